Background: an optimization exercise with open tools, aiming at small area. Do not read the settings as production practice. Where RTL was checked, it was by simulation tests only, not by an equivalence proof against the original. The runs stand in the order in which they began. Some may have run side by side, so a run need not build on the results above it, and the first need not be the original design. Not every run is shown, and edits may drop behaviour that the tests do not exercise. Function not checked in runs 4 to 6: the RTL went through the layout flow alone. In runs 11 to 16 the design's own scripts or RTL, not TritonCTS, make the clock network. The clock input has no modelled driver; a real chip could not lean on it and would need a root buffer or a full tree. Power and IR drop assume default switching activity.

**flow/design.v**
```verilog
`timescale 1ns / 1ps
module seg7ment_sub(
input wire [3:0] num,
output reg [6:0] a_to_g );
always @(*)
case(num)
0: a_to_g=7'b0000001;
1: a_to_g=7'b1001111;
2: a_to_g=7'b0010010;
3: a_to_g=7'b0000110;
4: a_to_g=7'b1001100;
5: a_to_g=7'b0100100;
6: a_to_g=7'b0100000; 
7: a_to_g=7'b0001111;
8: a_to_g=7'b0000000;
9: a_to_g=7'b0000100;
'hA: a_to_g=7'b0001000;
'hB: a_to_g=7'b1100000;
'hC: a_to_g=7'b0110001;
'hD: a_to_g=7'b1000010;
'hE: a_to_g=7'b0110000;
'hF: a_to_g=7'b0111000;
default: a_to_g=7'b0000001;
endcase
endmodule
`timescale 1ns / 1ps
module light_sub(
    input [1:0] light,
    output reg[3:0] convLight
    );
	 always@(*)
		case(light)
		0:convLight = 4'b0001;
		1:convLight = 4'b0010;
		2:convLight = 4'b0100;
		3:convLight = 4'b1101;
		default: convLight = 4'b0000;
		endcase
endmodule
`timescale 1ns / 1ps
module findFnum_sub(
	input [5:0]clk_copy,
	input [3:0]lighttag,
	input [15:0]snum,
	output reg point,
	output reg[3:0]an,
	output reg[3:0]fnum
    );
	 reg[5:0]enable;
	always @(*)
	 begin
	 enable[5:0] = clk_copy[5:0];          
	 if (enable[5:0] < 16 && enable[3:0] <= lighttag[3:0])
	  begin
		an[3:0] = 4'b0111;
		fnum[3:0] = snum[3:0];
		point = 1;
	  end
    else if (enable[5:0] < 32 && enable[3:0] <= lighttag[3:0])
	  begin
		an[3:0] = 4'b1011;
		fnum[3:0] = snum[7:4];
		point = 0;
	  end
	 else if (enable[5:0] < 48 && enable[3:0] <= lighttag[3:0])
	  begin
		an[3:0] = 4'b1101;
		fnum[3:0] = snum[11:8];
		point = 1;
	  end
	 else if (enable[5:0] <= 63 && enable[3:0] <= lighttag[3:0])
	  begin
		an[3:0] = 4'b1110;
		fnum[3:0] = snum[15:12];
		point = 1;
	  end
	 else 
	  begin
	   fnum[3:0] = snum[15:12];
	   an[3:0] = 4'b1111;
		point = 1;
	  end
	 end 
endmodule
`timescale 1ns / 1ps
module choose_show_sub(
    input [15:0] distance,
    input [19:0] altogether,
    input [19:0] onedrive,
    output reg[15:0] snum,
	 input showaltogether,
	 input showdistance
    );
	 always@(*)
	 begin
	 if (showdistance)
		snum[15:0] = distance[15:0];
	 else if (showaltogether)
		begin
		snum[3:0] = altogether[3:0];
		snum[7:4] = altogether[8:5];
		snum[11:8] = altogether[13:10];
		snum[15:12] = altogether[18:15];
		end
	 else 
		begin
	   snum[3:0] = onedrive[3:0];
		snum[7:4] = onedrive[8:5];
		snum[11:8] = onedrive[13:10];
		snum[15:12] = onedrive[18:15];
		end
	 end
endmodule
`timescale 1ns / 1ps
module taxi_top(
	input [1:0] light,
	input restart,
	input endcar,
	input park,
	input showaltogether,
	input clk,
	input rst,
	input showdistance,
	input restartall,
	output [6:0] a_to_g,
	output [3:0] enable,
	output point
    );
	reg [19:0]onedrive;
	reg [19:0]altogether;
	reg [19:0]renewall;
	reg [15:0]distance;
	reg [28:0]clk_cnt;
	reg [3:0]park_cnt;
	wire [3:0]convlight;
	wire [15:0]snum;
	wire [3:0]fnum;
	reg [19:0]onedrive_n;
	reg [19:0]altogether_n;
	reg [19:0]renewall_n;
	reg [15:0]distance_n;
	always @(posedge clk)
	begin
	if (rst)
		clk_cnt <= 0;
	else if (clk_cnt[28:0] == 63)
		clk_cnt <= 0;
	else
		clk_cnt <= clk_cnt + 1;
	end
	always @(posedge clk)
	begin
	if (rst)
		park_cnt <= 0;
	else if (clk_cnt[28:0] == 62)
		if (park_cnt < 10)
			park_cnt <= park_cnt + 1;
		else
			park_cnt <= 'b0000;
	end
	always @(posedge clk)
	begin
	distance_n = distance;
	if (restart || restartall)
		distance_n[15:0] = 0;
	else if (clk_cnt[28:0] == 62 && !park && !endcar)
		begin
		if (distance_n[3:0] < 9)
			distance_n[3:0] = distance_n[3:0] + 1;
		else
			begin
			distance_n[3:0] = distance_n[3:0] - 9;
			if (distance_n[7:4] < 9)
				distance_n[7:4] = distance_n[7:4] + 1;
			else
				begin
				distance_n[7:4] = distance_n[7:4] - 9;
				if (distance_n[11:8] < 9)
					distance_n[11:8] = distance_n[11:8]+1;
				else
					begin
					distance_n[11:8] =  distance_n[11:8] - 9;
					if (distance_n[15:12] < 9)
						distance_n[15:12] = distance_n[15:12]+1;
					else
						distance_n[15:0] = 'h9999;
					end
				end
			end
		end
	if (rst)
		distance <= 0;
	else
		distance <= distance_n;
	end
	always @(posedge clk)
	begin
	onedrive_n = onedrive;
	if (restart || restartall)
		begin
		if(light == 3)
			onedrive_n[19:0] = 20'b0000_0000_0100_1000_0000;
		else
			onedrive_n[19:0] = 20'b0000_0000_0100_1110_0000;
		end
	else if (clk_cnt[28:0] == 62 && !endcar)
		begin
		if(light == 3)
			begin
			if (park && park_cnt[3:0] == 0)
				begin
				onedrive_n[4:0] = onedrive_n[4:0] + 5;
				end
			else if (distance[15:0] > 'h0100 && distance[3:0] == 1)
				begin
				onedrive_n[9:5] = onedrive_n[9:5] + 4;
				end
			else if (distance[15:0] > 'h0030 && distance[3:0] == 1)
				begin
				onedrive_n[9:5] = onedrive_n[9:5] + 3;
				end
			end
		else if(light !=3)
		begin
			if (park && park_cnt[3:0] == 0)
				begin
				onedrive_n[4:0] = onedrive_n[4:0] + 5;
				end
			else if (distance[15:0] > 'h0100 && distance[3:0] == 1)
				begin
				onedrive_n[9:5] = onedrive_n[9:5] + 5;
				end
			else if (distance[15:0] > 'h0030 && distance[3:0] == 1)
				begin
				onedrive_n[9:5] = onedrive_n[9:5] + 4;
				end
			end
		end
	if (onedrive_n[4:0] > 9)
				begin
				onedrive_n[4:0] = onedrive_n[4:0] - 10;
				onedrive_n[9:5] = onedrive_n[9:5] + 1;
				if (onedrive_n[9:5] > 9)
					begin
					onedrive_n[9:5] = onedrive_n[9:5] - 10;
					onedrive_n[14:10] = onedrive_n[14:10] + 1;
					if (onedrive_n[14:10] > 9)
						begin
						onedrive_n[14:10] = onedrive_n[14:10] - 10;
						onedrive_n[19:15] = onedrive_n[19:15] + 1;
						if (onedrive_n[19:15] > 9)
							onedrive_n[19:0] = 'h99999;
						end
					end
				end
		else if (onedrive_n[9:5] > 9)
				begin
				onedrive_n[9:5] = onedrive_n[9:5] - 10;
				onedrive_n[14:10] = onedrive_n[14:10] + 1;
				if (onedrive_n[14:10] > 9)
					begin
					onedrive_n[14:10] = onedrive_n[14:10] - 10;
					onedrive_n[19:15] = onedrive_n[19:15] + 1;
					if (onedrive_n[19:15] > 9)
						onedrive_n[19:0] = 'h99999;
					end
				end
	if (rst)
		onedrive <= 0;
	else
		onedrive <= onedrive_n;
	end
	always @(posedge clk)
	begin
	altogether_n = altogether;
	renewall_n = renewall;
	if (restartall && restart)
		begin
		altogether_n[19:0] = 20'b0000_0000_0000_0000_0000;
		renewall_n[19:0] = 20'b0000_0000_0000_0000_0000;
		end
	else if (endcar && !restart)
		renewall_n[19:0] = altogether_n[19:0];
	else if (restart)
		begin
		if(light == 3)
			begin
			altogether_n[6:0] = renewall_n[6:0];
			altogether_n[9:7] = renewall_n[9:7] + 1;
			altogether_n[14:10] = renewall_n[14:10] + 1;
			altogether_n[19:15] = renewall_n[19:15];
			end
		else if(light!= 3)
			begin
			altogether_n[4:0] = renewall_n[4:0];
			altogether_n[7:5] = renewall_n[7:5] + 3'b111;
			altogether_n[9:8] = renewall_n[9:8];
			altogether_n[19:10] = renewall_n[19:10] + 1;
			end
		end
	else if (clk_cnt[28:0] == 62 && !endcar)
		begin
			if(light == 3)
				begin
				if (park && park_cnt[3:0] == 0)
					begin
					altogether_n[4:0] = altogether_n[4:0] + 5;
					end
				else if (distance[15:0] > 'h0100 && distance[3:0] == 1)
					begin
					altogether_n[9:5] = altogether_n[9:5] + 4;
					end
				else if (distance[15:0] > 'h0030 && distance[3:0] == 1)
					begin
					altogether_n[9:5] = altogether_n[9:5] + 3;
					end
				end
			else if(light != 3)
				begin
				if (park && park_cnt[3:0] == 0)
					begin
					altogether_n[4:0] = altogether_n[4:0] + 5;
					end
				else if (distance[15:0] > 'h0100 && distance[3:0] == 1)
					begin
					altogether_n[9:5] = altogether_n[9:5] + 5;
					end
				else if (distance[15:0] > 'h0030 && distance[3:0] == 1)
					begin
					altogether_n[9:5] = altogether_n[9:5] + 4;
					end
				end
		end
	if (altogether_n[4:0] > 9)
				begin
				altogether_n[4:0] = altogether_n[4:0] - 10;
				altogether_n[9:5] = altogether_n[9:5] + 1;
				if (altogether_n[9:5] > 9)
					begin
					altogether_n[9:5] = altogether_n[9:5] - 10;
					altogether_n[14:10] = altogether_n[14:10] + 1;
					if (altogether_n[14:10] > 9)
						begin
						altogether_n[14:10] = altogether_n[14:10] - 10;
						altogether_n[19:15] = altogether_n[19:15] + 1;
						if (altogether_n[19:15] > 9)
							altogether_n[19:0] = 'h99999;
						end
					end
				end
		else if (altogether_n[9:5] > 9)
				begin
				altogether_n[9:5] = altogether_n[9:5] - 10;
				altogether_n[14:10] = altogether_n[14:10] + 1;
				if (altogether_n[14:10] > 9)
					begin
					altogether_n[14:10] = altogether_n[14:10] - 10;
					altogether_n[19:15] = altogether_n[19:15] + 1;
					if (altogether_n[19:15] > 9)
						altogether_n[19:0] = 'h99999;
					end
				end
	if (rst)
		begin
		altogether <= 0;
		renewall <= 0;
		end
	else
		begin
		altogether <= altogether_n;
		renewall <= renewall_n;
		end
	end
   choose_show_sub D(.distance(distance),.altogether(renewall),.showdistance(showdistance),
	.showaltogether(showaltogether),.onedrive(onedrive),.snum(snum));
	light_sub A(.light(light),.convLight(convlight));
	findFnum_sub B(.clk_copy(clk_cnt[5:0]),.snum(snum),.fnum(fnum),.an(enable),.lighttag(convlight),.point(point));
	seg7ment_sub C(.num(fnum),.a_to_g(a_to_g));
endmodule
```
**flow/run.sh**
```bash
#!/bin/bash
# synth_recipe.tcl (not shown) runs the flow's synth.tcl, then flattens the netlist and writes it again
# the make line also repeats each setting of config.mk as NAME=value (left out here)
make -C /OpenROAD-flow-scripts/flow DESIGN_CONFIG=/design/flow/config.mk WORK_HOME=/design/flow/orfs CLKGATE_MAP_FILE= SYNTH_SCRIPT=/design/flow/synth_recipe.tcl finish
```
**flow/config.mk**
```make
export PLATFORM = sky130hd
export DESIGN_NAME = taxi_top
export DESIGN_NICKNAME = taxi_top
export VERILOG_FILES = /design/flow/design.v
export SDC_FILE = /design/flow/constraint.sdc
export NUM_CORES = 4
export LEC_CHECK = 0
export CAP_MARGIN = 20
export CORE_MARGIN = 2
export CORE_UTILIZATION = 40
export SLEW_MARGIN = 20
```
**flow/constraint.sdc**
```tcl
create_clock -name core_clock -period 12.0 [get_ports {clk}]
set_input_delay 2.4000 -clock core_clock [delete_from_list [all_inputs] [get_ports {clk}]]
set_output_delay 2.4000 -clock core_clock [all_outputs]
set_load 0.01 [all_outputs]
```
==> flow_summary.yaml, run 1 <==
timing:
  final_hold_viol_count: 0
  fin_skew_ns: 0.01054
  finalSetupTns_ns: 0
  fmax_mhz: 95.50
  finalSetupViolCount: 0
  period_needed_ns: 10.47
  worst_pin_slew_ns: 0.8910
  rsz0062_at_grt: "false"
  holdWs_ns: 0.4535
  drv_slew: 0
  slew_headroom: 0.3998
  finalCritPeriodShare: 0.8726
logic_synthesis:
  ys_seq_area_frac: 0.2285
  yosys_warnings: 5
  synth-edff-count: 0
  synth_ff_type: "dfxtp_1"
  synth-seq-cells: 109
  syn_inst: 1223
  async_flop_share: 0
  ys_types: 108
  syn_nets: 1304
  syn_area_sq_um: 9549
  syn_area_per_cell_sq_um: 7.808
detailed_routing:
  drtIter0Drc: 937
  vias: 9011
  wirelength_um: 26960
  drc: 0
  antenna_left: 0
  dr.pass1.iters: 5
  via_per_inst: 5.893
  wl_per_cell_um: 17.63
cells_and_area:
  final_cell_mix: "nand2_1 (157), dfxtp_1 (109), nor2_1 (102)"
  final_area_sq_um: 10290
  final.fill_count: 2384
  multi_input_area_sq_um: 6863
  num_antenna_cells: 0
  area_delta_synth_final_pct: 7.744
  layout.cells.most_common: "nand2_1"
  nets: 1286
  seq_area_sq_um: 2182
  final_layout_size_suffix_gt1_frac: 0.07934
  final_cells: 1529
outcome:
  outcome: "finished clean"
clock_tree:
  htree_num_levels: 3
  cts_tree: "yes"
  post_cts_buffers: 0
  insertion_delay_ns: 0.37
  clock_sinks: 109
  cts_made_buffers: 9
  clockBufferDepth: 2
  cts_hold_buf: 0
  clk_pin_slew_ns: 0.08
  cts_root_buf: "clkbuf_16"
  cts_resized: 0
die:
  die-width_um: 158.5
  fp.dieH_um: 158.5
  ios: 22
  core_area_sq_um: 23470
  start_util: 0.4068
  num_rows: 56
  fp.dieArea_sq_um: 25130
min_path:
  min_path_type: "flip-flop to flip-flop"
critical_path:
  cp-end-kind: "output pin"
  cp.required_ns: 9.60
  path_class: "primary input to output pin"
  arrival_ns: 8.07
  cp_max_fo: 21
  startpoint_type: "primary input"
global_route:
  antenna_found_initial: 1
  grt_pass1_vias: 8261
  gr-total-overflow: 0
  grt_max_degree: 45
  grt_use_total: 0.2211
  grt_pass1_wl_um: 44000
place:
  routabilityCongestion: 0.8905
  dp_hpwl_um: 19810
  place_inst: 1513
  port_buffers: 21
  placedInstanceArea_sq_um: 9968
power:
  leakage_uw: 0.003657
  peakVddDrop_v: 0.00006760
  power_density_nw_per_um2: 84.05
run:
  maxCapViolations: 0
cells in the mapped netlist (4+ instances only):
| cell type | instances | area (sq um) |
|---|---|---|
| nand2_1 | 157 | 589.3 |
| dfxtp_1 | 109 | 2182 |
| nor2_1 | 102 | 382.9 |
| ha_1 | 71 | 888.4 |
| a21oi_1 | 68 | 340.3 |
| inv_1 | 65 | 244.0 |
| o21ai_0 | 61 | 305.3 |
| nand3_1 | 42 | 210.2 |
| clkbuf_1 | 39 | 146.4 |
| nor3_1 | 39 | 195.2 |
| xor2_1 | 34 | 297.8 |
| xnor2_1 | 26 | 227.7 |
| a211oi_1 | 24 | 180.2 |
| mux2i_1 | 23 | 230.2 |
| a31oi_1 | 19 | 118.9 |
| nand4_1 | 16 | 100.1 |
| nor4_1 | 16 | 100.1 |
| o211ai_1 | 13 | 97.59 |
| buf_2 | 12 | 60.06 |
| o2111ai_1 | 12 | 105.1 |
| and3_1 | 11 | 68.82 |
| mux2_2 | 11 | 123.9 |
| nand2b_1 | 11 | 68.82 |
| and2_1 | 10 | 62.56 |
| o21a_1 | 10 | 75.07 |
| or3_1 | 10 | 62.56 |
| a21o_1 | 9 | 67.56 |
| nor2b_1 | 9 | 56.30 |
| mux4_2 | 8 | 180.2 |
| o22ai_1 | 8 | 50.05 |
| and4_1 | 7 | 61.31 |
| or4_1 | 7 | 52.55 |
| a221oi_1 | 6 | 52.55 |
| nor3b_1 | 6 | 45.04 |
| o21ai_1 | 6 | 30.03 |
| o31a_1 | 6 | 52.55 |
| o31ai_1 | 5 | 37.54 |
| a211o_1 | 4 | 35.03 |
| a21boi_0 | 4 | 30.03 |
| a22oi_1 | 4 | 30.03 |
| a311oi_1 | 4 | 35.03 |
| a41oi_1 | 4 | 35.03 |
| o21bai_1 | 4 | 30.03 |
| o41ai_1 | 4 | 35.03 |
critical path: stages:
cell and delay, ns:
clkdlybuf4s50_1 0.51, ha_1 0.70, clkinv_1 0.53, ha_1 0.44, o21a_1 0.11, o21ai_0 0.69, nand2_1 0.44, mux4_2 0.31
o21ai_0 0.07, o21ai_0 0.55, inv_1 0.18, ha_1 0.27, mux2_2 0.27, o2bb2ai_1 0.12, clkdlybuf4s50_1 0.48
power breakdown:
part           internal, uW  total [uW]  switching [uW]
clock network           168         331             163
logic                  55.6         157             101
registers               367         377            9.30
total                   591         865             274
final cells by class:
type                    instances  area share
clock buffers                   9     0.02189
repair buffers                 29     0.02578
clock inverters                 7    0.008513
inverters                      71     0.02590
flip-flops and latches        109      0.2121
well taps                     319     0.03879
multi-input cells             985      0.6670
path summary, 6_finish.rpt:
check	start	end	slack, ns	cells past startpoint
worst max-delay path	light[0]	a_to_g[1]	1.53	15
worst min register to register	altogether[11]	renewall[11]	0.45	2
worst max register to register	clk_cnt[24]	onedrive[13]	6.43	16
worst min-delay path	altogether[11]	renewall[11]	0.45	2
logic make-up after synthesis:
| kind of cell | count (synthesis) | share of synthesized area |
|---|---|---|
| simple gates | 474 | 0.2526 |
| mux | 44 | 0.05870 |
| buf+inv | 129 | 0.05424 |
| flops | 109 | 0.2285 |
| xor+xnor | 62 | 0.05844 |
| compound gates | 334 | 0.2545 |
| fa+ha+maj | 71 | 0.09303 |
metal layers:
metal | track usage | part of all wire
met5 | 0 | 0
met4 | 0.04805 | 0.014
met3 | 0.03321 | 0.054
met2 | 0.3530 | 0.44
met1 | 0.3151 | 0.49
stage by stage:
stage | util | total power [uW] | setup slack [ns]
global route | 0.4383 | 903.3 | 1.200
global placement | 0.4247 | 537.5 | 1.796
floorplan | - | 498.2 | 3.770
detailed placement | 0.4247 | 539.0 | 1.691
finish | 0.4383 | 864.7 | 1.529
CTS | 0.4380 | 868.7 | 1.688
flip-flops by register name, indices dropped and copies added, names as in the netlist:
name / count
park_cnt: 4
altogether: 20
onedrive: 20
clk_cnt: 29
renewall: 20
distance: 16
==> inputs of run 2 (changes only) <==
==> flow/design.v (replaced) <==
`timescale 1ns / 1ps
module seg7ment_sub(
input wire [3:0] num,
output reg [6:0] a_to_g );
always @(*)
case(num)
0: a_to_g=7'b0000001;
1: a_to_g=7'b1001111;
2: a_to_g=7'b0010010;
3: a_to_g=7'b0000110;
4: a_to_g=7'b1001100;
5: a_to_g=7'b0100100;
6: a_to_g=7'b0100000; 
7: a_to_g=7'b0001111;
8: a_to_g=7'b0000000;
9: a_to_g=7'b0000100;
'hA: a_to_g=7'b0001000;
'hB: a_to_g=7'b1100000;
'hC: a_to_g=7'b0110001;
'hD: a_to_g=7'b1000010;
'hE: a_to_g=7'b0110000;
'hF: a_to_g=7'b0111000;
default: a_to_g=7'b0000001;
endcase
endmodule
module taxi_top(
	input [1:0] light,
	input restart,
	input endcar,
	input park,
	input showaltogether,
	input clk,
	input rst,
	input showdistance,
	input restartall,
	output [6:0] a_to_g,
	output [3:0] enable,
	output point
    );
	reg [5:0]  clk_cnt;
	reg [3:0]  park_cnt;
	reg [15:0] distance;
	reg [19:0] onedrive;
	reg [19:0] altogether;
	reg [19:0] renewall;
	wire day  = light[1] & light[0];
	wire tick = (clk_cnt == 6'd62);
	wire rs   = restart | restartall;
	always @(posedge clk)
		if (rst) clk_cnt <= 0;
		else     clk_cnt <= clk_cnt + 1'b1;
	always @(posedge clk)
		if (rst) park_cnt <= 0;
		else if (tick) park_cnt <= (park_cnt == 4'd10) ? 4'd0 : park_cnt + 1'b1;
	wire [3:0] d0 = distance[3:0], d1 = distance[7:4], d2 = distance[11:8], d3 = distance[15:12];
	wire n0 = d0[3] & d0[0], n1 = d1[3] & d1[0], n2 = d2[3] & d2[0], n3 = d3[3] & d3[0];
	wire dinc = tick & ~park & ~endcar;
	reg [15:0] distance_n;
	always @(*) begin
		distance_n = distance;
		if (n0 & n1 & n2 & n3) distance_n = distance;
		else begin
			distance_n[3:0]   = n0 ? 4'd0 : d0 + 1'b1;
			if (n0) distance_n[7:4]   = n1 ? 4'd0 : d1 + 1'b1;
			if (n0 & n1) distance_n[11:8]  = n2 ? 4'd0 : d2 + 1'b1;
			if (n0 & n1 & n2) distance_n[15:12] = d3 + 1'b1;
		end
	end
	always @(posedge clk)
		if (rst | rs) distance <= 0;
		else if (dinc) distance <= distance_n;
	wire one  = (d0 == 4'd1);
	wire hi   = one & (distance[15:8] != 0);
	wire lo   = one & (d1 >= 4'd3);
	wire addt = tick & ~endcar;
	wire add0 = addt & park & (park_cnt == 0);
	wire add1 = addt & ~(park & (park_cnt == 0)) & (hi | lo);
	wire [2:0] amt1 = day ? (hi ? 3'd4 : 3'd3) : (hi ? 3'd5 : 3'd4);
	function [19:0] carry;
		input [19:0] v;
		reg [4:0] f0, f1, f2, f3;
		reg c0, c1, c2;
		begin
			c0 = v[4:0] > 9;
			f0 = c0 ? v[4:0] - 5'd10 : v[4:0];
			f1 = v[9:5] + c0;
			c1 = f1 > 9;
			if (c1) f1 = f1 - 5'd10;
			f2 = v[14:10] + c1;
			c2 = c1 & (f2 > 9);
			if (c2) f2 = f2 - 5'd10;
			f3 = v[19:15] + c2;
			if (c2 & (f3 > 9)) carry = 20'h99999;
			else carry = {f3, f2, f1, f0};
		end
	endfunction
	function [19:0] addc;
		input [19:0] v;
		begin
			addc = {v[19:10], v[9:5] + (add1 ? amt1 : 3'd0), v[4:0] + (add0 ? 5'd5 : 5'd0)};
		end
	endfunction
	wire [19:0] od_pre = rs ? (day ? 20'h00480 : 20'h004E0) : addc(onedrive);
	always @(posedge clk)
		if (rst) onedrive <= 0;
		else     onedrive <= carry(od_pre);
	reg [19:0] al_pre;
	always @(*) begin
		if (restart & restartall) al_pre = 0;
		else if (endcar & ~restart) al_pre = altogether;
		else if (restart) begin
			if (day) al_pre = {renewall[19:15], renewall[14:10] + 5'd1, renewall[9:7] + 3'd1, renewall[6:0]};
			else     al_pre = {renewall[19:10] + 10'd1, renewall[9:8], renewall[7:5] + 3'd7, renewall[4:0]};
		end
		else al_pre = addc(altogether);
	end
	always @(posedge clk)
		if (rst) altogether <= 0;
		else     altogether <= carry(al_pre);
	always @(posedge clk)
		if (rst | (restart & restartall)) renewall <= 0;
		else if (endcar & ~restart) renewall <= altogether;
	reg show;
	always @(*)
		case (light)
			2'd0: show = clk_cnt[3:0] <= 4'd1;
			2'd1: show = clk_cnt[3:0] <= 4'd2;
			2'd2: show = clk_cnt[3:0] <= 4'd4;
			default: show = clk_cnt[3:0] <= 4'd13;
		endcase
	wire [1:0] dig = clk_cnt[5:4] | {2{~show}};
	reg [3:0] fnum;
	always @(*)
		if (showdistance) fnum = distance[dig*4 +: 4];
		else if (showaltogether) fnum = renewall[dig*5 +: 4];
		else fnum = onedrive[dig*5 +: 4];
	assign enable = show ? ~(4'b1000 >> clk_cnt[5:4]) : 4'b1111;
	assign point  = ~(show & (clk_cnt[5:4] == 2'd1));
	seg7ment_sub C(.num(fnum), .a_to_g(a_to_g));
endmodule
==> flow_summary.yaml, run 2 <==
power:
  leakage_uw: 0.002774
  power_density_nw_per_um2: 96.85
  peakVddDrop_v: 0.00008727
clock_tree:
  cts_root_buf: "clkbuf_16"
  clockBufferDepth: 2
  insertion_delay_ns: 0.35
  cts_resized: 0
  cts_tree: "yes"
  clk_pin_slew_ns: 0.06
  post_cts_buffers: 0
  htree_num_levels: 3
  cts_hold_buf: 0
  cts_made_buffers: 9
  clock_sinks: 86
global_route:
  grt_use_total: 0.1959
  grt_pass1_wl_um: 27800
  grt_pass1_vias: 5439
  antenna_found_initial: 0
  grt_max_degree: 40
  gr-total-overflow: 0
detailed_routing:
  wl_per_cell_um: 16.31
  vias: 5956
  wirelength_um: 17210
  top_layer: "met4"
  drtIter0Drc: 399
  route.met3.wl_um: 810
  dr.pass1.iters: 5
  dr_wl_met2_um: 7928
  antenna_left: 0
  via_per_inst: 5.645
  drc: 0
  wl_met1_um: 8290
critical_path:
  startpoint_type: "primary input"
  cp.required_ns: 12.28
  cp_slowest_cell: "nor3_1"
  cp-end-kind: "flip-flop"
  cp_max_fo: 15
  crit_path_frequent_cell: "ha_1"
  arrival_ns: 10.94
  rrSetupSlack_ns: 2.60
  path_class: "primary input to flip-flop"
  critical-path-max-stage-delay_ns: 0.59
timing:
  finalCritPeriodShare: 0.8881
  finalSetupViolCount: 0
  slew_headroom: 0.3531
  drv_slew: 0
  period_needed_ns: 10.66
  fmax_mhz: 93.83
  fin_skew_ns: 0.005909
  holdWs_ns: 0.4487
  worst_pin_slew_ns: 0.9692
  final_hold_viol_count: 0
  rsz0062_at_grt: "false"
  finalSetupTns_ns: 0
logic_synthesis:
  ys_top_cells_by_count: "nand2_1 (99), dfxtp_1 (86), a21oi_1 (71)"
  synth-seq-cells: 86
  syn_nets: 895
  synth_top_area_frac: 0.2604
  ys_seq_area_frac: 0.2604
  syn_area_per_cell_sq_um: 7.977
  ys_top_cells_by_area: "dfxtp_1 (26%), ha_1 (10%), nand2_1 (5.6%)"
  syn_inst: 829
  synth_ff_type: "dfxtp_1"
  synth-edff-count: 0
  ys_types: 85
  yosysTopAreaCell: "dfxtp_1"
  async_flop_share: 0
  synthMostInstantiatedCell: "nand2_1"
  syn_area_sq_um: 6613
  yosys_warnings: 2
outcome:
  outcome: "finished clean"
cells_and_area:
  seq_area_sq_um: 1722
  multi_input_area_sq_um: 4583
  area_delta_synth_final_pct: 10.10
  layout.cells.most_common: "nand2_1"
  nets: 896
  final.fill_count: 1688
  num_antenna_cells: 0
  final_layout_size_suffix_gt1_frac: 0.06707
  final_cell_mix: "nand2_1 (99), dfxtp_1 (86), a21oi_1 (71)"
min_path:
  min_path_type: "flip-flop to flip-flop"
die:
  ios: 22
  num_rows: 47
  core_area_sq_um: 16350
  die-width_um: 132.6
  fp.dieH_um: 132.6
  fp.dieArea_sq_um: 17580
  start_util: 0.4045
place:
  routabilityCongestion: 0.8564
  dp_hpwl_um: 12470
  port_buffers: 21
run:
  maxCapViolations: 0
run 2: changes by cell type after synthesis, moves of 23 or more:
cell	change
o21ai_0	-35
dfxtp_1	-23
nor3_1	-25
nand2_1	-58
nor2_1	-41
inv_1	-30
run 2: stage by stage:
step / utilization / instance area, sq um / setup WS (ns) / power [uW] / instances
4_1_cts: 0.4454 / 7281 / 1.394 / 711.0 / 1055
3_3_place_gp: 0.4268 / 6978 / 1.259 / 420.9 / 1039
6_report: 0.4454 / 7281 / 1.343 / 705.1 / 1055
5_1_grt: 0.4454 / 7281 / 0.5438 / 735.0 / 1055
3_5_place_dp: 0.4268 / 6978 / 1.072 / 421.1 / 1039
2_1_floorplan: - / 6613 / 2.494 / 385.1 / 829
run 2: cells by family (layout without fill, tap and decap cells):
group	count (synthesis)	after routing	share of synthesized area
xor gates and xnor gates	45	45	0.06074
muxes	29	29	0.05109
AOI/OAI and AO/OA	206	206	0.2117
and+or+nand+nor	333	333	0.2609
adders and majority gates	56	56	0.1082
buffers and inverters	74	80	0.04692
DFF	86	86	0.2604
run 2: worst paths after layout:
| kind | cells past startpoint | start | to |
|---|---|---|---|
| worst max-delay path | 38 | endcar | altogether[0] |
| worst min register to register | 2 | altogether[16] | renewall[16] |
| worst max register to register | 38 | clk_cnt[5] | altogether[0] |
| worst min-delay path | 2 | altogether[16] | renewall[16] |
run 2: power by group:
part           internal, uW  switching (uW)  leakage, uW  total [uW]
Clock                   173             117     0.000146         289
Combinational          50.2            68.1      0.00193         118
Sequential              291            6.58     0.000696         297
Total                   514             191      0.00277         705
run 2: layer usage:
metal | vias up | global-route usage
met3 | 13 | 0.04023
met2 | 131 | 0.3195
met5 | - | 0
li1 | 2998 | -
met4 | 0 | 0.04062
met1 | 2814 | 0.2684
run 2: cell type report:
| cell class | instances | share of cell area |
|---|---|---|
| clock inverters | 3 | 0.005843 |
| inverters | 36 | 0.01856 |
| repair buffers | 28 | 0.03609 |
| well taps | 220 | 0.03781 |
| multi-input cells | 669 | 0.6295 |
| clock buffers | 13 | 0.03575 |
| flip-flops and latches | 86 | 0.2365 |
run 2: worst max-delay path: cells and delay by family:
family	cells	cell delay [ns]
adder cells (fa/ha/maj)	9	2.11
XOR/XNOR	1	0.14
buffers and inverters	4	0.70
AO/OA/AOI/OAI	14	3.36
AND/OR/NAND/NOR	10	2.20
==> inputs of run 3 (changes only) <==
--- a/flow/config.mk
+++ b/flow/config.mk
@@ -6,6 +6,8 @@
 export NUM_CORES = 4
 export LEC_CHECK = 0
+export ABC_AREA = 1
 export CAP_MARGIN = 20
 export CORE_MARGIN = 2
-export CORE_UTILIZATION = 40
+export CORE_UTILIZATION = 60
+export CTS_BUF_LIST = sky130_fd_sc_hd__clkbuf_2 sky130_fd_sc_hd__clkbuf_4 sky130_fd_sc_hd__clkbuf_8
 export SLEW_MARGIN = 20
==> flow_summary.yaml, run 3 <==
timing:
  finalCritPeriodShare: 0.7712
  worst_pin_slew_ns: 1.028
  fmax_mhz: 108.1
  fin_skew_ns: 0.01066
  slew_headroom: 0.3119
  final_hold_viol_count: 0
  rsz0062_at_grt: "false"
  holdWs_ns: 0.4831
  period_needed_ns: 9.254
  finalSetupViolCount: 0
  finalSetupTns_ns: 0
  drv_slew: 0
  worst_slack_ns: 2.746
logic_synthesis:
  synth-edff-count: 0
  synth_ff_type: "dfxtp_1"
  syn_inst: 1014
  ys_top_cells_by_count: "nand2_1 (273), inv_1 (135), nor2_1 (108)"
  async_flop_share: 0
  synth_top_area_frac: 0.2662
  yosys_warnings: 2
  ys_top_cells_by_area: "dfxtp_1 (27%), nand2_1 (16%), ha_1 (10%)"
  syn_area_sq_um: 6469
  synthMostInstantiatedCell: "nand2_1"
  synth_fa_ha_area_frac: 0.1106
  synth-seq-cells: 86
  syn_nets: 1080
  syn_area_per_cell_sq_um: 6.379
  synth_top_family_by_area: "simple AND/OR/NAND/NOR gates"
  ys_types: 45
  synth.area.mux_share: 0.006190
  yosysTopAreaCell: "dfxtp_1"
  synth-xor-area-share: 0.02708
  synth_compound_area_frac: 0.1257
  synth-simple-area-share: 0.3627
  ys_seq_area_frac: 0.2662
global_route:
  gr-total-overflow: 0
  grt_use_total: 0.2842
  grt_max_degree: 34
  antenna_found_initial: 0
  grt_pass1_wl_um: 26590
  grt_pass1_vias: 5668
critical_path:
  arrival_ns: 9.57
  crit_end: "altogether[9]"
  path_class: "primary input to flip-flop"
  startpoint_type: "primary input"
  crit_path_frequent_cell: "ha_1"
  reg2reg_depth: 50
  rr_endpoint: "altogether[9]"
  cp-end-kind: "flip-flop"
  rrSetupSlack_ns: 4.74
  timing.rr.start: "clk_cnt[4]"
  critical-path-max-stage-delay_ns: 0.47
  cp_slowest_cell: "clkdlybuf4s50_1"
  cp_max_fo: 10
  startpoint: "park"
  cp.required_ns: 12.32
power:
  leakage_uw: 0.003189
  power_uw: 655.0
  peakVddDrop_v: 0.00006890
  power_density_nw_per_um2: 94.58
cells_and_area:
  final.fill_count: 1023
  post-route-util: 0.6649
  num_antenna_cells: 0
  final_cell_mix: "nand2_1 (273), inv_1 (135), nor2_1 (108)"
  area_delta_synth_final_pct: 7.060
  final_layout_size_suffix_gt1_frac: 0.05335
  layout.cells.most_common: "nand2_1"
  nets: 1092
detailed_routing:
  dr.pass1.iters: 5
  route.met3.wl_um: 680
  top_layer: "met4"
  drtIter0Drc: 468
  vias: 6286
  wl_met1_um: 7634
  via_per_inst: 5.386
  dr_wl_met2_um: 7146
  wirelength_um: 15640
  drc: 0
  wl_per_cell_um: 13.40
  antenna_left: 0
die:
  num_rows: 37
  start_util: 0.6210
  ios: 22
  die-width_um: 107.8
  fp.dieH_um: 107.8
  core_area_sq_um: 10420
  fp.dieArea_sq_um: 11630
clock_tree:
  clk_pin_slew_ns: 0.09
  cts_made_buffers: 9
  cts_tree: "yes"
  clock_sinks: 86
  post_cts_buffers: 0
  cts_root_buf: "clkbuf_8"
  insertion_delay_ns: 0.38
  cts_resized: 0
  cts_hold_buf: 0
  clockBufferDepth: 2
  htree_num_levels: 3
run:
  maxCapViolations: 0
min_path:
  min_path_type: "flip-flop to flip-flop"
outcome:
  outcome: "finished clean"
place:
  dp_hpwl_um: 12240
  port_buffers: 21
  dp_slack_ns: 2.398
  routabilityCongestion: 0.8764
-- run 3: worst min-delay path by stage --
stage / from / slack (ns) / cells after the start / endpoint
floorplan: altogether[11] / 0.44 / 2 / renewall[11]
global placement: clk_cnt[0] / 0.46 / 1 / clk_cnt[0]
detailed placement: renewall[19] / 0.47 / 2 / renewall[19]
CTS: renewall[19] / 0.49 / 2 / renewall[19]
global route: distance[14] / 0.51 / 2 / distance[15]
finish: renewall[19] / 0.48 / 2 / renewall[19]
-- run 3: cell type report --
type	count	area [sq um]	share of cell area
clock buffer	10	131.4	0.01897
clock inverter	6	47.55	0.006865
inverter	143	539.3	0.07787
multi-input combinational	763	4090	0.5906
sequential	86	1722	0.2486
tap	136	170.2	0.02457
timing repair buffer	23	225.2	0.03252
-- run 3: metal layers --
| layer | up-vias | GRT usage |
|---|---|---|
| li1 | 3291 | - |
| met1 | 2854 | 0.3946 |
| met2 | 124 | 0.4654 |
| met3 | 17 | 0.04056 |
| met4 | 0 | 0.06777 |
| met5 | - | 0 |
-- run 3: kinds of logic after synthesis --
family	Yosys count
xor+xnor	20
mux	4
simple gates	538
flops	86
fa+ha+maj	56
buf+inv	165
compound gates	145
-- run 3: through the flow --
stage,instances,instance area (sq um)
floorplan,1014,6469
global placement,1151,6746
detailed placement,1151,6746
CTS,1167,6925
global route,1167,6925
finish,1167,6925
-- run 3: worst max-delay path: cells and delay by family --
kind	cells	cell delay (ns)
buf+inv	11	1.09
compound gates	6	0.95
simple gates	23	2.85
fa+ha+maj	11	2.28
-- run 3: power breakdown --
group	internal, uW	total, uW	leakage, uW	switching [uW]
Combinational	57.0	157	0.00240	99.9
Clock	79.0	193	0.0000903	114
Sequential	295	305	0.000698	9.64
Total	431	655	0.00319	224
==> inputs of run 4 (changes only) <==
--- a/flow/design.v
+++ b/flow/design.v
@@ -77,12 +77,14 @@
 	wire add1 = addt & ~(park & (park_cnt == 0)) & (hi | lo);
 	wire [2:0] amt1 = day ? (hi ? 3'd4 : 3'd3) : (hi ? 3'd5 : 3'd4);
-	function [19:0] carry;
+	function [19:0] step;
 		input [19:0] v;
+		input a0, a1;
 		reg [4:0] f0, f1, f2, f3;
 		reg c0, c1, c2;
 		begin
-			c0 = v[4:0] > 9;
-			f0 = c0 ? v[4:0] - 5'd10 : v[4:0];
-			f1 = v[9:5] + c0;
+			f0 = v[4:0] + (a0 ? 5'd5 : 5'd0);
+			c0 = f0 > 9;
+			if (c0) f0 = f0 - 5'd10;
+			f1 = v[9:5] + (a1 ? {2'b00, amt1} : 5'd0) + c0;
 			c1 = f1 > 9;
 			if (c1) f1 = f1 - 5'd10;
@@ -91,31 +93,20 @@
 			if (c2) f2 = f2 - 5'd10;
 			f3 = v[19:15] + c2;
-			if (c2 & (f3 > 9)) carry = 20'h99999;
-			else carry = {f3, f2, f1, f0};
+			if (c2 & (f3 > 9)) step = 20'h99999;
+			else step = {f3, f2, f1, f0};
 		end
 	endfunction
-	function [19:0] addc;
-		input [19:0] v;
-		begin
-			addc = {v[19:10], v[9:5] + (add1 ? amt1 : 3'd0), v[4:0] + (add0 ? 5'd5 : 5'd0)};
-		end
-	endfunction
-	wire [19:0] od_pre = rs ? (day ? 20'h00480 : 20'h004E0) : addc(onedrive);
 	always @(posedge clk)
 		if (rst) onedrive <= 0;
-		else     onedrive <= carry(od_pre);
+		else if (rs) onedrive <= day ? 20'h00480 : 20'h004E0;
+		else onedrive <= step(onedrive, add0, add1);
 	reg [19:0] al_pre;
 	always @(*) begin
-		if (restart & restartall) al_pre = 0;
-		else if (endcar & ~restart) al_pre = altogether;
-		else if (restart) begin
-			if (day) al_pre = {renewall[19:15], renewall[14:10] + 5'd1, renewall[9:7] + 3'd1, renewall[6:0]};
-			else     al_pre = {renewall[19:10] + 10'd1, renewall[9:8], renewall[7:5] + 3'd7, renewall[4:0]};
-		end
-		else al_pre = addc(altogether);
+		if (day) al_pre = {renewall[19:15], renewall[14:10] + 5'd1, renewall[9:7] + 3'd1, renewall[6:0]};
+		else     al_pre = {renewall[19:10] + 10'd1, renewall[9:8], renewall[7:5] + 3'd7, renewall[4:0]};
 	end
 	always @(posedge clk)
-		if (rst) altogether <= 0;
-		else     altogether <= carry(al_pre);
+		if (rst | (restart & restartall)) altogether <= 0;
+		else altogether <= step(restart ? al_pre : altogether, add0 & ~restart, add1 & ~restart);
 	always @(posedge clk)
 		if (rst | (restart & restartall)) renewall <= 0;
==> flow/flow/run.sh (new file) <==
#!/bin/bash
# Own layout flow: the standard flow, but synthesis maps the logic with an
# area-oriented abc script and without half/full-adder cells, and port buffers
# are the smallest buffer. Each step's full output is in orfs/logs/.
set -euo pipefail
W=$(pwd)
export FLOW_ABC_SCRIPT=$W/flow/abc_area.script
# standard.sh with our synthesis script in place of synth_recipe.tcl
sed "s|SYNTH_SCRIPT=[^ ]*|SYNTH_SCRIPT=$W/flow/synth.tcl|" standard.sh > run_standard.sh
grep -q "SYNTH_SCRIPT=$W/flow/synth.tcl" run_standard.sh
bash run_standard.sh ADDER_MAP_FILE= "BUFFER_PORTS_ARGS=-buffer_cell sky130_fd_sc_hd__buf_1" finish > flow.log 2>&1
==> flow/flow/abc_area.script (new file) <==
strash
dc2
balance
rewrite
refactor
balance
rewrite
rewrite -z
balance
refactor -z
rewrite -z
balance
dc2
balance
rewrite
refactor
balance
rewrite
rewrite -z
balance
refactor -z
rewrite -z
balance
&get -n
&dch -f
&nf -R 1000
&put
==> flow/flow/synth.tcl (new file) <==
# The standard flow's synthesis (synth_recipe.tcl) with one change: abc maps the logic with
# an area-oriented script (flow/abc_area.script) instead of ORFS's.
proc synth {args} { yosys synth -nofsm -noshare {*}$args }
rename source __orig_source
proc source {args} {
  set r [uplevel 1 [list __orig_source {*}$args]]
  if { [string match *synth_preamble.tcl [lindex $args end]] } {
    upvar #0 abc_args abc_args
    set i [lsearch -exact $abc_args -script]
    lset abc_args [expr {$i + 1}] $::env(FLOW_ABC_SCRIPT)
    puts "abc args: $abc_args"
  }
  return $r
}
source $::env(SCRIPTS_DIR)/synth.tcl
# left out here: clear keep_hierarchy, flatten, clean up, hide names made inside functions, write 1_2_yosys.v
==> flow/standard.sh (new file) <==
#!/bin/bash
# synth_recipe.tcl (not shown) runs the flow's synth.tcl, then flattens the netlist and writes it again
# the make line also repeats each setting of config.mk as NAME=value (left out here)
make -C /OpenROAD-flow-scripts/flow DESIGN_CONFIG=/design/flow/config.mk WORK_HOME=/design/flow/orfs CLKGATE_MAP_FILE= SYNTH_SCRIPT=/design/flow/synth_recipe.tcl "${@:-finish}"
==> flow/config.mk (replaced) <==
export PLATFORM = sky130hd
export DESIGN_NAME = taxi_top
export DESIGN_NICKNAME = taxi_top
export VERILOG_FILES = /design/flow/design.v
export SDC_FILE = /design/flow/constraint.sdc
export NUM_CORES = 4
export LEC_CHECK = 0
export CAP_MARGIN = 20
export CORE_MARGIN = 2
export CORE_UTILIZATION = 40
export SLEW_MARGIN = 20
removed: flow/run.sh
==> flow_summary.yaml, run 4 <==
logic_synthesis:
  synth_top_area_frac: 0.3677
  syn_inst: 596
  synth-edff-count: 0
  synth-seq-cells: 86
  ys_seq_area_frac: 0.3677
  ys_top_cells_by_count: "dfxtp_1 (86), a21oi_1 (77), nand2_1 (72), nor2_1 (72), o21ai_0 (29)"
  synth-xor-area-share: 0.08231
  yosys_warnings: 2
  synthMostInstantiatedCell: "dfxtp_1"
  synth_ff_type: "dfxtp_1"
  yosysTopAreaCell: "dfxtp_1"
  synth.area.mux_share: 0.04543
  ys_top_cells_by_area: "dfxtp_1 (37%), a21oi_1 (8.2%), nand2_1 (5.8%)"
  syn_nets: 606
  synth_compound_area_frac: 0.2215
  syn_area_per_cell_sq_um: 7.856
  synth_fa_ha_area_frac: 0.002138
  synth_top_family_by_area: "simple AND/OR/NAND/NOR gates"
  syn_area_sq_um: 4682
  async_flop_share: 0
  synth-simple-area-share: 0.2704
  ys_types: 45
place:
  port_buffers: 21
  placedInstanceArea_sq_um: 4974
  routabilityCongestion: 0.8304
  dp_hpwl_um: 8744
detailed_routing:
  dr.pass1.iters: 6
  drtIter0Drc: 274
  drc: 0
  wirelength_um: 12170
  via_per_inst: 5.713
  wl_per_cell_um: 15.61
  vias: 4456
  antenna_left: 0
global_route:
  grt_max_degree: 51
  grt_pass1_vias: 4168
  grt_use_met2: 0.3177
  grt_pass1_wl_um: 20230
  met3_usage: 0.05292
  met1_usage: 0.2595
  grt_use_total: 0.1994
  antenna_found_initial: 0
  gr-total-overflow: 0
  top_usage_layer: "met2"
critical_path:
  cp.required_ns: 12.26
  startpoint_type: "primary input"
  cp_max_fo: 15
  cp-end-kind: "flip-flop"
  reg2reg_depth: 30
  path_class: "primary input to flip-flop"
  crit_path_frequent_cell: "nand2_1"
  arrival_ns: 9.03
  rrSetupSlack_ns: 4.62
  critical-path-max-stage-delay_ns: 0.65
  crit_family: "simple AND/OR/NAND/NOR gates"
  timing.rr.start: "clk_cnt[4]"
  crit_buf_inv: 1
  cp_slowest_cell: "nor3_1"
  rr_endpoint: "altogether[13]"
outcome:
  outcome: "finished clean"
timing:
  slew_headroom: 0.3890
  finalCritPeriodShare: 0.7307
  fin_skew_ns: 0.009839
  holdWs_ns: 0.4523
  final_hold_viol_count: 0
  rsz0062_at_grt: "false"
  period_needed_ns: 8.769
  fmax_mhz: 114.0
  finalSetupViolCount: 0
  drv_slew: 0
  worst_pin_slew_ns: 0.9131
  finalSetupTns_ns: 0
power:
  power_uw: 634.6
  power_density_nw_per_um2: 120.3
  leakage_uw: 0.001885
  peakVddDrop_v: 0.0001199
cells_and_area:
  final.fill_count: 1170
  post-route-util: 0.4620
  area_delta_synth_final_pct: 12.67
  final_cell_mix: "dfxtp_1 (86), a21oi_1 (77), nand2_1 (72)"
  nets: 642
  final_layout_size_suffix_gt1_frac: 0.03768
  final_area_sq_um: 5275
  layout.cells.most_common: "dfxtp_1"
  num_antenna_cells: 0
clock_tree:
  cts_root_buf: "clkbuf_16"
  cts_resized: 0
  clockBufferDepth: 2
  cts_made_buffers: 9
  post_cts_buffers: 0
  clock_sinks: 86
  clk_pin_slew_ns: 0.06
  insertion_delay_ns: 0.35
  cts_hold_buf: 0
  htree_num_levels: 3
  cts_tree: "yes"
min_path:
  min_path_cells: 2
  min_from: "altogether[4]"
  hold_end: "renewall[4]"
  min_path_type: "flip-flop to flip-flop"
die:
  start_util: 0.4100
  fp.dieH_um: 112.2
  num_rows: 39
  ios: 22
  core_area_sq_um: 11420
  die-width_um: 112.2
  fp.dieArea_sq_um: 12590
run:
  maxCapViolations: 0
==> run 4: area by class of cell <==
type	count	area, sq um	area share
multi-input cells	498	2914	0.5524
repair buffers	26	117.6	0.02230
clock buffers	12	246.5	0.04673
inverters	11	41.29	0.007827
well taps	143	178.9	0.03392
clock inverters	4	55.05	0.01044
flip-flops and latches	86	1722	0.3264
==> run 4: through the flow <==
step	instances	worst slack, ns
floorplan	596	3.965
global placement	764	3.351
detailed placement	764	2.945
CTS	780	3.285
global route	780	2.285
finish	780	3.231
==> run 4: cells by family (layout without fill, tap and decap cells) <==
family | count (synthesis) | after routing
adders and majority gates | 1 | 1
xor gates and xnor gates | 44 | 44
AOI/OAI and AO/OA | 173 | 173
buffers and inverters | 12 | 53
DFF | 86 | 86
and+or+nand+nor | 263 | 263
muxes | 17 | 17
==> run 4: worst min-delay path: cells and delay by family (launching register included) <==
family	cells	cell delay (ns)
AOI/OAI and AO/OA	1	0.05
DFF	1	0.31
and+or+nand+nor	1	0.05
==> run 4: worst max-delay path by stage <==
stage	to	from	slack (ns)	depth (start not counted)
after global routing	altogether[9]	endcar	2.28	29
after floorplan	a_to_g[3]	light[0]	3.97	13
final	altogether[13]	endcar	3.23	29
after detailed placement	altogether[13]	endcar	2.95	29
after global placement	altogether[10]	endcar	3.35	29
after CTS	altogether[13]	endcar	3.28	29
==> run 4: metal layers <==
metal,vias to the layer above,part of all wire
met4,0,0.018
li1,2225,-
met3,17,0.048
met1,2106,0.47
met2,108,0.47
met5,-,0
==> run 4: where the power goes <==
part	leakage [uW]	switching, uW	total (uW)	internal (uW)
clock	0.000143	121	289	168
sequential	0.000696	3.56	292	289
combinational	0.00105	35.2	53.0	17.8
==> inputs of run 5 (changes only) <==
--- a/flow/config.mk
+++ b/flow/config.mk
@@ -8,4 +8,6 @@
 export CAP_MARGIN = 20
 export CORE_MARGIN = 2
-export CORE_UTILIZATION = 40
+export CORE_UTILIZATION = 60
+export CTS_BUF_LIST = sky130_fd_sc_hd__clkbuf_4 sky130_fd_sc_hd__clkbuf_8
+export CTS_CLUSTER_SIZE = 16
 export SLEW_MARGIN = 20
==> flow_summary.yaml, run 5 <==
cells_and_area:
  final.fill_count: 668
  num_antenna_cells: 0
  final_layout_size_suffix_gt1_frac: 0.03780
  final_cell_mix: "dfxtp_1 (86), a21oi_1 (77), nand2_1 (72)"
  area_delta_synth_final_pct: 9.460
  nets: 640
  layout.cells.most_common: "dfxtp_1"
  post-route-util: 0.6702
logic_synthesis:
  synth_top_area_frac: 0.3677
  synth-edff-count: 0
  syn_area_sq_um: 4682
  synthMostInstantiatedCell: "dfxtp_1"
  ys_seq_area_frac: 0.3677
  async_flop_share: 0
  ys_top_cells_by_area: "dfxtp_1 (37%), a21oi_1 (8.2%), nand2_1 (5.8%)"
  ys_top_cells_by_count: "dfxtp_1 (86), a21oi_1 (77), nand2_1 (72), nor2_1 (72), o21ai_0 (29)"
  yosys_warnings: 2
  synth_ff_type: "dfxtp_1"
  yosysTopAreaCell: "dfxtp_1"
  syn_nets: 606
  ys_types: 45
  synth-seq-cells: 86
  syn_area_per_cell_sq_um: 7.856
  syn_inst: 596
detailed_routing:
  drc: 0
  vias: 4453
  via_per_inst: 6.042
  dr.pass1.iters: 5
  antenna_left: 0
  wl_per_cell_um: 15.51
  drtIter0Drc: 236
  wirelength_um: 11430
clock_tree:
  clock_sinks: 86
  clockBufferDepth: 2
  clk_pin_slew_ns: 0.08
  post_cts_buffers: 0
  cts_resized: 0
  cts_tree: "yes"
  cts_hold_buf: 0
  htree_num_levels: 3
  cts_root_buf: "clkbuf_8"
  cts_made_buffers: 9
  insertion_delay_ns: 0.36
die:
  fp.dieH_um: 92.34
  num_rows: 32
  fp.dieArea_sq_um: 8526
  core_area_sq_um: 7647
  ios: 22
  start_util: 0.6122
  die-width_um: 92.34
run:
  maxCapViolations: 0
critical_path:
  cp-end-kind: "flip-flop"
  arrival_ns: 9.18
  critical-path-max-stage-delay_ns: 0.71
  crit_path_frequent_cell: "nand2_1"
  startpoint_type: "primary input"
  cp_max_fo: 15
  cp.required_ns: 12.27
  crit_buf_inv: 1
  path_class: "primary input to flip-flop"
  crit_family: "simple AND/OR/NAND/NOR gates"
  cp_slowest_cell: "nor3_1"
power:
  peakVddDrop_v: 0.00005763
  power_density_nw_per_um2: 110.9
  leakage_uw: 0.001842
  power_uw: 568.5
min_path:
  min_path_type: "flip-flop to flip-flop"
timing:
  finalCritPeriodShare: 0.7420
  period_needed_ns: 8.904
  rsz0062_at_grt: "false"
  fmax_mhz: 112.3
  final_hold_viol_count: 0
  finalSetupViolCount: 0
  slew_headroom: 0.3224
  drv_slew: 0
  worst_pin_slew_ns: 1.016
  finalSetupTns_ns: 0
  fin_skew_ns: 0.01074
global_route:
  antenna_found_initial: 0
  gr-total-overflow: 0
  grt_max_degree: 51
  grt_pass1_wl_um: 19070
  grt_use_total: 0.2785
  grt_pass1_vias: 4033
place:
  routabilityCongestion: 0.8785
  dp_hpwl_um: 8332
  port_buffers: 21
outcome:
  outcome: "finished clean"
## run 5: cell types whose count changed in the layout (fill, tap and decap cells not counted)
cell,previous run,this run
clkbuf_4,0,1
clkbuf_16,9,0
clkbuf_1,2,0
clkinv_2,0,2
buf_4,5,3
bufinv_16,1,2
clkbuf_8,1,9
inv_6,1,0
## run 5: layer usage
metal	share of wire	wire (um)	track usage	vias to the layer above
li1	-	-	-	2232
met1	0.45	5118	0.3585	2087
met2	0.48	5542	0.4653	106
met3	0.040	460	0.04557	28
met4	0.027	311	0.1144	0
met5	0	0	0	-
## run 5: cells by family after synthesis
family | synth area share
fa+ha+maj | 0.002138
buf+inv | 0.01042
simple gates | 0.2704
mux | 0.04543
flops | 0.3677
compound gates | 0.2215
xor+xnor | 0.08231
## run 5: through the flow
step / std cells / hold slack, ns / setup WS, ns / area [sq um]
after floorplan: 596 / 0.4315 / 3.965 / 4682
after global placement: 721 / 0.4429 / 3.338 / 4907
after detailed placement: 721 / 0.4445 / 2.863 / 4907
after CTS: 737 / 0.4591 / 3.193 / 5125
after global routing: 737 / 0.4835 / 2.073 / 5125
final: 737 / 0.4575 / 3.096 / 5125
## run 5: worst register-to-register path: cells and delay by family (launching register included)
| family | cells | cell delay, ns |
|---|---|---|
| AO/OA/AOI/OAI | 6 | 1.71 |
| XOR/XNOR | 4 | 0.94 |
| AND/OR/NAND/NOR | 19 | 4.26 |
| flip-flops | 1 | 0.55 |
## run 5: layout make-up
class	instances	area [sq um]	area share
Timing Repair Buffer	24	102.6	0.02002
Tap cell	102	127.6	0.02490
Clock inverter	6	86.33	0.01685
Multi-Input combinational cell	498	2914	0.5686
Sequential cell	86	1722	0.3359
Inverter	11	41.29	0.008057
Clock buffer	10	131.4	0.02563
## run 5: path summary, 6_finish.rpt
kind	start	end	slack, ns	cells past startpoint
worst max-delay path	endcar	altogether[9]	3.10	28
worst min-delay path	renewall[4]	renewall[4]	0.46	2
worst max register to register	clk_cnt[4]	altogether[9]	4.43	29
worst min register to register	renewall[4]	renewall[4]	0.46	2
## run 5: where the power goes
part | switching [uW] | internal, uW
clock | 105 | 119
combinational | 34.4 | 17.4
sequential | 3.63 | 289
==> inputs of run 6 (changes only) <==
--- a/flow/config.mk
+++ b/flow/config.mk
@@ -9,5 +9,6 @@
 export CORE_MARGIN = 2
 export CORE_UTILIZATION = 60
-export CTS_BUF_LIST = sky130_fd_sc_hd__clkbuf_4 sky130_fd_sc_hd__clkbuf_8
-export CTS_CLUSTER_SIZE = 16
+export CTS_BUF_LIST = sky130_fd_sc_hd__clkbuf_8
+export CTS_CLUSTER_DIAMETER = 80
+export CTS_CLUSTER_SIZE = 24
 export SLEW_MARGIN = 20
==> flow_summary.yaml, run 6 <==
logic_synthesis:
  async_flop_share: 0
  synth-edff-count: 0
  ys_top_cells_by_area: "dfxtp_1 (37%), a21oi_1 (8.2%), nand2_1 (5.8%)"
  yosys_warnings: 2
  syn_area_sq_um: 4682
  synth_ff_type: "dfxtp_1"
  ys_types: 45
  synth_top_area_frac: 0.3677
  syn_inst: 596
  ys_seq_area_frac: 0.3677
  syn_area_per_cell_sq_um: 7.856
  ys_top_cells_by_count: "dfxtp_1 (86), a21oi_1 (77), nand2_1 (72), nor2_1 (72), o21ai_0 (29)"
  syn_nets: 606
  synth-seq-cells: 86
  synthMostInstantiatedCell: "dfxtp_1"
  yosysTopAreaCell: "dfxtp_1"
clock_tree:
  clockBufferDepth: 2
  cts_tree: "yes"
  htree_num_levels: 3
  cts_made_buffers: 9
  cts_hold_buf: 0
  clk_pin_slew_ns: 0.08
  insertion_delay_ns: 0.36
  cts_root_buf: "clkbuf_8"
  cts_resized: 0
  clock_sinks: 86
  post_cts_buffers: 0
global_route:
  grt_pass1_vias: 4039
  grt_use_total: 0.2787
  met1_usage: 0.3590
  top_usage_layer: "met2"
  grt_use_met2: 0.4653
  gr-total-overflow: 0
  antenna_found_initial: 0
  grt_pass1_wl_um: 19090
  met3_usage: 0.04557
  grt_max_degree: 51
power:
  power.switching_uw: 143.0
  power.internal_uw: 422.1
  power_frac_comb: 0.092
  seq_power_share: 0.517
  power_density_nw_per_um2: 110.3
  swShare: 0.2530
  peakVddDrop_v: 0.00005762
  leakage_uw: 0.001843
  p_clk_frac: 0.391
detailed_routing:
  vias: 4447
  drc: 0
  dr.pass1.iters: 5
  via_per_inst: 6.034
  wl_per_cell_um: 15.53
  wirelength_um: 11450
  antenna_left: 0
  drtIter0Drc: 231
timing:
  slew_headroom: 0.3193
  finalSetupTns_ns: 0
  rsz0062_at_grt: "false"
  finalSetupViolCount: 0
  holdWs_ns: 0.4575
  period_needed_ns: 8.925
  fin_skew_ns: 0.009540
  final_hold_viol_count: 0
  worst_pin_slew_ns: 1.021
  finalCritPeriodShare: 0.7437
  fmax_mhz: 112.0
  drv_slew: 0
critical_path:
  startpoint_type: "primary input"
  crit_buf_inv: 1
  critical-path-max-stage-delay_ns: 0.71
  arrival_ns: 9.20
  cp.required_ns: 12.27
  cp_slowest_cell: "nor3_1"
  cp_max_fo: 15
  path_class: "primary input to flip-flop"
  crit_family: "simple AND/OR/NAND/NOR gates"
  cp-end-kind: "flip-flop"
  crit_path_frequent_cell: "nand2_1"
cells_and_area:
  nets: 640
  layout.cells.most_common: "dfxtp_1"
  area_delta_synth_final_pct: 9.380
  final_layout_size_suffix_gt1_frac: 0.03622
  num_antenna_cells: 0
  final_cell_mix: "dfxtp_1 (86), a21oi_1 (77), nand2_1 (72)"
run:
  maxCapViolations: 0
die:
  num_rows: 32
  ios: 22
  start_util: 0.6122
  fp.dieH_um: 92.34
  core_area_sq_um: 7647
  die-width_um: 92.34
  fp.dieArea_sq_um: 8526
place:
  routabilityCongestion: 0.8785
  dp_hpwl_um: 8332
  port_buffers: 21
outcome:
  outcome: "finished clean"
min_path:
  min_path_type: "flip-flop to flip-flop"
-- run 6: cell counts after synthesis --
No cell type changed its count.
-- run 6: worst register-to-register path: cells and delay by family (launching register included) --
family,cells,cell delay (ns)
xor+xnor,4,0.94
compound gates,6,1.72
flops,1,0.55
simple gates,19,4.29
-- run 6: per-stage QoR --
| step | power [uW] | util | area [sq um] | instances | worst slack [ns] |
|---|---|---|---|---|---|
| floorplan | 331.0 | - | 4682 | 596 | 3.965 |
| global placement | 349.0 | 0.6417 | 4907 | 721 | 3.338 |
| detailed placement | 350.1 | 0.6417 | 4907 | 721 | 2.863 |
| CTS | 568.2 | 0.6697 | 5121 | 737 | 3.193 |
| global route | 585.6 | 0.6697 | 5121 | 737 | 2.073 |
| finish | 565.1 | 0.6697 | 5121 | 737 | 3.075 |
-- run 6: worst paths after layout --
kind / start / endpoint / slack, ns / depth (start not counted)
hold reg to reg: renewall[4] / renewall[4] / 0.46 / 2
setup / recovery: endcar / altogether[9] / 3.08 / 28
setup reg to reg: clk_cnt[4] / altogether[9] / 4.42 / 29
hold / removal: renewall[4] / renewall[4] / 0.46 / 2
-- run 6: routing by layer --
layer  routed length [um]  up-vias
li1                     -     2233
met3                  464       25
met5                    0        -
met1                 5110     2083
met4                  296        0
met2                 5575      106
-- run 6: logic make-up after synthesis --
family,share of synthesized area
simple gates,0.2704
buf+inv,0.01042
flops,0.3677
xor+xnor,0.08231
compound gates,0.2215
mux,0.04543
fa+ha+maj,0.002138
-- run 6: area by class of cell --
cell class | instances | area [sq um]
well taps | 102 | 127.6
repair buffers | 24 | 102.6
clock buffers | 9 | 123.9
flip-flops and latches | 86 | 1722
multi-input cells | 498 | 2914
inverters | 11 | 41.29
clock inverters | 7 | 90.09
fillers | 668 | 2526
-- run 6: power by group through the flow --
stage	Clock [uW]	Combinational, uW	Sequential (uW)
after detailed placement	0	51.2	299
final	221	51.8	292
after floorplan	0	33.2	298
after global placement	0	50.3	299
after global routing	235	57.8	293
after CTS	225	51.5	292
==> inputs of run 7 (changes only) <==
--- a/flow/design.v
+++ b/flow/design.v
@@ -41,7 +41,9 @@
 	reg [3:0]  park_cnt;
 	reg [15:0] distance;
-	reg [19:0] onedrive;
-	reg [19:0] altogether;
-	reg [19:0] renewall;
+	reg [2:0]  od_k;
+	reg [3:0]  od_f1, od_f2;
+	reg [4:0]  od_f3;
+	reg [2:0]  al_k, rn_k;
+	reg [14:0] al_f, rn_f;     
 	wire day  = light[1] & light[0];
 	wire tick = (clk_cnt == 6'd62);
@@ -77,39 +79,56 @@
 	wire add1 = addt & ~(park & (park_cnt == 0)) & (hi | lo);
 	wire [2:0] amt1 = day ? (hi ? 3'd4 : 3'd3) : (hi ? 3'd5 : 3'd4);
-	function [19:0] step;
-		input [19:0] v;
-		input a0, a1;
-		reg [4:0] f0, f1, f2, f3;
-		reg c0, c1, c2;
-		begin
-			f0 = v[4:0] + (a0 ? 5'd5 : 5'd0);
-			c0 = f0 > 9;
-			if (c0) f0 = f0 - 5'd10;
-			f1 = v[9:5] + (a1 ? {2'b00, amt1} : 5'd0) + c0;
-			c1 = f1 > 9;
-			if (c1) f1 = f1 - 5'd10;
-			f2 = v[14:10] + c1;
-			c2 = c1 & (f2 > 9);
-			if (c2) f2 = f2 - 5'd10;
-			f3 = v[19:15] + c2;
-			if (c2 & (f3 > 9)) step = 20'h99999;
-			else step = {f3, f2, f1, f0};
+	wire [2:0] od_s0 = od_k + add0;
+	wire od_c0 = od_s0[2] | od_s0[1];
+	wire [4:0] od_s1 = od_f1 + (add1 ? amt1 : 3'd0) + od_c0;
+	wire od_c1 = od_s1 > 9;
+	wire od_c2 = od_c1 & od_f2[3] & od_f2[0];
+	wire od_sat = od_c2 & (od_f3[4] | (od_f3[3] & od_f3[0]));
+	always @(posedge clk)
+		if (rst) {od_f3, od_f2, od_f1, od_k} <= 0;
+		else if (rs) {od_f3, od_f2, od_f1, od_k} <= {5'd0, 4'd1, day ? 4'd4 : 4'd7, 3'd0};
+		else if (od_sat) {od_f3, od_f2, od_f1, od_k} <= {5'd19, 4'd6, 4'd12, 3'd5};
+		else begin
+			od_k  <= od_c0 ? od_s0 - 3'd2 : od_s0;
+			od_f1 <= od_c1 ? od_s1 - 5'd10 : od_s1;
+			od_f2 <= od_c2 ? 4'd0 : od_f2 + od_c1;
+			if (od_c2) od_f3 <= {1'b0, od_f3[3:0] + 4'd1};
 		end
+	reg [14:0] al_pf;
+	always @(*)
+		if (~restart) al_pf = al_f;
+		else if (day) al_pf = {rn_f[14:10], rn_f[9:5] + 5'd1, rn_f[4:2] + 3'd1, rn_f[1:0]};
+		else          al_pf = {{rn_f[14:10], rn_f[9:5]} + 10'd1, rn_f[4:3], rn_f[2:0] + 3'd7};
+	wire [2:0] al_pk = restart ? rn_k : al_k;
+	wire al_a0 = add0 & ~restart, al_a1 = add1 & ~restart;
+	wire [2:0] al_s0 = al_pk + al_a0;
+	wire al_c0 = al_s0[2] | al_s0[1];
+	wire [4:0] al_s1 = al_pf[4:0] + (al_a1 ? amt1 : 3'd0) + al_c0;
+	wire al_c1 = al_s1 > 9;
+	wire [4:0] al_s2 = al_pf[9:5] + al_c1;
+	wire al_c2 = al_c1 & (al_s2 > 9);
+	wire [4:0] al_s3 = al_pf[14:10] + al_c2;
+	wire al_sat = al_c2 & (al_s3 > 9);
+	always @(posedge clk)
+		if (rst | (restart & restartall)) {al_f, al_k} <= 0;
+		else if (al_sat) {al_f, al_k} <= {5'd19, 5'd6, 5'd12, 3'd5};
+		else begin
+			al_k <= al_c0 ? al_s0 - 3'd2 : al_s0;
+			al_f <= {al_s3, al_c2 ? al_s2 - 5'd10 : al_s2, al_c1 ? al_s1 - 5'd10 : al_s1};
+		end
+	always @(posedge clk)
+		if (rst | (restart & restartall)) {rn_f, rn_k} <= 0;
+		else if (endcar & ~restart) {rn_f, rn_k} <= {al_f, al_k};
+	function [3:0] f0dig;
+		input [2:0] k;
+		case (k)
+			3'd0: f0dig = 4'h0;
+			3'd1: f0dig = 4'h5;
+			3'd2: f0dig = 4'hA;
+			3'd3: f0dig = 4'hF;
+			3'd4: f0dig = 4'h4;
+			default: f0dig = 4'h9;
+		endcase
 	endfunction
-	always @(posedge clk)
-		if (rst) onedrive <= 0;
-		else if (rs) onedrive <= day ? 20'h00480 : 20'h004E0;
-		else onedrive <= step(onedrive, add0, add1);
-	reg [19:0] al_pre;
-	always @(*) begin
-		if (day) al_pre = {renewall[19:15], renewall[14:10] + 5'd1, renewall[9:7] + 3'd1, renewall[6:0]};
-		else     al_pre = {renewall[19:10] + 10'd1, renewall[9:8], renewall[7:5] + 3'd7, renewall[4:0]};
-	end
-	always @(posedge clk)
-		if (rst | (restart & restartall)) altogether <= 0;
-		else altogether <= step(restart ? al_pre : altogether, add0 & ~restart, add1 & ~restart);
-	always @(posedge clk)
-		if (rst | (restart & restartall)) renewall <= 0;
-		else if (endcar & ~restart) renewall <= altogether;
 	reg show;
 	always @(*)
@@ -124,6 +143,10 @@
 	always @(*)
 		if (showdistance) fnum = distance[dig*4 +: 4];
-		else if (showaltogether) fnum = renewall[dig*5 +: 4];
-		else fnum = onedrive[dig*5 +: 4];
+		else case (dig)
+			2'd0: fnum = f0dig(showaltogether ? rn_k : od_k);
+			2'd1: fnum = showaltogether ? rn_f[3:0]   : od_f1;
+			2'd2: fnum = showaltogether ? rn_f[8:5]   : od_f2;
+			default: fnum = showaltogether ? rn_f[13:10] : od_f3[3:0];
+		endcase
 	assign enable = show ? ~(4'b1000 >> clk_cnt[5:4]) : 4'b1111;
 	assign point  = ~(show & (clk_cnt[5:4] == 2'd1));
==> flow/flow/run.sh (replaced) <==
#!/bin/bash
# Own layout flow: the standard flow (standard.sh) with these changes:
#  - synthesis maps the logic with an area-oriented abc script
#    (flow/abc_area.script) and without half/full-adder cells; the registers
#    are those of the standard synthesis;
#  - port buffers are the smallest buffer;
#  - clock tree: small buffers and no dummy loads (settings in flow/cts.env).
# The make output is in flow.log; each step's own log is under orfs/logs/.
set -euo pipefail
W=$(pwd)
export FLOW_ABC_SCRIPT=$W/flow/abc_area.script
source $W/flow/cts.env
sed "s|SYNTH_SCRIPT=[^ ]*|SYNTH_SCRIPT=$W/flow/synth.tcl|" standard.sh > run_standard.sh
grep -q "SYNTH_SCRIPT=$W/flow/synth.tcl" run_standard.sh
bash run_standard.sh ADDER_MAP_FILE= "BUFFER_PORTS_ARGS=-buffer_cell sky130_fd_sc_hd__buf_1" \
  "CTS_ARGS=$CTS_ARGS" finish > flow.log 2>&1
==> flow/flow/cts.env (new file) <==
CTS_ARGS="-sink_clustering_enable -repair_clock_nets -sink_clustering_size 30 -sink_clustering_max_diameter 120 -buf_list sky130_fd_sc_hd__clkbuf_8 -root_buf sky130_fd_sc_hd__clkbuf_8 -dont_use_dummy_load"
--- a/flow/config.mk
+++ b/flow/config.mk
@@ -9,6 +9,3 @@
 export CORE_MARGIN = 2
 export CORE_UTILIZATION = 60
-export CTS_BUF_LIST = sky130_fd_sc_hd__clkbuf_8
-export CTS_CLUSTER_DIAMETER = 80
-export CTS_CLUSTER_SIZE = 24
 export SLEW_MARGIN = 20
==> flow_summary.yaml, run 7 <==
logic_synthesis:
  synth-seq-cells: 78
  ys_top_cells_by_area: "dfxtp_1 (37%), a21oi_1 (7.4%), nor2_1 (6.3%)"
  synth_ff_type: "dfxtp_1"
  syn_area_sq_um: 4195
  syn_area_per_cell_sq_um: 7.769
  synth_top_area_frac: 0.3722
  ys_seq_area_frac: 0.3722
  synth-edff-count: 0
  syn_nets: 550
  syn_inst: 540
  yosysTopAreaCell: "dfxtp_1"
  async_flop_share: 0
  synthMostInstantiatedCell: "dfxtp_1"
  ys_types: 45
  ys_top_cells_by_count: "dfxtp_1 (78), nor2_1 (70), a21oi_1 (62)"
  yosys_warnings: 2
global_route:
  grt_use_total: 0.2724
  antenna_found_initial: 0
  gr-total-overflow: 0
  grt_max_degree: 48
  grt_pass1_wl_um: 16460
  grt_pass1_vias: 3512
run:
  maxCapViolations: 0
clock_tree:
  clock_sinks: 78
  htree_num_levels: 3
  post_cts_buffers: 0
  cts_resized: 0
  cts_tree: "yes"
  cts_made_buffers: 9
  clk_pin_slew_ns: 0.07
  cts_hold_buf: 0
  clockBufferDepth: 2
  insertion_delay_ns: 0.35
  cts_root_buf: "clkbuf_8"
power:
  leakage_uw: 0.001598
  peakVddDrop_v: 0.00006564
  power_density_nw_per_um2: 101.1
  power_uw: 459.5
min_path:
  min_path_type: "flip-flop to flip-flop"
detailed_routing:
  antenna_left: 0
  wirelength_um: 9853
  via_per_inst: 5.949
  drc: 0
  dr.pass1.iters: 6
  wl_per_cell_um: 14.73
  drtIter0Drc: 456
  vias: 3980
cells_and_area:
  top_register: "distance"
  final_cells: 669
  num_antenna_cells: 0
  final_area_sq_um: 4547
  largest_reg_flops: 16
  final_cell_mix: "dfxtp_1 (78), nor2_1 (70), a21oi_1 (62)"
  final_layout_size_suffix_gt1_frac: 0.02618
  nets: 585
  layout.cells.most_common: "dfxtp_1"
  area_delta_synth_final_pct: 8.381
  final.fill_count: 600
timing:
  slew_headroom: 0.4137
  finalSetupViolCount: 0
  final_hold_viol_count: 0
  drv_slew: 0
  fin_skew_ns: 0.02765
  finalSetupTns_ns: 0
  period_needed_ns: 8.046
  fmax_mhz: 124.3
  worst_pin_slew_ns: 0.8747
  finalCritPeriodShare: 0.6705
  holdWs_ns: 0.4395
  rsz0062_at_grt: "false"
critical_path:
  rr_endpoint: "al_f[9]"
  rrSetupSlack_ns: 5.19
  cp-end-kind: "flip-flop"
  cp_max_fo: 47
  startpoint_type: "primary input"
  crit_end: "al_f[9]"
  path_class: "primary input to flip-flop"
  arrival_ns: 8.31
  startpoint: "restart"
  cp.required_ns: 12.26
  timing.rr.start: "clk_cnt[4]"
  reg2reg_depth: 29
die:
  core_area_sq_um: 6794
  start_util: 0.6175
  fp.dieArea_sq_um: 7677
  ios: 22
  die-width_um: 87.62
  num_rows: 30
  fp.dieH_um: 87.62
place:
  dp_hpwl_um: 7225
  routabilityCongestion: 0.9108
  port_buffers: 21
  placedInstanceArea_sq_um: 4423
  place_inst: 660
outcome:
  outcome: "finished clean"
run 7: metal layers:
metal | GRT usage | share of wire | vias up | wire [um]
li1 | - | - | 2020 | -
met1 | 0.3956 | 0.50 | 1836 | 4928
met2 | 0.4001 | 0.43 | 102 | 4206
met3 | 0.04430 | 0.049 | 22 | 481
met4 | 0.1161 | 0.024 | 0 | 236
met5 | 0 | 0 | - | 0
run 7: how the worst min path moves through the flow:
| stage | startpoint | endpoint | cells past startpoint |
|---|---|---|---|
| floorplan | od_f3[4] | od_f3[4] | 2 |
| global placement | od_f3[4] | od_f3[4] | 2 |
| detailed placement | od_f3[4] | od_f3[4] | 2 |
| CTS | od_f3[4] | od_f3[4] | 2 |
| global route | od_f3[4] | od_f3[4] | 2 |
| finish | od_f3[4] | od_f3[4] | 2 |
run 7: where the power goes:
group,switching (uW),internal [uW]
Sequential,3.72,262
Combinational,28.1,15.0
Clock,83.4,66.9
Total,115,344
run 7: critical path, cell delays in order:
cell,delay [ns]
clkbuf_2,0.47
nor2b_1,0.35
nand2_1,0.12
nor2_1,0.23
xor2_1,0.11
nor2b_1,0.17
o31a_1,0.32
nor2_1,0.11
nor2_1,0.07
o22a_1,0.19
nor2_1,0.13
xor2_1,0.25
nand2_1,0.19
nand2_1,0.19
nor2_1,0.08
xnor2_1,0.30
o21ai_0,0.17
nand2b_1,0.19
and2_0,0.24
nor2_1,0.21
and2_0,0.26
nor2b_1,0.23
nand2b_1,0.10
xnor2_1,0.31
a21o_1,0.39
nand2b_1,0.26
a211oi_1,0.22
run 7: metrics by stage:
stage / setup WS [ns] / utilization
floorplan: 4.914 / -
global placement: 4.133 / 0.6510
detailed placement: 3.734 / 0.6510
CTS: 4.061 / 0.6692
global route: 3.333 / 0.6692
finish: 3.954 / 0.6692
run 7: cell families (layout without fill, tap and decap cells):
kind of cell | count (synthesis) | in the layout | share of synthesized area
AO/OA/AOI/OAI | 154 | 154 | 0.2204
XOR/XNOR | 33 | 33 | 0.06889
adder cells (fa/ha/maj) | 1 | 1 | 0.002386
buffers and inverters | 8 | 41 | 0.008054
flip-flops | 78 | 78 | 0.3722
multiplexers | 17 | 17 | 0.04086
AND/OR/NAND/NOR | 249 | 249 | 0.2872
run 7: cell type report:
type                       instances  area [sq um]  share of cell area
inverter                           7         26.28            0.005779
sequential                        78          1562              0.3434
tap                               96         120.1             0.02642
clock buffer                       9         123.9             0.02724
multi-input combinational        454          2605              0.5729
timing repair buffer              25         110.1             0.02422
==> inputs of run 8 (changes only) <==
==> flow/flow/cts.env (replaced) <==
CTS_ARGS="-sink_clustering_enable -repair_clock_nets -sink_clustering_size 16 -sink_clustering_max_diameter 100 -buf_list sky130_fd_sc_hd__clkbuf_4 -root_buf sky130_fd_sc_hd__clkbuf_8 -dont_use_dummy_load"
==> flow_summary.yaml, run 8 <==
cells_and_area:
  final_cell_mix: "dfxtp_1 (78), nor2_1 (70), a21oi_1 (62)"
  final_layout_size_suffix_gt1_frac: 0.02618
  area_delta_synth_final_pct: 8.381
  top_register: "distance"
  nets: 585
  largest_reg_flops: 16
  layout.cells.most_common: "dfxtp_1"
  num_antenna_cells: 0
global_route:
  grt_pass1_wl_um: 16460
  grt_max_degree: 48
  antenna_found_initial: 0
  grt_use_met2: 0.4001
  top_usage_layer: "met2"
  met3_usage: 0.04430
  met1_usage: 0.3956
  grt_use_total: 0.2724
  grt_pass1_vias: 3512
  gr-total-overflow: 0
critical_path:
  arrival_ns: 8.31
  cp.required_ns: 12.26
  crit_family: "simple AND/OR/NAND/NOR gates"
  crit_buf_inv: 1
  cp-end-kind: "flip-flop"
  critical-path-max-stage-delay_ns: 0.47
  cp_slowest_cell: "clkbuf_2"
  startpoint_type: "primary input"
  crit_path_frequent_cell: "nor2_1"
  reg2reg_depth: 29
  critical_path_depth: 27
  cp_max_fo: 47
  path_class: "primary input to flip-flop"
clock_tree:
  clockBufferDepth: 2
  post_cts_buffers: 0
  cts_tree: "yes"
  clock_sinks: 78
  insertion_delay_ns: 0.35
  cts_resized: 0
  htree_num_levels: 3
  cts_root_buf: "clkbuf_8"
  cts_made_buffers: 9
  clk_pin_slew_ns: 0.07
  cts_hold_buf: 0
die:
  num_rows: 30
  fp.dieH_um: 87.62
  core_area_sq_um: 6794
  fp.dieArea_sq_um: 7677
  start_util: 0.6175
  ios: 22
  die-width_um: 87.62
logic_synthesis:
  synth_ff_type: "dfxtp_1"
  synth-seq-cells: 78
  ys_types: 45
  syn_inst: 540
  synth_top_area_frac: 0.3722
  yosysTopAreaCell: "dfxtp_1"
  ys_seq_area_frac: 0.3722
  syn_area_sq_um: 4195
  async_flop_share: 0
  ys_top_cells_by_count: "dfxtp_1 (78), nor2_1 (70), a21oi_1 (62)"
  syn_area_per_cell_sq_um: 7.769
  yosys_warnings: 2
  synthMostInstantiatedCell: "dfxtp_1"
  synth-edff-count: 0
  syn_nets: 550
  ys_top_cells_by_area: "dfxtp_1 (37%), a21oi_1 (7.4%), nor2_1 (6.3%)"
detailed_routing:
  vias: 3980
  wl_per_cell_um: 14.73
  drtIter0Drc: 456
  drc: 0
  dr.pass1.iters: 6
  antenna_left: 0
  via_per_inst: 5.949
  wirelength_um: 9853
min_path:
  min_path_type: "flip-flop to flip-flop"
  min_path_cells: 2
timing:
  holdWs_ns: 0.4395
  finalSetupTns_ns: 0
  worst_pin_slew_ns: 0.8747
  fin_skew_ns: 0.02765
  drv_slew: 0
  worst_slack_ns: 3.954
  rsz0062_at_grt: "false"
  finalCritPeriodShare: 0.6705
  period_needed_ns: 8.046
  finalSetupViolCount: 0
  final_hold_viol_count: 0
  slew_headroom: 0.4137
  fmax_mhz: 124.3
place:
  dp_slack_ns: 3.734
  dp_hpwl_um: 7225
  port_buffers: 21
  routabilityCongestion: 0.9108
power:
  leakage_uw: 0.001598
  power_uw: 459.5
  peakVddDrop_v: 0.00006564
  power_density_nw_per_um2: 101.1
outcome:
  outcome: "finished clean"
run:
  maxCapViolations: 0
-- run 8: cell counts in the layout (fill, tap and decap cells not counted) --
Identical to the previous run, type by type.
-- run 8: metal layers --
layer  share of wire  vias up  wire length [um]
met5               0        -                 0
met4           0.024        0               236
met3           0.049       22               481
met2            0.43      102              4206
met1            0.50     1836              4928
li1                -     2020                 -
-- run 8: worst paths after layout --
path                                  from  endpoint  slack, ns
worst max-delay path               restart   al_f[9]       3.95
worst min register to register    od_f3[4]  od_f3[4]       0.44
worst min-delay path              od_f3[4]  od_f3[4]       0.44
worst max register to register  clk_cnt[4]   al_f[9]       5.19
-- run 8: worst reg2reg max path: cells and delay by family, from the launching register on --
kind / cells / cell delay (ns)
flops: 1 / 0.58
compound gates: 5 / 1.30
simple gates: 20 / 3.88
xor+xnor: 4 / 0.97
-- run 8: where the power goes --
group | switching [uW] | internal, uW
Clock | 83.4 | 66.9
Sequential | 3.72 | 262
Combinational | 28.1 | 15.0
Total | 115 | 344
-- run 8: logic make-up after synthesis --
family | share of synthesized area
fa+ha+maj | 0.002386
flops | 0.3722
buf+inv | 0.008054
compound gates | 0.2204
simple gates | 0.2872
mux | 0.04086
xor+xnor | 0.06889
-- run 8: cell type report --
cell class              instances  area, sq um
clock buffers                   9        123.9
fillers                       600         2247
inverters                       7        26.28
multi-input cells             454         2605
flip-flops and latches         78         1562
well taps                      96        120.1
repair buffers                 25        110.1
-- run 8: metrics by stage --
stage / area (sq um) / instances / utilization
final: 4547 / 669 / 0.6692
after global routing: 4547 / 669 / 0.6692
after CTS: 4547 / 669 / 0.6692
after detailed placement: 4423 / 660 / 0.6510
after global placement: 4423 / 660 / 0.6510
after floorplan: 4195 / 540 / -
==> inputs of run 9 (changes only) <==
--- a/flow/flow/abc_area.script
+++ b/flow/flow/abc_area.script
@@ -22,6 +22,8 @@
 rewrite -z
 balance
-&get -n
-&dch -f
-&nf -R 1000
-&put
+dch -f
+amap
+mfs
+strash
+dch -f
+amap
==> flow_summary.yaml, run 9 <==
outcome:
  outcome: "finished clean"
global_route:
  grt_pass1_vias: 3700
  grt_max_degree: 30
  grt_pass1_wl_um: 16480
  grt_use_total: 0.2777
  antenna_found_initial: 0
  gr-total-overflow: 0
detailed_routing:
  wirelength_um: 9913
  dr.pass1.iters: 7
  drc: 0
  wl_per_cell_um: 14.35
  antenna_left: 0
  vias: 4154
  drtIter0Drc: 196
  via_per_inst: 6.012
logic_synthesis:
  syn_inst: 585
  syn_area_per_cell_sq_um: 6.863
  ys_types: 39
  syn_nets: 595
  ys_top_cells_by_count: "nor2_1 (153), dfxtp_1 (78), clkinv_1 (67)"
  synth_top_area_frac: 0.3889
  ys_seq_area_frac: 0.3889
  synth_ff_type: "dfxtp_1"
  yosysTopAreaCell: "dfxtp_1"
  async_flop_share: 0
  ys_top_cells_by_area: "dfxtp_1 (39%), nor2_1 (14%), clkinv_1 (6.3%)"
  synth-seq-cells: 78
  synthMostInstantiatedCell: "nor2_1"
  yosys_warnings: 2
  synth-edff-count: 0
  syn_area_sq_um: 4015
power:
  power_density_nw_per_um2: 115.9
  leakage_uw: 0.001406
  peakVddDrop_v: 0.00008362
cells_and_area:
  num_antenna_cells: 0
  largest_reg_flops: 16
  multi_input_area_sq_um: 2195
  final_cell_mix: "nor2_1 (153), dfxtp_1 (78), clkinv_1 (67)"
  nets: 626
  top_register: "distance"
  final.fill_count: 578
  area_delta_synth_final_pct: 7.261
  layout.cells.most_common: "nor2_1"
  final_layout_size_suffix_gt1_frac: 0.01466
  seq_area_sq_um: 1562
clock_tree:
  clock_sinks: 78
  cts_root_buf: "clkbuf_8"
  cts_resized: 0
  cts_made_buffers: 9
  htree_num_levels: 3
  clk_pin_slew_ns: 0.08
  post_cts_buffers: 0
  insertion_delay_ns: 0.36
  cts_hold_buf: 0
  cts_tree: "yes"
  clockBufferDepth: 2
timing:
  finalCritPeriodShare: 0.7637
  rsz0062_at_grt: "false"
  fin_skew_ns: 0.02536
  slew_headroom: 0.3106
  final_hold_viol_count: 0
  fmax_mhz: 109.1
  finalSetupViolCount: 0
  worst_pin_slew_ns: 1.023
  finalSetupTns_ns: 0
  drv_slew: 0
  period_needed_ns: 9.164
  worst_slack_ns: 2.836
critical_path:
  path_class: "primary input to flip-flop"
  cp.required_ns: 12.20
  critical-path-max-stage-delay_ns: 0.81
  crit_path_frequent_cell: "nor2_1"
  cp-end-kind: "flip-flop"
  crit_family: "simple AND/OR/NAND/NOR gates"
  arrival_ns: 9.37
  startpoint_type: "primary input"
  cp_max_fo: 29
  cp_slowest_cell: "o21ai_0"
  crit_buf_inv: 6
min_path:
  min_path_type: "flip-flop to flip-flop"
die:
  core_area_sq_um: 6422
  die-width_um: 85.81
  fp.dieH_um: 85.81
  start_util: 0.6252
  fp.dieArea_sq_um: 7363
  num_rows: 29
  ios: 22
place:
  dp_hpwl_um: 7491
  routabilityCongestion: 0.8956
  dp_slack_ns: 2.535
  port_buffers: 21
run:
  maxCapViolations: 0
run 9: changes by cell type after synthesis, sizes merged, moves of 14 or more:
cell	change
nor2	+83
o22ai	+19
nor2b	-14
xnor2	-20
nand2b	-15
a21oi	-16
clkinv	+60
o21ai	+20
mux2i	-16
run 9: final cells by class:
| type | count | area share |
|---|---|---|
| Clock buffer | 9 | 0.02876 |
| Multi-Input combinational cell | 439 | 0.5096 |
| Sequential cell | 78 | 0.3626 |
| Tap cell | 77 | 0.02237 |
| Inverter | 67 | 0.05840 |
| Timing Repair Buffer | 21 | 0.01830 |
run 9: worst paths after layout:
check / startpoint / to / slack (ns) / cells past startpoint
worst max-delay path: restart / al_f[5] / 2.84 / 33
worst min-delay path: clk_cnt[0] / clk_cnt[0] / 0.46 / 1
worst max register to register: clk_cnt[5] / al_f[5] / 4.21 / 36
worst min register to register: clk_cnt[0] / clk_cnt[0] / 0.46 / 1
run 9: cell families after synthesis:
logic type | synth area share
AOI/OAI and AO/OA | 0.2758
buffers and inverters | 0.06451
DFF | 0.3889
and+or+nand+nor | 0.2708
run 9: metal layers:
| layer | track usage | vias up | part of all wire |
|---|---|---|---|
| li1 | - | 2124 | - |
| met1 | 0.3480 | 1892 | 0.47 |
| met2 | 0.4595 | 108 | 0.46 |
| met3 | 0.06641 | 30 | 0.043 |
| met4 | 0.1140 | 0 | 0.027 |
| met5 | 0 | - | 0 |
run 9: power breakdown:
part / internal (uW) / total (uW) / switching [uW]
logic: 25.4 / 76.4 / 51.0
clock network: 66.9 / 149 / 81.8
registers: 267 / 274 / 6.72
total: 360 / 499 / 140
run 9: worst register-to-register path: cells and delay by family, from the launching register on:
family	cells	cell delay [ns]
buffers and inverters	7	0.95
and+or+nand+nor	21	4.38
AOI/OAI and AO/OA	8	1.96
DFF	1	0.37
run 9: per-stage QoR:
step / std cells / power, uW / utilization / hold slack (ns) / cell area, sq um
finish: 691 / 499.3 / 0.6706 / 0.4641 / 4307
global route: 691 / 525.3 / 0.6706 / 0.4831 / 4307
CTS: 691 / 501.6 / 0.6706 / 0.4686 / 4307
detailed placement: 682 / 355.1 / 0.6513 / 0.4596 / 4183
global placement: 682 / 353.4 / 0.6513 / 0.4492 / 4183
floorplan: 585 / 333.9 / - / 0.4264 / 4015
==> inputs of run 10 (changes only) <==
--- a/flow/design.v
+++ b/flow/design.v
@@ -43,5 +43,5 @@
 	reg [2:0]  od_k;
 	reg [3:0]  od_f1, od_f2;
-	reg [4:0]  od_f3;
+	reg [3:0]  od_f3;
 	reg [2:0]  al_k, rn_k;
 	reg [14:0] al_f, rn_f;     
@@ -84,29 +84,29 @@
 	wire od_c1 = od_s1 > 9;
 	wire od_c2 = od_c1 & od_f2[3] & od_f2[0];
-	wire od_sat = od_c2 & (od_f3[4] | (od_f3[3] & od_f3[0]));
+	wire od_sat = od_c2 & od_f3[3] & od_f3[0];
 	always @(posedge clk)
 		if (rst) {od_f3, od_f2, od_f1, od_k} <= 0;
-		else if (rs) {od_f3, od_f2, od_f1, od_k} <= {5'd0, 4'd1, day ? 4'd4 : 4'd7, 3'd0};
-		else if (od_sat) {od_f3, od_f2, od_f1, od_k} <= {5'd19, 4'd6, 4'd12, 3'd5};
+		else if (rs) {od_f3, od_f2, od_f1, od_k} <= {4'd0, 4'd1, day ? 4'd4 : 4'd7, 3'd0};
+		else if (od_sat) {od_f3, od_f2, od_f1, od_k} <= {4'd11, 4'd6, 4'd12, 3'd5};
 		else begin
 			od_k  <= od_c0 ? od_s0 - 3'd2 : od_s0;
 			od_f1 <= od_c1 ? od_s1 - 5'd10 : od_s1;
 			od_f2 <= od_c2 ? 4'd0 : od_f2 + od_c1;
-			if (od_c2) od_f3 <= {1'b0, od_f3[3:0] + 4'd1};
+			if (od_c2) od_f3 <= od_f3 + 4'd1;
 		end
-	reg [14:0] al_pf;
-	always @(*)
-		if (~restart) al_pf = al_f;
-		else if (day) al_pf = {rn_f[14:10], rn_f[9:5] + 5'd1, rn_f[4:2] + 3'd1, rn_f[1:0]};
-		else          al_pf = {{rn_f[14:10], rn_f[9:5]} + 10'd1, rn_f[4:3], rn_f[2:0] + 3'd7};
+	wire [4:0] al_x1 = ~restart ? al_f[4:0] :
+		day ? {rn_f[4:2] + 3'd1, rn_f[1:0]} : {rn_f[4:3], rn_f[2:0] - 3'd1};
+	wire [4:0] al_x2 = restart ? rn_f[9:5] : al_f[9:5];
+	wire [4:0] al_x3 = restart ? rn_f[14:10] : al_f[14:10];
+	wire al_i3 = restart & ~day & (&rn_f[9:5]);
 	wire [2:0] al_pk = restart ? rn_k : al_k;
 	wire al_a0 = add0 & ~restart, al_a1 = add1 & ~restart;
 	wire [2:0] al_s0 = al_pk + al_a0;
 	wire al_c0 = al_s0[2] | al_s0[1];
-	wire [4:0] al_s1 = al_pf[4:0] + (al_a1 ? amt1 : 3'd0) + al_c0;
+	wire [4:0] al_s1 = al_x1 + (al_a1 ? amt1 : 3'd0) + al_c0;
 	wire al_c1 = al_s1 > 9;
-	wire [4:0] al_s2 = al_pf[9:5] + al_c1;
+	wire [4:0] al_s2 = al_x2 + restart + al_c1;
 	wire al_c2 = al_c1 & (al_s2 > 9);
-	wire [4:0] al_s3 = al_pf[14:10] + al_c2;
+	wire [4:0] al_s3 = al_x3 + al_i3 + al_c2;
 	wire al_sat = al_c2 & (al_s3 > 9);
 	always @(posedge clk)
@@ -147,5 +147,5 @@
 			2'd1: fnum = showaltogether ? rn_f[3:0]   : od_f1;
 			2'd2: fnum = showaltogether ? rn_f[8:5]   : od_f2;
-			default: fnum = showaltogether ? rn_f[13:10] : od_f3[3:0];
+			default: fnum = showaltogether ? rn_f[13:10] : {od_f3[3] & ~od_f3[1], od_f3[2:0]};
 		endcase
 	assign enable = show ? ~(4'b1000 >> clk_cnt[5:4]) : 4'b1111;
==> flow/flow/cts.env (replaced) <==
CTS_ARGS="-sink_clustering_enable -repair_clock_nets -root_buf sky130_fd_sc_hd__clkbuf_8 -buf_list sky130_fd_sc_hd__clkbuf_8 -dont_use_dummy_load"
--- a/flow/config.mk
+++ b/flow/config.mk
@@ -8,4 +8,4 @@
 export CAP_MARGIN = 20
 export CORE_MARGIN = 2
-export CORE_UTILIZATION = 60
+export CORE_UTILIZATION = 70
 export SLEW_MARGIN = 20
==> flow_summary.yaml, run 10 <==
critical_path:
  crit_path_frequent_cell: "nor2_1"
  critical-path-max-stage-delay_ns: 0.54
  cp.required_ns: 12.21
  cp_slowest_cell: "o311ai_0"
  path_class: "primary input to flip-flop"
  startpoint_type: "primary input"
  cp_max_fo: 8
  cp-end-kind: "flip-flop"
  arrival_ns: 9.52
global_route:
  grt_use_total: 0.3443
  grt_max_degree: 27
  antenna_found_initial: 0
  gr-total-overflow: 0
  grt_pass1_wl_um: 17130
  grt_pass1_vias: 3846
timing:
  slew_headroom: 0.3010
  worst_pin_slew_ns: 1.045
  final_hold_viol_count: 0
  finalCritPeriodShare: 0.7761
  finalSetupViolCount: 0
  drv_slew: 0
  rsz0062_at_grt: "false"
  fin_skew_ns: 0.02412
  worst_slack_ns: 2.686
  period_needed_ns: 9.314
  finalSetupTns_ns: 0
  fmax_mhz: 107.4
power:
  power_frac_comb: 0.155
  leakage_uw: 0.001396
  seq_power_share: 0.540
  power.switching_uw: 144.7
  p_clk_frac: 0.305
  swShare: 0.2879
  power_density_nw_per_um2: 118.9
  peakVddDrop_v: 0.00009277
  power.internal_uw: 357.9
cells_and_area:
  final_layout_size_suffix_gt1_frac: 0.02041
  top_register: "distance"
  num_antenna_cells: 0
  largest_reg_flops: 16
  nets: 600
  final_cell_mix: "nor2_1 (121), dfxtp_1 (77), clkinv_1 (63)"
  area_delta_synth_final_pct: 7.852
  layout.cells.most_common: "nor2_1"
  final_cells: 660
logic_synthesis:
  syn_nets: 566
  syn_area_sq_um: 3920
  synth-edff-count: 0
  async_flop_share: 0
  ys_top_cells_by_area: "dfxtp_1 (39%), nor2_1 (12%), o21ai_0 (6.1%)"
  synth-seq-cells: 77
  syn_area_per_cell_sq_um: 7.050
  ys_types: 41
  ys_seq_area_frac: 0.3932
  ys_top_cells_by_count: "nor2_1 (121), dfxtp_1 (77), clkinv_1 (63)"
  synth_top_area_frac: 0.3932
  syn_inst: 556
  yosysTopAreaCell: "dfxtp_1"
  synth_ff_type: "dfxtp_1"
  yosys_warnings: 2
  synthMostInstantiatedCell: "nor2_1"
run:
  maxCapViolations: 0
clock_tree:
  cts_hold_buf: 0
  cts_resized: 0
  post_cts_buffers: 0
  cts_root_buf: "clkbuf_8"
  cts_tree: "yes"
  clockBufferDepth: 2
  insertion_delay_ns: 0.36
  htree_num_levels: 3
  clk_pin_slew_ns: 0.07
  cts_made_buffers: 9
  clock_sinks: 77
die:
  num_rows: 27
  core_area_sq_um: 5473
  fp.dieH_um: 78.84
  die-width_um: 78.84
  ios: 22
  start_util: 0.7163
  fp.dieArea_sq_um: 6215
detailed_routing:
  antenna_left: 0
  wl_per_cell_um: 15.53
  dr.pass1.iters: 5
  drtIter0Drc: 296
  via_per_inst: 6.347
  vias: 4189
  wirelength_um: 10250
  drc: 0
place:
  place_inst: 651
  routabilityCongestion: 0.8848
  dp_slack_ns: 2.526
  dp_hpwl_um: 7447
  port_buffers: 21
min_path:
  min_path_type: "flip-flop to flip-flop"
outcome:
  outcome: "finished clean"
-- run 10: changes by cell type in the layout (fill, tap and decap cells not counted), moves of 4 or more --
cell | previous run | this run
o22ai_1 | 25 | 37
a21oi_1 | 46 | 36
nand3_1 | 10 | 6
clkinv_1 | 67 | 63
nor2_1 | 153 | 121
nand2_1 | 47 | 54
-- run 10: final timing paths --
check | start | slack (ns) | endpoint | depth (start not counted)
max | park | 2.69 | al_k[2] | 43
min | clk_cnt[0] | 0.47 | clk_cnt[0] | 1
max reg2reg | clk_cnt[5] | 3.82 | al_k[2] | 44
min reg2reg | clk_cnt[0] | 0.47 | clk_cnt[0] | 1
-- run 10: cell families (layout without fill, tap and decap cells) --
family                 Yosys count  count (layout)  share of synthesized area
buffers and inverters           64              96                    0.06224
AOI/OAI and AO/OA              182             182                     0.2924
DFF                             77              77                     0.3932
and+or+nand+nor                233             233                     0.2522
-- run 10: power by group through the flow --
| stage | logic, uW | registers (uW) | clock network [uW] |
|---|---|---|---|
| after floorplan | 55.5 | 275 | 0 |
| after global placement | 73.5 | 276 | 0 |
| after detailed placement | 75.6 | 277 | 0 |
| after CTS | 76.3 | 271 | 149 |
| after global routing | 87.0 | 272 | 161 |
| final | 77.9 | 271 | 153 |
-- run 10: stage by stage --
step / util / hold slack [ns] / power, uW / instance area, sq um
after detailed placement: 0.7499 / 0.4598 / 352.2 / 4104
after CTS: 0.7725 / 0.4702 / 496.7 / 4228
after global routing: 0.7725 / 0.4855 / 520.5 / 4228
final: 0.7725 / 0.4664 / 502.7 / 4228
after floorplan: - / 0.4264 / 330.0 / 3920
after global placement: 0.7499 / 0.4460 / 349.8 / 4104
-- run 10: area by class of cell --
cell class | instances | area (sq um)
Fill cell | 446 | 1245
Timing Repair Buffer | 24 | 101.3
Tap cell | 72 | 90.09
Inverter | 63 | 236.5
Multi-Input combinational cell | 415 | 2135
Clock buffer | 9 | 123.9
Sequential cell | 77 | 1541
-- run 10: per-layer routing --
metal / vias up / GRT usage / part of all wire
li1: 2059 / - / -
met1: 1903 / 0.4220 / 0.42
met2: 192 / 0.6009 / 0.49
met3: 35 / 0.05341 / 0.067
met4: 0 / 0.1483 / 0.025
met5: - / 0 / 0
-- run 10: worst max-delay path: cells and delay by family --
kind,cells,cell delay [ns]
buffers and inverters,6,0.96
and+or+nand+nor,25,3.46
AOI/OAI and AO/OA,12,2.68
==> inputs of run 11 (changes only) <==
--- a/flow/flow/run.sh
+++ b/flow/flow/run.sh
@@ -5,12 +5,14 @@
 #    are those of the standard synthesis;
 #  - port buffers are the smallest buffer;
-#  - clock tree: small buffers and no dummy loads (settings in flow/cts.env).
+#  - clock tree: after CTS, a root buffer feeding 8 small leaf buffers, each
+#    driving a location-based group of registers (flow/post_cts.tcl).
 # The make output is in flow.log; each step's own log is under orfs/logs/.
 set -euo pipefail
 W=$(pwd)
 export FLOW_ABC_SCRIPT=$W/flow/abc_area.script
+export FLOW_FLOW_DIR=$W/flow
 source $W/flow/cts.env
 sed "s|SYNTH_SCRIPT=[^ ]*|SYNTH_SCRIPT=$W/flow/synth.tcl|" standard.sh > run_standard.sh
 grep -q "SYNTH_SCRIPT=$W/flow/synth.tcl" run_standard.sh
 bash run_standard.sh ADDER_MAP_FILE= "BUFFER_PORTS_ARGS=-buffer_cell sky130_fd_sc_hd__buf_1" \
-  "CTS_ARGS=$CTS_ARGS" finish > flow.log 2>&1
+  "CTS_ARGS=$CTS_ARGS" "POST_CTS_TCL=$W/flow/post_cts.tcl" finish > flow.log 2>&1
==> flow/flow/clock_tree.tcl (new file) <==
# Replace the clock tree with a root buffer feeding NLEAF leaf buffers, each
# driving a balanced, location-based group of the registers' clock pins.
proc ctree_rebuild { nleaf root_cell leaf_cell } {
  set db [ord::get_db]
  set block [ord::get_db_block]
  set clk_bterm [$block findBTerm clk]
  set clk_net [$clk_bterm getNet]
  # collect register clock pins (through the existing tree) and the tree's cells
  set sinks {}
  set tree_insts {}
  set tree_nets {}
  set todo [list $clk_net]
  while {[llength $todo]} {
    set net [lindex $todo 0]; set todo [lrange $todo 1 end]
    foreach it [$net getITerms] {
      if {[$it isOutputSignal]} continue
      set inst [$it getInst]
      set m [[$inst getMaster] getName]
      if {[string match "*clkbuf*" $m] || [string match "*clkinv*" $m] || [string match "*bufinv*" $m] || [string match "*inv_*" $m] || [string match "*buf_*" $m]} {
        if {[string match "*df*" $m]} { lappend sinks $it; continue }
        lappend tree_insts $inst
        foreach o [$inst getITerms] {
          if {[$o isOutputSignal] && [$o getNet] ne "NULL"} { lappend todo [$o getNet]; lappend tree_nets [$o getNet] }
        }
      } else {
        lappend sinks $it
      }
    }
  }
  puts "ctree: [llength $sinks] sinks, removing [llength $tree_insts] tree cells"
  foreach it $sinks { $it disconnect }
  foreach inst $tree_insts { odb::dbInst_destroy $inst }
  foreach net $tree_nets { odb::dbNet_destroy $net }
  # location of each sink
  set pts {}
  foreach it $sinks {
    set bb [[$it getInst] getBBox]
    lappend pts [list [expr {([$bb xMin] + [$bb xMax]) / 2}] [expr {([$bb yMin] + [$bb yMax]) / 2}] $it]
  }
  # balanced split: recursively halve along the longer side
  set groups [list $pts]
  while {[llength $groups] < $nleaf} {
    set best -1; set bi 0; set i 0
    foreach g $groups { if {[llength $g] > $best} { set best [llength $g]; set bi $i }; incr i }
    set g [lindex $groups $bi]
    set xs [lmap p $g {lindex $p 0}]; set ys [lmap p $g {lindex $p 1}]
    set dx [expr {[tcl::mathfunc::max {*}$xs] - [tcl::mathfunc::min {*}$xs]}]
    set dy [expr {[tcl::mathfunc::max {*}$ys] - [tcl::mathfunc::min {*}$ys]}]
    set k [expr {$dx >= $dy ? 0 : 1}]
    set g [lsort -integer -index $k $g]
    set h [expr {[llength $g] / 2}]
    set groups [lreplace $groups $bi $bi [lrange $g 0 [expr {$h - 1}]] [lrange $g $h end]]
  }
  set root_m [$db findMaster $root_cell]
  set leaf_m [$db findMaster $leaf_cell]
  set root [odb::dbInst_create $block $root_m ctree_root]
  set root_net [odb::dbNet_create $block ctree_root_net]
  $root_net setSigType CLOCK
  $clk_net setSigType CLOCK
  [$root findITerm A] connect $clk_net
  [$root findITerm X] connect $root_net
  set sx 0; set sy 0; set i 0
  foreach g $groups {
    set cx 0; set cy 0
    foreach p $g { incr cx [lindex $p 0]; incr cy [lindex $p 1] }
    set cx [expr {$cx / [llength $g]}]; set cy [expr {$cy / [llength $g]}]
    set leaf [odb::dbInst_create $block $leaf_m ctree_leaf_$i]
    set net [odb::dbNet_create $block ctree_leaf_net_$i]
    $net setSigType CLOCK
    [$leaf findITerm A] connect $root_net
    [$leaf findITerm X] connect $net
    foreach p $g { [lindex $p 2] connect $net }
    $leaf setLocation $cx $cy
    $leaf setPlacementStatus PLACED
    incr sx $cx; incr sy $cy; incr i
    puts "ctree: leaf $i drives [llength $g] sinks at $cx $cy"
  }
  $root setLocation [expr {$sx / $i}] [expr {$sy / $i}]
  $root setPlacementStatus PLACED
}
==> flow/flow/post_cts.tcl (new file) <==
# After CTS: replace the H-tree with a two-level tree of small buffers
source $::env(FLOW_FLOW_DIR)/clock_tree.tcl
ctree_rebuild 8 sky130_fd_sc_hd__clkbuf_8 sky130_fd_sc_hd__clkbuf_4
detailed_placement
check_placement -verbose
estimate_parasitics -placement
report_clock_skew
==> flow_summary.yaml, run 11 <==
cells_and_area:
  multi_input_area_sq_um: 2135
  final.fill_count: 448
  final_cell_mix: "nor2_1 (121), dfxtp_1 (77), clkinv_1 (63)"
  top_register: "distance"
  nets: 600
  seq_area_sq_um: 1541
  final_layout_size_suffix_gt1_frac: 0.02041
  layout.cells.most_common: "nor2_1"
  area_delta_synth_final_pct: 6.575
  largest_reg_flops: 16
  num_antenna_cells: 0
logic_synthesis:
  syn_nets: 566
  synth_ff_type: "dfxtp_1"
  yosysTopAreaCell: "dfxtp_1"
  ys_seq_area_frac: 0.3932
  ys_top_cells_by_count: "nor2_1 (121), dfxtp_1 (77), clkinv_1 (63)"
  syn_area_sq_um: 3920
  synth-seq-cells: 77
  syn_area_per_cell_sq_um: 7.050
  async_flop_share: 0
  synth-edff-count: 0
  ys_top_cells_by_area: "dfxtp_1 (39%), nor2_1 (12%), o21ai_0 (6.1%)"
  syn_inst: 556
  ys_types: 41
  yosys_warnings: 2
  synth_top_area_frac: 0.3932
  synthMostInstantiatedCell: "nor2_1"
detailed_routing:
  drtIter0Drc: 299
  antenna_left: 0
  vias: 4160
  wirelength_um: 10250
  via_per_inst: 6.303
  drc: 0
  dr.pass1.iters: 5
  wl_per_cell_um: 15.54
min_path:
  min_path_type: "flip-flop to flip-flop"
  min_path_cells: 1
power:
  peakVddDrop_v: 0.00008175
  power_density_nw_per_um2: 112.3
  leakage_uw: 0.001375
outcome:
  outcome: "finished clean"
place:
  dp_hpwl_um: 7447
  dp_slack_ns: 2.526
  routabilityCongestion: 0.8848
  port_buffers: 21
run:
  maxCapViolations: 0
die:
  start_util: 0.7163
  fp.dieH_um: 78.84
  num_rows: 27
  ios: 22
  die-width_um: 78.84
  fp.dieArea_sq_um: 6215
  core_area_sq_um: 5473
global_route:
  grt_max_degree: 27
  gr-total-overflow: 0
  grt_pass1_vias: 3852
  grt_use_total: 0.3375
  antenna_found_initial: 0
  grt_pass1_wl_um: 17150
timing:
  finalCritPeriodShare: 0.7716
  finalSetupViolCount: 0
  worst_pin_slew_ns: 1.021
  worst_slack_ns: 2.741
  drv_slew: 0
  fmax_mhz: 108.0
  fin_skew_ns: 0.01682
  rsz0062_at_grt: "false"
  slew_headroom: 0.3170
  period_needed_ns: 9.259
  finalSetupTns_ns: 0
  final_hold_viol_count: 0
critical_path:
  cp_slowest_cell: "o311ai_0"
  rrSetupSlack_ns: 3.83
  cp.required_ns: 12.24
  crit_buf_inv: 6
  critical_path_depth: 43
  startpoint_type: "primary input"
  crit_path_frequent_cell: "nor2_1"
  critical-path-max-stage-delay_ns: 0.53
  cp-end-kind: "flip-flop"
  path_class: "primary input to flip-flop"
  arrival_ns: 9.50
  reg2reg_depth: 44
  cp_max_fo: 8
  crit_family: "simple AND/OR/NAND/NOR gates"
clock_tree:
  insertion_delay_ns: 0.37
  clock_sinks: 77
  clk_pin_slew_ns: 0.11
-- run 11: worst paths after layout --
kind	startpoint	endpoint
min reg2reg	clk_cnt[0]	clk_cnt[0]
max reg2reg	clk_cnt[5]	al_f[10]
min	clk_cnt[0]	clk_cnt[0]
max	park	al_f[10]
-- run 11: area by class of cell --
class,instances,share of cell area
Tap cell,72,0.02156
Multi-Input combinational cell,415,0.5109
Inverter,63,0.05660
Buffer,9,0.01767
Timing Repair Buffer,24,0.02426
Sequential cell,77,0.3690
-- run 11: layer usage --
metal  up-vias  global-route usage  routed length (um)
met5         -                   0                   0
met4         0              0.1362                 316
li1       2061                   -                   -
met3        40             0.05114                 703
met2       165              0.5932                4903
met1      1894              0.4147                4329
-- run 11: logic make-up after synthesis --
| logic type | synth area share |
|---|---|
| simple gates | 0.2522 |
| compound gates | 0.2924 |
| flops | 0.3932 |
| buf+inv | 0.06224 |
-- run 11: through the flow --
stage               cell area, sq um    util  cells  total power, uW  hold slack, ns
global placement                4104  0.7499    651            349.8          0.4460
global route                    4178  0.7634    660            490.3          0.4955
floorplan                       3920       -    556            330.0          0.4264
detailed placement              4104  0.7499    651            352.2          0.4598
finish                          4178  0.7634    660            469.1          0.4761
-- run 11: power breakdown --
part | internal (uW) | total [uW] | switching [uW]
sequential | 264 | 271 | 7.12
combinational | 26.6 | 77.8 | 51.2
clock | 38.9 | 120 | 81.0
total | 330 | 469 | 139
==> inputs of run 12 (changes only) <==
--- a/flow/flow/abc_area.script
+++ b/flow/flow/abc_area.script
@@ -1,3 +1,14 @@
 strash
+dc2
+balance
+rewrite
+refactor
+balance
+rewrite
+rewrite -z
+balance
+refactor -z
+rewrite -z
+balance
 dc2
 balance
@@ -28,2 +39,6 @@
 dch -f
 amap
+mfs
+strash
+dch -f
+amap
==> flow/flow/post_cts.tcl (replaced) <==
# After CTS: replace the H-tree with a two-level tree of small buffers
source $::env(FLOW_FLOW_DIR)/clock_tree.tcl
ctree_rebuild 8 sky130_fd_sc_hd__clkbuf_4 sky130_fd_sc_hd__clkbuf_4
detailed_placement
check_placement -verbose
estimate_parasitics -placement
report_clock_skew
--- a/flow/config.mk
+++ b/flow/config.mk
@@ -8,4 +8,4 @@
 export CAP_MARGIN = 20
 export CORE_MARGIN = 2
-export CORE_UTILIZATION = 70
+export CORE_UTILIZATION = 80
 export SLEW_MARGIN = 20
==> flow_summary.yaml, run 12 <==
global_route:
  gr-total-overflow: 0
  grt_max_degree: 28
  grt_use_total: 0.3912
  grt_pass1_wl_um: 17060
  grt_pass1_vias: 3903
  antenna_found_initial: 0
logic_synthesis:
  ys_seq_area_frac: 0.3907
  syn_nets: 570
  ys_types: 41
  synth_ff_type: "dfxtp_1"
  async_flop_share: 0
  synth-edff-count: 0
  synthMostInstantiatedCell: "nor2_1"
  syn_inst: 560
  syn_area_sq_um: 3945
  ys_top_cells_by_count: "nor2_1 (148), dfxtp_1 (77), clkinv_1 (65)"
  synth-seq-cells: 77
  yosysTopAreaCell: "dfxtp_1"
  yosys_warnings: 2
  ys_top_cells_by_area: "dfxtp_1 (39%), nor2_1 (14%), clkinv_1 (6.2%)"
  syn_area_per_cell_sq_um: 7.045
  synth_top_area_frac: 0.3907
place:
  dp_hpwl_um: 7615
  routabilityCongestion: 0.9308
  port_buffers: 21
timing:
  finalSetupTns_ns: 0
  fin_skew_ns: 0.01536
  worst_pin_slew_ns: 0.9204
  drv_slew: 0
  finalSetupViolCount: 0
  rsz0062_at_grt: "false"
  holdWs_ns: 0.4835
  final_hold_viol_count: 0
  slew_headroom: 0.3864
  period_needed_ns: 10.31
  fmax_mhz: 97.00
  finalCritPeriodShare: 0.8591
cells_and_area:
  top_register: "distance"
  area_delta_synth_final_pct: 5.645
  num_antenna_cells: 0
  final_layout_size_suffix_gt1_frac: 0.01528
  nets: 601
  largest_reg_flops: 16
  post-route-util: 0.8766
  final_cell_mix: "nor2_1 (148), dfxtp_1 (77), clkinv_1 (65)"
  layout.cells.most_common: "nor2_1"
detailed_routing:
  vias: 4301
  wl_met1_um: 4103
  antenna_left: 0
  wirelength_um: 10750
  dr.pass1.iters: 5
  dr_wl_met2_um: 5165
  route.met3.wl_um: 913
  wl_per_cell_um: 16.39
  via_per_inst: 6.556
  drc: 0
  drtIter0Drc: 414
  top_layer: "met4"
power:
  power_density_nw_per_um2: 114.7
  leakage_uw: 0.001424
  peakVddDrop_v: 0.00008719
clock_tree:
  insertion_delay_ns: 0.45
  clk_pin_slew_ns: 0.11
  clock_sinks: 77
critical_path:
  path_class: "primary input to flip-flop"
  cp_slowest_cell: "clkinv_1"
  cp.required_ns: 12.38
  startpoint_type: "primary input"
  crit_path_frequent_cell: "nor2_1"
  cp_max_fo: 27
  cp-end-kind: "flip-flop"
  arrival_ns: 10.69
  critical-path-max-stage-delay_ns: 0.88
die:
  num_rows: 25
  die-width_um: 74.23
  ios: 22
  core_area_sq_um: 4755
  fp.dieH_um: 74.23
  fp.dieArea_sq_um: 5509
  start_util: 0.8297
run:
  maxCapViolations: 0
outcome:
  outcome: "finished clean"
min_path:
  min_path_type: "flip-flop to flip-flop"
[run 12: layer usage]
| layer | up-vias | global-route usage |
|---|---|---|
| met1 | 1905 | 0.4514 |
| met2 | 273 | 0.6915 |
| li1 | 2053 | - |
| met4 | 0 | 0.2004 |
| met3 | 70 | 0.07317 |
| met5 | - | 0 |
[run 12: final cells by class]
type	count	area, sq um
Multi-Input combinational cell	417	2152
Sequential cell	77	1541
Fill cell	283	586.8
Inverter	65	244.0
Tap cell	67	83.83
Timing Repair Buffer	21	78.83
Buffer	9	67.56
[run 12: worst paths after layout]
path	startpoint	depth (start not counted)	endpoint	slack (ns)
hold / removal	clk_cnt[0]	1	clk_cnt[0]	0.48
setup reg to reg	clk_cnt[4]	45	al_f[0]	3.21
setup / recovery	restart	41	al_f[0]	1.69
hold reg to reg	clk_cnt[0]	1	clk_cnt[0]	0.48
[run 12: logic make-up (layout without fill, tap and decap cells)]
logic type,count (synthesis),in the layout,synth area share
AND/OR/NAND/NOR,252,252,0.2728
AO/OA/AOI/OAI,165,165,0.2728
flip-flops,77,77,0.3907
buffers and inverters,66,95,0.06375
[run 12: critical path: cells and delay by family]
family                 cells  cell delay (ns)
buffers and inverters      6             2.31
AO/OA/AOI/OAI             11             2.46
AND/OR/NAND/NOR           24             3.48
[run 12: metrics by stage]
stage,instance area [sq um],instances,setup WS [ns],total power [uW]
global route,4168,656,0.5843,494.8
finish,4168,656,1.691,478.1
detailed placement,4100,647,1.548,364.1
floorplan,3945,560,3.437,340.7
global placement,4100,647,2.062,360.6
[run 12: power breakdown]
group	total (uW)	internal [uW]	switching [uW]	leakage [uW]
combinational	89.5	30.5	59.1	0.000755
clock	115	34.8	79.8	0.0000414
sequential	274	266	8.36	0.000627
==> inputs of run 13 (changes only) <==
--- a/flow/config.mk
+++ b/flow/config.mk
@@ -8,4 +8,4 @@
 export CAP_MARGIN = 20
 export CORE_MARGIN = 2
-export CORE_UTILIZATION = 80
+export CORE_UTILIZATION = 70
 export SLEW_MARGIN = 20
==> flow_summary.yaml, run 13 <==
die:
  fp.dieH_um: 79.07
  start_util: 0.7209
  fp.dieArea_sq_um: 6252
  core_area_sq_um: 5473
  ios: 22
  num_rows: 27
  die-width_um: 79.07
place:
  placedInstanceArea_sq_um: 4106
  port_buffers: 21
  dp_slack_ns: 1.404
  routabilityCongestion: 0.9062
  dp_hpwl_um: 7572
logic_synthesis:
  syn_area_sq_um: 3945
  synth-edff-count: 0
  synth_top_family_by_area: "simple AND/OR/NAND/NOR gates"
  synth-seq-cells: 77
  syn_nets: 570
  synth_ff_type: "dfxtp_1"
  synthMostInstantiatedCell: "nor2_1"
  async_flop_share: 0
  yosys_warnings: 2
  synth.area.mux_share: 0
  synth-xor-area-share: 0
  syn_inst: 560
  synth_compound_area_frac: 0.2728
  ys_types: 41
  synth_fa_ha_area_frac: 0
  ys_seq_area_frac: 0.3907
  synth_top_area_frac: 0.3907
  synth-simple-area-share: 0.2728
  ys_top_cells_by_area: "dfxtp_1 (39%), nor2_1 (14%), clkinv_1 (6.2%)"
  ys_top_cells_by_count: "nor2_1 (148), dfxtp_1 (77), clkinv_1 (65)"
  syn_area_per_cell_sq_um: 7.045
  yosysTopAreaCell: "dfxtp_1"
timing:
  worst_pin_slew_ns: 0.8885
  worst_slack_ns: 1.429
  finalSetupTns_ns: 0
  period_needed_ns: 10.57
  drv_slew: 0
  fin_skew_ns: 0.01387
  final_hold_viol_count: 0
  slew_headroom: 0.4077
  rsz0062_at_grt: "false"
  fmax_mhz: 94.60
  finalSetupViolCount: 0
  finalCritPeriodShare: 0.8809
global_route:
  grt_use_total: 0.3351
  grt_pass1_vias: 3896
  antenna_found_initial: 0
  grt_pass1_wl_um: 17160
  gr-total-overflow: 0
  grt_max_degree: 28
critical_path:
  path_class: "primary input to flip-flop"
  critical-path-max-stage-delay_ns: 0.85
  cp.required_ns: 12.35
  cp-end-kind: "flip-flop"
  crit_path_frequent_cell: "nor2_1"
  crit_family: "simple AND/OR/NAND/NOR gates"
  cp_slowest_cell: "clkinv_1"
  arrival_ns: 10.92
  startpoint_type: "primary input"
  cp_max_fo: 27
  crit_buf_inv: 6
clock_tree:
  clock_sinks: 77
  insertion_delay_ns: 0.44
  clk_pin_slew_ns: 0.10
cells_and_area:
  top_register: "distance"
  nets: 601
  layout.cells.most_common: "nor2_1"
  area_delta_synth_final_pct: 5.804
  largest_reg_flops: 16
  post-route-util: 0.7627
  final_cell_mix: "nor2_1 (148), dfxtp_1 (77), clkinv_1 (65)"
  final_layout_size_suffix_gt1_frac: 0.01528
  num_antenna_cells: 0
  final_area_sq_um: 4174
detailed_routing:
  vias: 4221
  wirelength_um: 10330
  wl_per_cell_um: 15.63
  dr.pass1.iters: 5
  via_per_inst: 6.386
  drtIter0Drc: 252
  antenna_left: 0
  drc: 0
power:
  power_density_nw_per_um2: 114.5
  power_uw: 477.9
  leakage_uw: 0.001424
  peakVddDrop_v: 0.00008794
min_path:
  min_path_type: "flip-flop to flip-flop"
run:
  maxCapViolations: 0
outcome:
  outcome: "finished clean"
## run 13: cell counts in the layout (fill, tap and decap cells not counted)
No cell type changed its count.
## run 13: kinds of logic (layout without fill, tap and decap cells)
kind of cell,count (synthesis),in the layout
simple gates,252,252
compound gates,165,165
flops,77,77
buf+inv,66,95
## run 13: cell type report
class / count / area (sq um)
multi-input cells: 417 / 2152
flip-flops and latches: 77 / 1541
fillers: 454 / 1299
inverters: 65 / 244.0
well taps: 72 / 90.09
repair buffers: 21 / 78.83
plain buffers: 9 / 67.56
## run 13: stage by stage
stage	instances	hold slack, ns
final	661	0.4799
after global routing	661	0.5010
after detailed placement	652	0.4643
after global placement	652	0.4517
after floorplan	560	0.4264
## run 13: worst paths after layout
kind	start	slack, ns	end	cells past startpoint
setup / recovery	restart	1.43	al_f[0]	41
hold / removal	clk_cnt[0]	0.48	clk_cnt[0]	1
setup reg to reg	clk_cnt[4]	3.06	al_f[0]	45
hold reg to reg	clk_cnt[0]	0.48	clk_cnt[0]	1
## run 13: power breakdown
| group | internal (uW) | switching (uW) | total (uW) | leakage, uW |
|---|---|---|---|---|
| combinational | 30.5 | 58.7 | 89.1 | 0.000755 |
| clock | 34.8 | 80.7 | 116 | 0.0000414 |
| sequential | 266 | 7.50 | 273 | 0.000627 |
## run 13: metal layers
metal / track usage / share of wire / vias up
li1: - / - / 2057
met1: 0.4040 / 0.41 / 1933
met2: 0.6144 / 0.49 / 187
met3: 0.03409 / 0.064 / 44
met4: 0.1224 / 0.030 / 0
met5: 0 / 0 / -
==> inputs of run 14 (changes only) <==
--- a/flow/flow/run.sh
+++ b/flow/flow/run.sh
@@ -1,7 +1,7 @@
 #!/bin/bash
 # Own layout flow: the standard flow (standard.sh) with these changes:
-#  - synthesis maps the logic with an area-oriented abc script
-#    (flow/abc_area.script) and without half/full-adder cells; the registers
-#    are those of the standard synthesis;
+#  - synthesis maps the logic with several area-oriented abc scripts
+#    (flow/abc_*.script), keeps the smallest result, and uses no half/full-
+#    adder cells; the registers are those of the standard synthesis;
 #  - port buffers are the smallest buffer;
 #  - clock tree: after CTS, a root buffer feeding 8 small leaf buffers, each
@@ -10,5 +10,5 @@
 set -euo pipefail
 W=$(pwd)
-export FLOW_ABC_SCRIPT=$W/flow/abc_area.script
+
 export FLOW_FLOW_DIR=$W/flow
 source $W/flow/cts.env
==> flow/flow/abc_amap2d.script (new file) <==
strash
dc2
balance
rewrite
refactor
balance
rewrite
rewrite -z
balance
refactor -z
rewrite -z
balance
dc2
balance
rewrite
refactor
balance
rewrite
rewrite -z
balance
refactor -z
rewrite -z
balance
dch -f
amap
mfs
strash
dch -f
amap
==> flow/flow/abc_amap3.script (new file) <==
strash
dc2
balance
rewrite
refactor
balance
rewrite
rewrite -z
balance
refactor -z
rewrite -z
balance
dc2
balance
rewrite
refactor
balance
rewrite
rewrite -z
balance
refactor -z
rewrite -z
balance
dch -f
amap
strash
dch -f
amap
strash
dch -f
amap
==> flow/flow/abc_nf.script (new file) <==
strash
dc2
balance
rewrite
refactor
balance
rewrite
rewrite -z
balance
refactor -z
rewrite -z
balance
dc2
balance
rewrite
refactor
balance
rewrite
rewrite -z
balance
refactor -z
rewrite -z
balance
&get -n
&dch -f
&nf -R 1000
&put
==> flow/flow/abc_s3.script (new file) <==
strash
dc2
balance
rewrite
refactor
balance
rewrite
rewrite -z
balance
refactor -z
rewrite -z
balance
dc2
balance
rewrite
refactor
balance
rewrite
rewrite -z
balance
refactor -z
rewrite -z
balance
dch -f
amap
strash
dch -f
amap
strash
dch -f
amap
strash
dch -f
amap
==> flow/flow/abc_s5.script (new file) <==
strash
dc2
balance
rewrite
refactor
balance
rewrite
rewrite -z
balance
refactor -z
rewrite -z
balance
dc2
balance
rewrite
refactor
balance
rewrite
rewrite -z
balance
refactor -z
rewrite -z
balance
dc2
balance
rewrite
refactor
balance
rewrite
rewrite -z
balance
refactor -z
rewrite -z
balance
dch -f
amap
mfs
strash
dch -f
amap
mfs
strash
dch -f
amap
==> flow/flow/synth.tcl (replaced) <==
# The standard flow's synthesis (synth_recipe.tcl) with one change: abc maps the logic
# with each of the area-oriented scripts flow/abc_*.script, and the smallest
# result (by the library's cell area) is kept.
proc synth {args} { yosys synth -nofsm -noshare {*}$args }
rename source __orig_source
proc source {args} {
  set r [uplevel 1 [list __orig_source {*}$args]]
  if { [string match *synth_preamble.tcl [lindex $args end]] } {
    rename abc __orig_abc
    proc abc {args} {
      set i [lsearch -exact $args -script]
      set scripts [lsort [glob $::env(FLOW_FLOW_DIR)/abc_*.script]]
      set lib [lindex $::env(LIB_FILES) 0]
      design -save __pre_abc
      set best ""; set best_area 1e18
      foreach s $scripts {
        design -load __pre_abc
        __orig_abc {*}[lreplace $args [expr {$i + 1}] [expr {$i + 1}] $s]
        set f $::env(OBJECTS_DIR)/abc_try_[file rootname [file tail $s]].txt
        tee -q -o $f stat -liberty $lib
        set fh [open $f]; set txt [read $fh]; close $fh
        regexp {Chip area for module '[^']*': ([0-9.]+)} $txt -> area
        puts "abc script [file tail $s]: area $area"
        if { $area < $best_area } { set best_area $area; set best $s }
      }
      puts "abc: keeping [file tail $best] (area $best_area)"
      design -load __pre_abc
      __orig_abc {*}[lreplace $args [expr {$i + 1}] [expr {$i + 1}] $best]
    }
  }
  return $r
}
source $::env(SCRIPTS_DIR)/synth.tcl
# left out here: clear keep_hierarchy, flatten, clean up, hide names made inside functions, write 1_2_yosys.v
removed: flow/flow/abc_area.script
==> flow_summary.yaml, run 14 <==
outcome:
  outcome: "finished clean"
power:
  power.internal_uw: 325.7
  power_frac_comb: 0.168
  seq_power_share: 0.583
  p_clk_frac: 0.249
  power.switching_uw: 139.6
  power_density_nw_per_um2: 111.5
  peakVddDrop_v: 0.00009576
  leakage_uw: 0.001372
  swShare: 0.3001
logic_synthesis:
  syn_area_sq_um: 3920
  ys_top_cells_by_count: "nor2_1 (121), dfxtp_1 (77), clkinv_1 (63)"
  syn_inst: 556
  yosys_warnings: 2
  syn_area_per_cell_sq_um: 7.050
  synth-edff-count: 0
  synth-seq-cells: 77
  ys_types: 41
  synthMostInstantiatedCell: "nor2_1"
  synth_top_area_frac: 0.3932
  synth_ff_type: "dfxtp_1"
  syn_nets: 566
  ys_seq_area_frac: 0.3932
  ys_top_cells_by_area: "dfxtp_1 (39%), nor2_1 (12%), o21ai_0 (6.1%)"
  yosysTopAreaCell: "dfxtp_1"
  async_flop_share: 0
global_route:
  grt_pass1_vias: 3901
  grt_use_total: 0.3411
  gr-total-overflow: 0
  grt_max_degree: 27
  grt_pass1_wl_um: 17350
  antenna_found_initial: 0
critical_path:
  cp_slowest_cell: "o311ai_0"
  cp_max_fo: 8
  crit_path_frequent_cell: "nor2_1"
  reg2reg_depth: 43
  cp.required_ns: 12.34
  path_class: "primary input to flip-flop"
  cp-end-kind: "flip-flop"
  startpoint_type: "primary input"
  critical-path-max-stage-delay_ns: 0.67
  rrSetupSlack_ns: 3.47
  arrival_ns: 9.98
timing:
  finalSetupTns_ns: 0
  finalSetupViolCount: 0
  period_needed_ns: 9.635
  final_hold_viol_count: 0
  drv_slew: 0
  fmax_mhz: 103.8
  finalCritPeriodShare: 0.8029
  rsz0062_at_grt: "false"
  worst_pin_slew_ns: 1.115
  slew_headroom: 0.2541
  fin_skew_ns: 0.007660
place:
  port_buffers: 21
  dp_hpwl_um: 7606
  place_inst: 651
  routabilityCongestion: 0.9359
die:
  fp.dieH_um: 78.84
  start_util: 0.7163
  num_rows: 27
  core_area_sq_um: 5473
  fp.dieArea_sq_um: 6215
  ios: 22
  die-width_um: 78.84
cells_and_area:
  final_cell_mix: "nor2_1 (121), dfxtp_1 (77), clkinv_1 (63)"
  largest_reg_flops: 16
  final_layout_size_suffix_gt1_frac: 0.02041
  final.fill_count: 436
  nets: 600
  layout.cells.most_common: "nor2_1"
  area_delta_synth_final_pct: 6.416
  num_antenna_cells: 0
  final_cells: 660
  top_register: "distance"
clock_tree:
  clock_sinks: 77
  clk_pin_slew_ns: 0.10
  insertion_delay_ns: 0.43
min_path:
  min_path_type: "flip-flop to flip-flop"
  min_path_cells: 2
detailed_routing:
  dr.pass1.iters: 6
  via_per_inst: 6.339
  antenna_left: 0
  wl_per_cell_um: 15.86
  wirelength_um: 10470
  vias: 4184
  drc: 0
  drtIter0Drc: 311
run:
  maxCapViolations: 0
[run 14: changes by cell type after synthesis, sizes merged, moves of 4 or more]
cell    before  now
nor2       148  121
o21ai       30   48
a22oi        2    7
a31oi        3    7
a221oi       7    3
nand2       41   54
[run 14: worst max-delay path, delay by kind of cell]
family	cells	cell delay, ns
simple gates	24	3.70
compound gates	13	3.19
buf+inv	5	0.68
[run 14: power by group through the flow]
stage               sequential, uW  clock [uW]  combinational (uW)
global placement               276           0                73.4
finish                         271         116                78.0
floorplan                      275           0                55.5
global route                   272         127                87.2
detailed placement             277           0                75.4
[run 14: per-layer routing]
metal	vias to the layer above	wire [um]	global-route usage
met1	1926	4312	0.4051
met2	158	5221	0.6410
met4	0	269	0.09655
met5	-	0	0
li1	2073	-	-
met3	27	661	0.04545
[run 14: layout make-up]
type | count | area, sq um | share of cell area
inverters | 63 | 236.5 | 0.05669
multi-input cells | 415 | 2135 | 0.5117
repair buffers | 24 | 101.3 | 0.02430
plain buffers | 9 | 67.56 | 0.01620
well taps | 72 | 90.09 | 0.02160
flip-flops and latches | 77 | 1541 | 0.3695
[run 14: kinds of logic (layout without fill, tap and decap cells)]
kind of cell	after synthesis	after routing	synth area share
compound gates	182	182	0.2924
buf+inv	64	96	0.06224
flops	77	77	0.3932
simple gates	233	233	0.2522
[run 14: worst paths after layout]
check             startpoint       to
hold / removal       rn_k[0]  rn_k[0]
setup / recovery        park  al_f[0]
hold reg to reg      rn_k[0]  rn_k[0]
setup reg to reg  clk_cnt[5]  al_f[0]
[run 14: metrics by stage]
step / total power [uW] / area (sq um) / hold WS [ns] / util / setup slack [ns]
3_5_place_dp: 352.1 / 4104 / 0.4528 / 0.7499 / 2.233
5_1_grt: 486.9 / 4172 / 0.4912 / 0.7622 / 1.286
6_report: 465.3 / 4172 / 0.4768 / 0.7622 / 2.365
2_1_floorplan: 330.0 / 3920 / 0.4264 / - / 3.833
3_3_place_gp: 349.8 / 4104 / 0.4412 / 0.7499 / 2.886
==> inputs of run 15 (changes only) <==
--- a/flow/config.mk
+++ b/flow/config.mk
@@ -6,6 +6,6 @@
 export NUM_CORES = 4
 export LEC_CHECK = 0
-export CAP_MARGIN = 20
+export CAP_MARGIN = 5
 export CORE_MARGIN = 2
 export CORE_UTILIZATION = 70
-export SLEW_MARGIN = 20
+export SLEW_MARGIN = 5
==> flow_summary.yaml, run 15 <==
outcome:
  outcome: "finished clean"
die:
  num_rows: 27
  fp.dieH_um: 78.84
  ios: 22
  core_area_sq_um: 5473
  die-width_um: 78.84
  start_util: 0.7163
  fp.dieArea_sq_um: 6215
logic_synthesis:
  synth-seq-cells: 77
  synth-simple-area-share: 0.2522
  synth-xor-area-share: 0
  ys_top_cells_by_area: "dfxtp_1 (39%), nor2_1 (12%), o21ai_0 (6.1%)"
  syn_area_per_cell_sq_um: 7.050
  synthMostInstantiatedCell: "nor2_1"
  syn_nets: 566
  synth_fa_ha_area_frac: 0
  synth_top_family_by_area: "compound AO/OA/AOI/OAI gates"
  synth.area.mux_share: 0
  synth_top_area_frac: 0.3932
  syn_area_sq_um: 3920
  ys_seq_area_frac: 0.3932
  synth_compound_area_frac: 0.2924
  synth_ff_type: "dfxtp_1"
  async_flop_share: 0
  yosysTopAreaCell: "dfxtp_1"
  ys_top_cells_by_count: "nor2_1 (121), dfxtp_1 (77), clkinv_1 (63)"
  syn_inst: 556
  ys_types: 41
  synth-edff-count: 0
  yosys_warnings: 2
cells_and_area:
  layout.cells.most_common: "nor2_1"
  top_register: "distance"
  final.fill_count: 436
  largest_reg_flops: 16
  area_delta_synth_final_pct: 6.416
  num_antenna_cells: 0
  final_layout_size_suffix_gt1_frac: 0.02041
  final_cells: 660
  nets: 600
  final_cell_mix: "nor2_1 (121), dfxtp_1 (77), clkinv_1 (63)"
timing:
  fin_skew_ns: 0.007660
  finalSetupTns_ns: 0
  worst_slack_ns: 2.365
  period_needed_ns: 9.635
  finalCritPeriodShare: 0.8029
  worst_pin_slew_ns: 1.115
  fmax_mhz: 103.8
  rsz0062_at_grt: "false"
  slew_headroom: 0.2541
  drv_slew: 0
  finalSetupViolCount: 0
  final_hold_viol_count: 0
power:
  power_frac_comb: 0.168
  swShare: 0.3001
  power_uw: 465.3
  p_clk_frac: 0.249
  power.switching_uw: 139.6
  power_density_nw_per_um2: 111.5
  leakage_uw: 0.001372
  peakVddDrop_v: 0.00009576
  power.internal_uw: 325.7
  seq_power_share: 0.583
critical_path:
  cp.required_ns: 12.34
  crit_buf_inv: 5
  startpoint_type: "primary input"
  cp_max_fo: 8
  arrival_ns: 9.98
  crit_family: "simple AND/OR/NAND/NOR gates"
  cp_slowest_cell: "o311ai_0"
  crit_path_frequent_cell: "nor2_1"
  critical-path-max-stage-delay_ns: 0.67
  path_class: "primary input to flip-flop"
  cp-end-kind: "flip-flop"
clock_tree:
  clk_pin_slew_ns: 0.10
  clock_sinks: 77
  insertion_delay_ns: 0.43
place:
  port_buffers: 21
  dp_hpwl_um: 7606
  routabilityCongestion: 0.9359
  dp_slack_ns: 2.233
  place_inst: 651
detailed_routing:
  wl_per_cell_um: 15.86
  drc: 0
  via_per_inst: 6.339
  vias: 4184
  drtIter0Drc: 311
  dr.pass1.iters: 6
  wirelength_um: 10470
  antenna_left: 0
global_route:
  grt_pass1_wl_um: 17350
  antenna_found_initial: 0
  grt_use_total: 0.3411
  gr-total-overflow: 0
  grt_pass1_vias: 3901
  grt_max_degree: 27
run:
  maxCapViolations: 0
min_path:
  min_path_type: "flip-flop to flip-flop"
-- run 15: cell counts after synthesis --
No cell type changed its count.
-- run 15: area by class of cell --
cell class / count / area (sq um) / share of cell area
Tap cell: 72 / 90.09 / 0.02160
Timing Repair Buffer: 24 / 101.3 / 0.02430
Inverter: 63 / 236.5 / 0.05669
Multi-Input combinational cell: 415 / 2135 / 0.5117
Buffer: 9 / 67.56 / 0.01620
Sequential cell: 77 / 1541 / 0.3695
-- run 15: kinds of logic (layout without fill, tap and decap cells) --
family                 Yosys count  count (layout)
AO/OA/AOI/OAI                  182             182
buffers and inverters           64              96
flip-flops                      77              77
AND/OR/NAND/NOR                233             233
-- run 15: worst paths after layout --
kind	cells after the start	slack, ns	end	from
setup reg to reg	43	3.47	al_f[0]	clk_cnt[5]
hold reg to reg	2	0.48	rn_k[0]	rn_k[0]
setup / recovery	42	2.37	al_f[0]	park
hold / removal	2	0.48	rn_k[0]	rn_k[0]
-- run 15: through the flow --
stage	hold slack, ns	area [sq um]	util
floorplan	0.4264	3920	-
global placement	0.4412	4104	0.7499
detailed placement	0.4528	4104	0.7499
global route	0.4912	4172	0.7622
finish	0.4768	4172	0.7622
-- run 15: power by group through the flow --
stage | Combinational (uW) | Clock (uW) | Sequential [uW]
2_1_floorplan | 55.5 | 0 | 275
3_3_place_gp | 73.4 | 0 | 276
3_5_place_dp | 75.4 | 0 | 277
5_1_grt | 87.2 | 127 | 272
6_report | 78.0 | 116 | 271
-- run 15: worst reg2reg max path, delay by kind of cell, from the launching register on --
family | cells | cell delay [ns]
AND/OR/NAND/NOR | 26 | 5.04
buffers and inverters | 5 | 0.73
AO/OA/AOI/OAI | 12 | 2.28
flip-flops | 1 | 0.41
-- run 15: metal layers --
metal  track usage  wire, um
met5             0         0
met3       0.04545       661
met1        0.4051      4312
met2        0.6410      5221
met4       0.09655       269
==> inputs of run 16 (changes only) <==
--- a/flow/config.mk
+++ b/flow/config.mk
@@ -6,6 +6,7 @@
 export NUM_CORES = 4
 export LEC_CHECK = 0
-export CAP_MARGIN = 5
+export CAP_MARGIN = 20
 export CORE_MARGIN = 2
 export CORE_UTILIZATION = 70
-export SLEW_MARGIN = 5
+export GPL_TIMING_DRIVEN = 0
+export SLEW_MARGIN = 20
==> flow_summary.yaml, run 16 <==
critical_path:
  critical-path-max-stage-delay_ns: 0.89
  arrival_ns: 10.58
  cp_max_fo: 26
  rrSetupSlack_ns: 3.45
  startpoint: "restart"
  crit_family: "simple AND/OR/NAND/NOR gates"
  cp.required_ns: 12.34
  path_class: "primary input to flip-flop"
  timing.rr.start: "clk_cnt[5]"
  reg2reg_depth: 44
  rr_endpoint: "al_f[0]"
  startpoint_type: "primary input"
  crit_buf_inv: 5
  crit_path_frequent_cell: "nor2_1"
  cp_slowest_cell: "clkinv_1"
  cp-end-kind: "flip-flop"
cells_and_area:
  final.fill_count: 465
  num_antenna_cells: 0
  final_area_sq_um: 4161
  final_layout_size_suffix_gt1_frac: 0.01874
  nets: 599
  final_cell_mix: "nor2_1 (121), dfxtp_1 (77), clkinv_1 (63)"
  top_register: "distance"
  area_delta_synth_final_pct: 6.160
  largest_reg_flops: 16
  layout.cells.most_common: "nor2_1"
logic_synthesis:
  syn_nets: 566
  syn_inst: 556
  yosys_warnings: 2
  synth-seq-cells: 77
  syn_area_per_cell_sq_um: 7.050
  ys_types: 41
  synth_ff_type: "dfxtp_1"
  synthMostInstantiatedCell: "nor2_1"
  synth_top_area_frac: 0.3932
  async_flop_share: 0
  ys_top_cells_by_area: "dfxtp_1 (39%), nor2_1 (12%), o21ai_0 (6.1%)"
  yosysTopAreaCell: "dfxtp_1"
  ys_seq_area_frac: 0.3932
  synth-edff-count: 0
  syn_area_sq_um: 3920
  ys_top_cells_by_count: "nor2_1 (121), dfxtp_1 (77), clkinv_1 (63)"
power:
  power.internal_uw: 324.9
  seq_power_share: 0.588
  power_frac_comb: 0.164
  swShare: 0.2949
  leakage_uw: 0.001367
  p_clk_frac: 0.247
  power.switching_uw: 135.9
  peakVddDrop_v: 0.00007605
  power_density_nw_per_um2: 110.7
min_path:
  min_from: "rn_k[0]"
  min_path_cells: 2
  hold_end: "rn_k[0]"
  min_path_type: "flip-flop to flip-flop"
die:
  die-width_um: 78.84
  core_area_sq_um: 5473
  ios: 22
  fp.dieH_um: 78.84
  num_rows: 27
  start_util: 0.7163
  fp.dieArea_sq_um: 6215
timing:
  fmax_mhz: 97.67
  finalSetupTns_ns: 0
  fin_skew_ns: 0.01420
  final_hold_viol_count: 0
  rsz0062_at_grt: "false"
  finalCritPeriodShare: 0.8532
  drv_slew: 0
  slew_headroom: 0.3618
  period_needed_ns: 10.24
  worst_pin_slew_ns: 0.9544
  finalSetupViolCount: 0
global_route:
  grt_pass1_vias: 3781
  grt_max_degree: 27
  gr-total-overflow: 0
  grt_use_total: 0.3177
  antenna_found_initial: 0
  grt_pass1_wl_um: 16240
detailed_routing:
  wirelength_um: 9827
  antenna_left: 0
  vias: 4091
  wl_per_cell_um: 14.91
  dr.pass1.iters: 4
  drtIter0Drc: 248
  drc: 0
  via_per_inst: 6.208
clock_tree:
  clock_sinks: 77
  clk_pin_slew_ns: 0.10
  insertion_delay_ns: 0.43
place:
  routabilityCongestion: 0.9268
  placedInstanceArea_sq_um: 4089
  port_buffers: 21
  dp_hpwl_um: 7128
run:
  maxCapViolations: 0
outcome:
  outcome: "finished clean"
[run 16: tightest hold or removal path: cells and delay by family (launching register included)]
family	cells	cell delay, ns
compound gates	1	0.05
flops	1	0.32
buf+inv	1	0.05
[run 16: worst max path at each step]
stage | endpoint | depth (start not counted)
floorplan | al_f[0] | 41
global placement | al_f[2] | 42
detailed placement | al_k[1] | 41
global route | al_k[1] | 41
finish | al_f[0] | 41
[run 16: metrics by stage]
stage | setup WS [ns] | utilization | total power (uW) | hold slack [ns] | instances
5_1_grt | 0.6492 | 0.7604 | 483.5 | 0.4972 | 659
2_1_floorplan | 3.833 | - | 330.0 | 0.4264 | 556
3_5_place_dp | 1.545 | 0.7471 | 350.7 | 0.4530 | 649
3_3_place_gp | 1.815 | 0.7471 | 347.7 | 0.4413 | 649
6_report | 1.761 | 0.7604 | 460.9 | 0.4691 | 659
[run 16: logic make-up after synthesis]
kind of cell / Yosys count / share of synthesized area
buffers and inverters: 64 / 0.06224
flip-flops: 77 / 0.3932
AND/OR/NAND/NOR: 233 / 0.2522
AO/OA/AOI/OAI: 182 / 0.2924
[run 16: power groups by stage]
stage | Clock [uW] | Combinational, uW | Sequential, uW
2_1_floorplan | 0 | 55.5 | 275
3_3_place_gp | 0 | 71.6 | 276
3_5_place_dp | 0 | 74.1 | 277
5_1_grt | 126 | 85.9 | 272
6_report | 114 | 75.7 | 271
[run 16: final cells by class]
| type | count | area (sq um) | area share |
|---|---|---|---|
| Sequential cell | 77 | 1541 | 0.3704 |
| Multi-Input combinational cell | 415 | 2135 | 0.5129 |
| Inverter | 63 | 236.5 | 0.05683 |
| Buffer | 10 | 75.07 | 0.01804 |
| Timing Repair Buffer | 22 | 83.83 | 0.02014 |
| Tap cell | 72 | 90.09 | 0.02165 |
[run 16: per-layer routing]
metal	GRT usage	vias to the layer above	wire length, um
li1	-	2072	-
met1	0.3863	1859	4084
met2	0.5744	131	4877
met3	0.04659	29	589
met4	0.1086	0	276
met5	0	-	0

static timing again, ports no longer ideal:
In the flow no input, the clock included, has a driving cell. The finished layouts below were timed again as built, in two steps. Step 1, drivers: a clkbuf_16 drives clk and a buf_2 each remaining input, both assumed. Step 2 times the ports against the registers' clock, not the clock port: input delays grow and output delays shrink by t, the midpoint of the rising clock arrivals with the driver on. a / b / c = ideal ports / drivers / drivers and shift; a / b = the first two.
run | t (ns) | slack for setup (ns) | worst setup path at the end | latest minus earliest clock arrival (ns) | slew at the worst register clock pin (ns)
run 1 | 0.417 | 1.529 / 1.506 / 1.506 | input to output | 0.011 / 0.011 | 0.08 / 0.08
run 2 | 0.390 | 1.343 / 1.364 / 0.974 | input to register | 0.006 / 0.006 | 0.06 / 0.06
run 3 | 0.411 | 2.746 / 2.759 / 2.348 | input to register | 0.010 / 0.010 | 0.10 / 0.10
run 4 | 0.387 | 3.231 / 3.246 / 2.859 | input to register | 0.010 / 0.010 | 0.07 / 0.07
run 5 | 0.388 | 3.096 / 3.106 / 2.718 | input to register | 0.011 / 0.010 | 0.09 / 0.09
run 6 | 0.388 | 3.075 / 3.086 / 2.698 | input to register | 0.009 / 0.010 | 0.09 / 0.09
run 7 | 0.370 | 3.954 / 3.960 / 3.590 | input to register | 0.028 / 0.028 | 0.08 / 0.08
run 8 | 0.370 | 3.954 / 3.960 / 3.590 | input to register | 0.028 / 0.028 | 0.08 / 0.08
run 9 | 0.376 | 2.836 / 2.838 / 2.462 | input to register | 0.026 / 0.025 | 0.08 / 0.08
run 10 | 0.375 | 2.686 / 2.696 / 2.321 | input to register | 0.024 / 0.024 | 0.09 / 0.09
run 11 | 0.390 | 2.741 / 2.752 / 2.363 | input to register | 0.016 / 0.017 | 0.11 / 0.11
run 12 | 0.476 | 1.691 / 1.693 / 1.218 | input to register | 0.015 / 0.015 | 0.11 / 0.11
run 13 | 0.466 | 1.429 / 1.429 / 0.963 | input to register | 0.013 / 0.014 | 0.11 / 0.11
run 14 | 0.453 | 2.365 / 2.370 / 1.917 | input to register | 0.008 / 0.007 | 0.11 / 0.11
run 15 | 0.453 | 2.365 / 2.370 / 1.917 | input to register | 0.008 / 0.007 | 0.11 / 0.11
run 16 | 0.452 | 1.761 / 1.761 / 1.309 | input to register | 0.014 / 0.014 | 0.11 / 0.11
After both steps every run listed still meets setup and hold. The setup slack of run 12, which loses most, moves by +0.002 ns with the drivers and by -0.473 ns with both steps.
